What follows belongs to an exercise in optimizing a design on an open flow for small area; a production flow would make more cautious choices.
RTL that was checked went through simulation tests only; none was proved equivalent to the original.
The runs stand in the order in which they began. Some may have run side by side, so a run need not build on the results above it, and the first need not be the original design.
The series may have gaps, and a smaller design here may also do less where the tests do not look.
The RTL of run 1 was laid out without a check of its function.
Power is estimated from default activity; no workload was simulated.

**flow/run.sh**
```bash
#!/bin/bash
# synth_recipe.tcl (not shown) runs the flow's synth.tcl, then flattens the netlist and writes it again
# the make line also repeats each setting of config.mk as NAME=value (left out here)
make -C /OpenROAD-flow-scripts/flow DESIGN_CONFIG=/design/flow/config.mk WORK_HOME=/design/flow/orfs CLKGATE_MAP_FILE= SYNTH_SCRIPT=/design/flow/synth_recipe.tcl finish
```
**flow/config.mk**
```make
export PLATFORM = sky130hd
export DESIGN_NAME = key_control
export DESIGN_NICKNAME = key_control
export VERILOG_FILES = /design/flow/design.v
export SDC_FILE = /design/flow/constraint.sdc
export NUM_CORES = 4
export LEC_CHECK = 0
export CAP_MARGIN = 20
export CORE_MARGIN = 2
export CORE_UTILIZATION = 40
export SLEW_MARGIN = 20
```
**flow/constraint.sdc**
```tcl
create_clock -name core_clock -period 10.0 [get_ports {clk}]
set_input_delay 2.0000 -clock core_clock [delete_from_list [all_inputs] [get_ports {clk}]]
set_output_delay 2.0000 -clock core_clock [all_outputs]
set_load 0.01 [all_outputs]
```
**flow/design.v**
```verilog
module key_fliter (
    input  wire sys_clk,
    input  wire sys_rst_n,
    input  wire key_in,
    output reg  key_flag
);
reg [7:0] cnt;
wire sat = cnt[7] & cnt[6] & cnt[3];                          
always @(posedge sys_clk or negedge sys_rst_n)
    if (!sys_rst_n)
        cnt <= 8'd0;
    else if (key_in)
        cnt <= 8'd0;
    else if (!sat)
        cnt <= cnt + 8'd1;
always @(posedge sys_clk or negedge sys_rst_n)
    if (!sys_rst_n)
        key_flag <= 1'b0;
    else
        key_flag <= cnt[7] & cnt[6] & cnt[2] & cnt[1] & cnt[0];   
endmodule
module key_control(
input wire clk,
input wire reset_n,
input wire key_in0, 
input wire key_in1, 
input wire key_in2, 
input wire key_in3, 
input wire key_in4, 
output wire  [5:0]   wave_sel,
output wire  [3:0]   mode_sel,
output wire  [8:0]   F,
output wire  [10:0]  T,
output wire  [6:0]   Z,
output wire         RCLK,
output wire         SRCLK,
output wire         DIO
);
wire kw, km, kf, kt, kz;
key_fliter kf0 (.sys_clk(clk), .sys_rst_n(reset_n), .key_in(key_in0), .key_flag(kw));
key_fliter kf1 (.sys_clk(clk), .sys_rst_n(reset_n), .key_in(key_in1), .key_flag(km));
key_fliter kf2 (.sys_clk(clk), .sys_rst_n(reset_n), .key_in(key_in2), .key_flag(kf));
key_fliter kf3 (.sys_clk(clk), .sys_rst_n(reset_n), .key_in(key_in3), .key_flag(kt));
key_fliter kf4 (.sys_clk(clk), .sys_rst_n(reset_n), .key_in(key_in4), .key_flag(kz));
reg [2:0] ws;
wire ws_zero = ws[2] & ws[1];
wire [2:0] ws_n = kw ? ws + 3'd1 : (ws_zero ? 3'd0 : ws);
reg [2:0] ms;
wire ms_zero = ms[2];
wire [2:0] ms_n = km ? ms + 3'd1 : (ms_zero ? 3'd0 : ms);
reg [4:0] fk;
wire [4:0] fk_n = kf ? fk + 5'd1 : ((fk[4] & fk[3] & fk[2] & fk[1]) ? 5'd1 : fk);    
reg [6:0] tk;
wire [6:0] tk_n = kt ? tk + 7'd1 : ((tk[6] & tk[4]) ? 7'd1 : tk);                   
reg [4:0] zv;
wire [4:0] zv_n = kz ? zv + 5'd1 : ((zv[4] & zv[2]) ? 5'd2 : zv);                  
reg [2:0] flag;
wire [2:0] flag_n = kw ? 3'd0 : km ? 3'd1 : kf ? 3'd2 : kt ? 3'd3 : kz ? 3'd4 : flag;
always @(posedge clk or negedge reset_n)
    if (!reset_n) begin
        ws <= 3'd0; ms <= 3'd0; fk <= 5'd1; tk <= 7'd1; zv <= 5'd2; flag <= 3'd0;
    end else begin
        ws <= ws_n; ms <= ms_n; fk <= fk_n; tk <= tk_n; zv <= zv_n; flag <= flag_n;
    end
assign wave_sel = {ws[2] & ws[0], ws[2] & ~ws[1] & ~ws[0], ws[1] & ws[0],
                   ~ws[2] & ws[1] & ~ws[0], ~ws[2] & ~ws[1] & ws[0], ~ws[2] & ~ws[1] & ~ws[0]};
assign mode_sel = {~ms[2] & ms[1] & ms[0], ~ms[2] & ms[1] & ~ms[0],
                   ~ms[2] & ~ms[1] & ms[0], ~ms[2] & ~ms[1] & ~ms[0]};
assign F = fk * 9'd10;
assign T = tk * 11'd10;
assign Z = {2'b00, zv};
reg [15:0] div;
reg [2:0]  cs;
reg [3:0]  c11;
wire div_end = div[15] & div[14] & div[9] & div[8] & div[6] & div[3] & div[2] & div[1] & div[0];  
wire [15:0] div_n = div_end ? 16'd0 : div + 16'd1;
wire [2:0]  cs_n  = cs + {2'b00, div_end};
always @(posedge clk or negedge reset_n)
    if (!reset_n) begin
        div <= 16'd0; cs <= 3'd0; c11 <= 4'd0;
    end else begin
        div <= div_n; cs <= cs_n; c11 <= (c11[3] & c11[1]) ? 4'd0 : c11 + 4'd1;
    end
wire [5:0] ph   = {div[5:4] + cs[1:0], div[3:0]};
wire [5:0] ph_n = ph + 6'd1;
wire ld_s = div[1] & div[0] & c11[3] & c11[1];               
wire ld_d = div[1] & ~div[0] & c11[3] & c11[0];              
reg [6:0] su, du;
reg       sx, dx;
reg [6:0] u_n;
reg       x_n;
always @(*) begin
    x_n = 1'b0;
    case (flag_n)
        3'd0: u_n = ws_zero ? 7'd1 : {4'd0, ws + 3'd1};
        3'd1: u_n = ms_zero ? 7'd0 : {4'd0, ms + 3'd1};
        3'd2: begin u_n = {2'd0, fk_n}; x_n = 1'b1; end
        3'd3: begin u_n = tk_n; x_n = 1'b1; end
        default: u_n = {2'd0, zv_n};
    endcase
end
always @(posedge clk or negedge reset_n)
    if (!reset_n) begin
        su <= 7'd0; sx <= 1'b0; du <= 7'd0; dx <= 1'b0;
    end else begin
        if (ld_s) begin su <= u_n; sx <= x_n; end
        if (ld_d) begin du <= su; dx <= sx; end
    end
wire [3:0] d_u = du % 7'd10;
wire [3:0] d_t = du / 7'd10;
reg  [3:0] nib;
always @(*)
    case (cs_n)
        3'd0: nib = dx ? 4'd0 : d_u;
        3'd1: nib = dx ? d_u : d_t;
        3'd2: nib = dx ? d_t : 4'd0;
        3'd7: nib = flag + 3'd1;
        default: nib = 4'd0;
    endcase
reg [7:0] seg;
always @(*)
    case (nib)
        4'h0: seg = 8'b1100_0000;
        4'h1: seg = 8'b1111_1001;
        4'h2: seg = 8'b1010_0100;
        4'h3: seg = 8'b1011_0000;
        4'h4: seg = 8'b1001_1001;
        4'h5: seg = 8'b1001_0010;
        4'h6: seg = 8'b1000_0010;
        4'h7: seg = 8'b1111_1000;
        4'h8: seg = 8'b1000_0000;
        default: seg = 8'b1001_0000;
    endcase
wire [2:0] j = ph_n[4:2];
wire bit_n = ph_n[5] ? (cs == ~j) : seg[~j];
reg pre, dio_r, srclk_r;
always @(posedge clk or negedge reset_n)
    if (!reset_n) begin
        dio_r <= 1'b0; srclk_r <= 1'b0;
    end else begin
        srclk_r <= ph[1];
        if (!ph[1]) dio_r <= pre;
    end
always @(posedge clk or negedge reset_n)
    if (!reset_n) pre <= 1'b1;
    else          pre <= bit_n;
assign DIO   = dio_r;
assign SRCLK = srclk_r;
assign RCLK  = ~ph[5] & ~ph[4] & ~ph[3] & ~ph[2] & (ph[1] ^ ph[0]);
endmodule
```
==> flow_summary.yaml, run 1 <==
synth:
  synthArstFlopShare_pct: 100
  syn_avg_cell_area_um2: 9.72
  ys_seq_elements: 113
  yosys.area.top_type: "dfrtp_1"
  synth_top_area_share_pct: 41.0
  yosysSeqAreaShare_pct: 42.6
  synth_edf_count: 0
  synth_cells: 684
  ys.flop_type: "dfrtp_1"
  yosys.cell_types.count: 70
  synthTopCellsByArea: "dfrtp_1, ha_1, nor2_1"
  yosysWarnings: 2
  syn-cell-area_mm2: 0.00665
detailed_routing:
  dr.pass1.iters: 4
  drt-wirelength-per-cell_um: 14.1
  antenna_left: 0
  vias: 4965
  drt-initial-drc-count: 290
  routed_wl_um: 13300
  vias_per_cell: 5.23
  drcViolationCount: 0
timing:
  tightest_slew_ns: 0.745
  slew_viol_final: 0
  holdWs_ns: 0.482
  max_freq_mhz: 201
  setup_viol: 0
  relSlewSlack_pct: 49.9
  hold_violations: 0
  fin_crit_ns: 4.97
  tns_ns: 0
  fin_skew_ns: 0.00766
  rsz0062_at_grt: "no"
  post-route-period-util_pct: 49.7
worst_setup_path:
  crit_required_ns: 8.00
  cp-start-kind: "flop"
  critPathKind: "flop to output port"
  critPathSlowestCell: "clkdlybuf4s50_1"
  crit_start: "tk[2]"
  cp.arrival_ns: 2.97
  reg2reg_depth: 14
  path_cells: "ha_1 -> ha_1 -> a21o_1 -> a21oi_1 -> inv_1 -> a21oi_1 -> nor2_1 -> nor2_1 -> xnor2_1 -> clkdlybuf4s50_1"
  cp_slowest_stage_delay_ns: 0.55
  end_kind: "output port"
  r2r_end: "pre"
  r2r_setup_slack_ns: 6.21
  cp_max_fo: 7
  r2r_start: "div[1]"
clocking:
  cts.repair.resized: 0
  cts_tree: "yes"
  post_cts.repair.setup_buffers: 0
  hold_buffers: 0
  cts_root_buf: "clkbuf_16"
  numCtsBuffers: 17
  cts_sinks: 113
  clock_path_buffers: 2
  clk_latency_ns: 0.41
  cts-htree-levels: 4
  cts.clk_slew.worst_paths_ns: 0.06
placed_design:
  dpl_cell_area_mm2: 0.00717
  io_buffer_count: 42
  dp_hpwl_um: 9590
  dp.cells: 917
  gp_congestion: 0.793
floorplanning:
  die_x_um: 133
  start_util_pct: 40.5
  rows: 47
  die_y_um: 133
  coreArea_mm2: 0.0164
  io_pins: 47
  dieArea_mm2: 0.0177
cells_and_area:
  area_growth_pct: 17.0
  drive_above_1_share_pct: 8.64
  final_common_cell: "dfrtp_1"
  antenna_cells: 0
  finalNonFillerCells: 949
  num-fill-cells: 1504
  finalInstanceArea_mm2: 0.00778
  post-route-util_pct: 47.4
  most-common-layout-cells: "dfrtp_1, nor2_1, nand2_1, ha_1, clkdlybuf4s50_1"
  nets: 767
power:
  ir_worst_vdd_mv: 0.107
  powerDensity_mw_per_mm2: 145
  leakage_nw: 3.67
outcome:
  status: "finished clean"
global_routing:
  overflow: 0
  grt_pass1_wl_um: 23600
  track_usage_pct: 16.3
  grt_pass1_vias: 5099
  antenna_found_initial: 0
  grt_max_degree: 58
worst_hold_path:
  hold_depth: 2
  hold_end: "su[0]"
  holdCritStartpoint: "su[0]"
  hold_path.class: "flop to flop"
job:
  drv_cap: 0
-- synth_stat cells (2+ instances only) --
cell type	instances
mux4_2	2
o22ai_1	2
fa_1	2
dfrtp_1	109
dfstp_2	4
a31oi_1	9
a21oi_1	27
inv_1	19
buf_4	9
a21boi_0	2
o21ai_0	30
nand4_1	11
o31ai_1	2
a2bb2oi_1	4
o211ai_1	5
nand2b_4	2
and3_1	25
a22oi_1	4
xnor2_1	26
a221o_1	2
buf_2	3
and2_1	4
nor2_1	80
ha_1	42
nor3_2	2
a22o_1	8
nor4_1	3
nand2b_1	10
nor3_1	10
nor3b_1	5
xor2_1	33
a21o_1	3
buf_6	5
nor2b_1	7
nand3_1	31
or3_1	4
nor4bb_1	2
buf_1	5
nand2_1	62
mux2i_1	19
mux2_2	9
clkbuf_1	12
and4_1	2
-- through the flow --
| step | power [mW] | setup WS [ns] |
|---|---|---|
| after floorplan | 0.499 | 6.07 |
| after global routing | 1.17 | 4.83 |
| after detailed placement | 0.518 | 5.46 |
| final | 1.13 | 5.03 |
| after global placement | 0.516 | 5.46 |
| after CTS | 1.14 | 5.01 |
-- critical path: cells and delay by family (launching register included) --
kind | cells | cell delay (ns)
AO/OA/AOI/OAI | 3 | 0.52
XOR/XNOR | 1 | 0.12
adder cells (fa/ha/maj) | 2 | 0.68
buffers and inverters | 2 | 0.62
flip-flops | 1 | 0.46
AND/OR/NAND/NOR | 2 | 0.17
-- flip-flops by register name, summed over array words and instances, names as in the netlist, 4 cells and up --
name     count
div         16
kf0.cnt      8
kf1.cnt      8
kf2.cnt      8
kf3.cnt      8
kf4.cnt      8
du           7
su           7
tk           7
fk           5
zv           5
c11          4
-- worst max-delay path by stage --
stage	to	slack [ns]
3_3_place_gp	T[9]	5.46
2_1_floorplan	T[8]	6.07
3_5_place_dp	T[9]	5.46
4_1_cts	T[9]	5.01
6_report	T[9]	5.03
5_1_grt	T[9]	4.83
-- power breakdown --
group / switching (mW) / internal [mW] / total [mW]
Sequential: 0.00710 / 0.465 / 0.472
Clock: 0.202 / 0.416 / 0.618
Combinational: 0.0234 / 0.0141 / 0.0375
-- per-layer routing --
layer | up-vias | wire, um | GRT usage (%)
met2 | 72 | 6660 | 27.8
met5 | - | 0 | 0
met4 | 0 | 202 | 5.56
met1 | 2418 | 6050 | 20.0
met3 | 16 | 430 | 4.21
li1 | 2459 | - | -
-- kinds of logic (layout without fill, tap and decap cells) --
| logic type | count (synthesis) | count (layout) | share of synthesized area (%) |
|---|---|---|---|
| other | 1 | 4 | 0.0564 |
| flip-flops | 113 | 113 | 42.6 |
| adder cells (fa/ha/maj) | 44 | 44 | 8.50 |
| AO/OA/AOI/OAI | 115 | 115 | 11.8 |
| buffers and inverters | 54 | 96 | 4.18 |
| XOR/XNOR | 60 | 60 | 8.01 |
| AND/OR/NAND/NOR | 267 | 267 | 19.8 |
| multiplexers | 30 | 30 | 5.06 |
-- area by class of cell --
class                      instances  area (um2)  share of cell area, %
clock buffer                      22         484                   6.22
clock inverter                    10         131                   1.69
inverter                          20        75.1                  0.964
multi-input combinational        520        3550                   45.6
sequential                       113        2830                   36.4
tap                              220         275                   3.54
timing repair buffer              44         433                   5.56
==> inputs of run 2 (changes only) <==
==> flow/design.v (replaced) <==
module key_fliter (
    input  wire sys_clk,
    input  wire sys_rst_n,
    input  wire key_in,
    output reg  key_flag
);
localparam [7:0] P  = 8'b0101_0101;
localparam [7:0] S0 = 8'b1101_0001 ^ P;         
reg  [7:0] s;
wire [7:0] q    = s ^ P;
wire       last = (q == 8'b0111_1111);          
wire       fb   = ~(q[7] ^ q[2]) | last;
always @(posedge sys_clk or negedge sys_rst_n)
    if (!sys_rst_n)
        s <= S0;
    else if (key_in)
        s <= S0;
    else
        s <= {q[6:0], fb} ^ P;
always @(posedge sys_clk or negedge sys_rst_n)
    if (!sys_rst_n)
        key_flag <= 1'b0;
    else
        key_flag <= last;
endmodule
module key_control(
input wire clk,
input wire reset_n,
input wire key_in0, 
input wire key_in1, 
input wire key_in2, 
input wire key_in3, 
input wire key_in4, 
output wire  [5:0]   wave_sel,
output wire  [3:0]   mode_sel,
output wire  [8:0]   F,
output wire  [10:0]  T,
output wire  [6:0]   Z,
output wire         RCLK,
output wire         SRCLK,
output wire         DIO
);
function [15:0] inc;
    input [15:0] a;
    integer i;
    reg c;
    begin
        c = 1'b1;
        for (i = 0; i < 16; i = i + 1) begin
            inc[i] = a[i] ^ c;
            c = a[i] & c;
        end
    end
endfunction
function [9:0] add;
    input [9:0] a, b;
    integer i;
    reg c;
    begin
        c = 1'b0;
        for (i = 0; i < 10; i = i + 1) begin
            add[i] = a[i] ^ b[i] ^ c;
            c = (a[i] & b[i]) | (c & (a[i] ^ b[i]));
        end
    end
endfunction
wire kw, km, kf, kt, kz;
key_fliter kf0 (.sys_clk(clk), .sys_rst_n(reset_n), .key_in(key_in0), .key_flag(kw));
key_fliter kf1 (.sys_clk(clk), .sys_rst_n(reset_n), .key_in(key_in1), .key_flag(km));
key_fliter kf2 (.sys_clk(clk), .sys_rst_n(reset_n), .key_in(key_in2), .key_flag(kf));
key_fliter kf3 (.sys_clk(clk), .sys_rst_n(reset_n), .key_in(key_in3), .key_flag(kt));
key_fliter kf4 (.sys_clk(clk), .sys_rst_n(reset_n), .key_in(key_in4), .key_flag(kz));
reg  [2:0] wi;
wire       wi_zero = &wi;
wire [2:0] wi_inc = inc({13'd0, wi});
wire [2:0] wi_n = kw ? wi_inc : (wi_zero ? 3'd1 : wi);
reg  [2:0] mi;
wire       mi_zero = mi[2] & mi[0];
wire [2:0] mi_inc = inc({13'd0, mi});
wire [2:0] mi_n = km ? mi_inc : (mi_zero ? 3'd1 : mi);
reg  [4:0] fk;
wire [4:0] fk_inc = inc({11'd0, fk});
wire [4:0] fk_n = kf ? fk_inc : ((fk[4] & fk[3] & fk[2] & fk[1]) ? 5'd1 : fk);   
reg  [6:0] tk;
wire [6:0] tk_inc = inc({9'd0, tk});
wire [6:0] tk_n = kt ? tk_inc : ((tk[6] & tk[4]) ? 7'd1 : tk);                  
reg  [4:0] zv;
wire [4:0] zv_inc = inc({11'd0, zv});
wire [4:0] zv_n = kz ? zv_inc : ((zv[4] & zv[2]) ? 5'd2 : zv);                 
reg  [2:0] flag;
wire [2:0] flag_n = kw ? 3'd0 : km ? 3'd1 : kf ? 3'd2 : kt ? 3'd3 : kz ? 3'd4 : flag;
always @(posedge clk or negedge reset_n)
    if (!reset_n) begin
        wi <= 3'd1; mi <= 3'd1; fk <= 5'd1; tk <= 7'd1; zv <= 5'd2; flag <= 3'd0;
    end else begin
        wi <= wi_n; mi <= mi_n; fk <= fk_n; tk <= tk_n; zv <= zv_n; flag <= flag_n;
    end
assign wave_sel = {wi == 3'd6, wi == 3'd5, wi == 3'd4, wi == 3'd3, wi == 3'd2, wi == 3'd1};
assign mode_sel = {mi == 3'd4, mi == 3'd3, mi == 3'd2, mi == 3'd1};
wire [9:0] f5 = add({5'd0, fk}, {3'd0, fk, 2'd0});
wire [9:0] t5 = add({3'd0, tk}, {1'd0, tk, 2'd0});
assign F = {f5[7:0], 1'b0};
assign T = {t5, 1'b0};
assign Z = {2'b00, zv};
reg  [15:0] div;
reg  [2:0]  cs;
reg  [3:0]  c11;
wire div_end = div[15] & div[14] & div[9] & div[8] & div[6] & div[3] & div[2] & div[1] & div[0];  
wire [15:0] div_n = div_end ? 16'd0 : inc(div);
wire [2:0]  cs_inc = inc({13'd0, cs});
wire [2:0]  cs_n  = div_end ? cs_inc : cs;
wire [3:0]  c11_inc = inc({12'd0, c11});
always @(posedge clk or negedge reset_n)
    if (!reset_n) begin
        div <= 16'd0; cs <= 3'd0; c11 <= 4'd0;
    end else begin
        div <= div_n; cs <= cs_n; c11 <= (c11[3] & c11[1]) ? 4'd0 : c11_inc;
    end
wire [5:0] ph   = {div[5] ^ cs[1] ^ (div[4] & cs[0]), div[4] ^ cs[0], div[3:0]};
wire [5:0] ph_n = {div_n[5] ^ cs_n[1] ^ (div_n[4] & cs_n[0]), div_n[4] ^ cs_n[0], div_n[3:0]};
wire ld_s = div[1] & div[0] & c11[3] & c11[1];               
wire ld_d = div[1] & ~div[0] & c11[3] & c11[0];              
reg [6:0] su, du;
reg       sx, dx;
reg [6:0] u_n;
reg       x_n;
always @(*) begin
    x_n = 1'b0;
    case (flag_n)
        3'd0: u_n = {4'd0, wi[2] & ~(wi[1] & wi[0]), wi[1] & ~(wi[2] & wi[0]), wi[0]};
        3'd1: u_n = mi_zero ? 7'd0 : {4'd0, mi};
        3'd2: begin u_n = {2'd0, fk_n}; x_n = 1'b1; end
        3'd3: begin u_n = tk_n; x_n = 1'b1; end
        default: u_n = {2'd0, zv_n};
    endcase
end
always @(posedge clk or negedge reset_n)
    if (!reset_n) begin
        sx <= 1'b1; dx <= 1'b1;
    end else begin
        if (ld_s) sx <= x_n;
        if (ld_d) dx <= sx;
    end
always @(posedge clk) begin
    if (ld_s) su <= u_n;
    if (ld_d) du <= su;
end
function [3:0] a3;
    input [3:0] x;
    case (x)
        4'd5: a3 = 4'd8;  4'd6: a3 = 4'd9;  4'd7: a3 = 4'd10;
        4'd8: a3 = 4'd11; 4'd9: a3 = 4'd12;
        default: a3 = x;
    endcase
endfunction
wire [3:0] s1 = a3({1'b0, du[6:4]});
wire [3:0] s2 = a3({s1[2:0], du[3]});
wire [3:0] s3 = a3({s2[2:0], du[2]});
wire [3:0] s4 = a3({s3[2:0], du[1]});
wire [3:0] d_t = {s1[3], s2[3], s3[3], s4[3]};
wire [3:0] d_u = {s4[2:0], du[0]};
reg  [3:0] nib;
always @(*)
    case (cs_n)
        3'd0: nib = dx ? 4'd0 : d_u;
        3'd1: nib = dx ? d_u : d_t;
        3'd2: nib = dx ? d_t : 4'd0;
        3'd7: nib = {flag == 3'd3 || flag == 3'd4, flag == 3'd1 || flag == 3'd2, flag == 3'd0 || flag == 3'd2 || flag == 3'd4};
        default: nib = 4'd0;
    endcase
reg [7:0] seg;
always @(*)
    case (nib)
        4'h0: seg = 8'b1100_0000;
        4'h1: seg = 8'b1111_1001;
        4'h2: seg = 8'b1010_0100;
        4'h3: seg = 8'b1011_0000;
        4'h4: seg = 8'b1001_1001;
        4'h5: seg = 8'b1001_0010;
        4'h6: seg = 8'b1000_0010;
        4'h7: seg = 8'b1111_1000;
        4'h8: seg = 8'b1000_0000;
        default: seg = 8'b1001_0000;
    endcase
wire [2:0] j = ph_n[4:2];
wire bit_n = ph_n[5] ? (cs == ~j) : seg[~j];
reg pre, dio_r, srclk_r;
always @(posedge clk or negedge reset_n)
    if (!reset_n) begin
        dio_r <= 1'b0; srclk_r <= 1'b0; pre <= 1'b1;
    end else begin
        srclk_r <= ph[1];
        if (!ph[1]) dio_r <= pre;
        pre <= bit_n;
    end
assign DIO   = dio_r;
assign SRCLK = srclk_r;
assign RCLK  = ~ph[5] & ~ph[4] & ~ph[3] & ~ph[2] & (ph[1] ^ ph[0]);
endmodule
--- a/flow/config.mk
+++ b/flow/config.mk
@@ -6,6 +6,10 @@
 export NUM_CORES = 4
 export LEC_CHECK = 0
+export ABC_AREA = 1
 export CAP_MARGIN = 20
 export CORE_MARGIN = 2
-export CORE_UTILIZATION = 40
+export CORE_UTILIZATION = 60
+export CTS_BUF_LIST = sky130_fd_sc_hd__clkbuf_4
+export CTS_CLUSTER_DIAMETER = 100
+export CTS_CLUSTER_SIZE = 40
 export SLEW_MARGIN = 20
==> flow_summary.yaml, run 2 <==
clocking:
  numCtsBuffers: 17
  cts.repair.resized: 0
  clk_latency_ns: 0.52
  cts-htree-levels: 4
  cts_root_buf: "clkbuf_4"
  cts_sinks: 113
  post_cts.repair.setup_buffers: 0
  cts.clk_slew.worst_paths_ns: 0.11
  hold_buffers: 0
  cts_tree: "yes"
  clock_path_buffers: 2
global_routing:
  grt_pass1_wl_um: 20400
  track_usage_pct: 23.4
  grt_pass1_vias: 4502
  overflow: 0
  antenna_found_initial: 0
  grt_max_degree: 55
synth:
  syn-cell-area_mm2: 0.00600
  synthArstFlopShare_pct: 87.6
  synth_common_cells: "nand2_1, inv_1, dfrtp_1"
  synth_top_area_share_pct: 33.8
  synth_edf_count: 14
  yosys.area.top_type: "dfrtp_1"
  synthTopCellsByArea: "dfrtp_1, ha_1, nand2_1"
  syn_avg_cell_area_um2: 9.20
  yosys.cell_types.count: 49
  ys_seq_elements: 113
  ys.flop_type: "dfrtp_1"
  synth_cells: 652
  yosysSeqAreaShare_pct: 48.7
  yosysWarnings: 2
  yosysMostFrequentCell: "nand2_1"
cells_and_area:
  largest_reg_flops: 16
  drive_above_1_share_pct: 11.3
  most-common-layout-cells: "nand2_1, inv_1, dfrtp_1, nor2_1, ha_1"
  nets: 775
  area_growth_pct: 13.7
  top_register: "div"
  final_common_cell: "nand2_1"
  antenna_cells: 0
floorplanning:
  coreArea_mm2: 0.00973
  start_util_pct: 61.7
  die_y_um: 104
  rows: 36
  dieArea_mm2: 0.0108
  die_x_um: 104
  io_pins: 47
power:
  p_comb_share_pct: 2.6
  switchingPower_mw: 0.190
  seqPwrFrac_pct: 56.5
  clkPwrFrac_pct: 40.9
  p_sw_share_pct: 22.3
  powerDensity_mw_per_mm2: 125
  ir_worst_vdd_mv: 0.0726
  leakage_nw: 3.53
  intPower_mw: 0.662
placed_design:
  dp_hpwl_um: 8520
  gp_congestion: 0.805
  io_buffer_count: 42
detailed_routing:
  routed_wl_um: 11400
  drcViolationCount: 0
  vias_per_cell: 5.09
  antenna_left: 0
  vias: 4334
  drt-wirelength-per-cell_um: 13.4
  dr.pass1.iters: 4
  drt-initial-drc-count: 237
timing:
  max_freq_mhz: 178
  rsz0062_at_grt: "no"
  setup_viol: 0
  holdWs_ns: 0.400
  post-route-period-util_pct: 56.0
  tns_ns: 0
  fin_skew_ns: 0.0212
  hold_violations: 0
  fin_crit_ns: 5.60
  relSlewSlack_pct: 42.6
  slew_viol_final: 0
  tightest_slew_ns: 0.854
worst_setup_path:
  reg2reg_depth: 17
  cp_max_fo: 4
  r2r_start: "div[1]"
  critPathKind: "flop to output port"
  r2r_end: "div[15]"
  end_kind: "output port"
  crit_required_ns: 8.00
  crit_start: "tk[2]"
  r2r_setup_slack_ns: 6.57
  cp-start-kind: "flop"
  cp.arrival_ns: 3.60
worst_hold_path:
  hold_path.class: "flop to flop"
  hold_end: "kf4.s[2]"
  holdCritStartpoint: "kf4.s[1]"
  hold_depth: 1
job:
  drv_cap: 0
outcome:
  status: "finished clean"
## run 2: metrics by stage
step	cells	area, um2	power (mW)	setup WS, ns	util [%]
finish	852	6820	0.852	4.40	70.1
global route	852	6820	0.887	4.25	70.1
CTS	852	6820	0.862	4.34	70.1
detailed placement	820	6530	0.514	4.94	67.1
global placement	820	6530	0.513	5.00	67.1
floorplan	655	6010	0.499	5.57	-
## run 2: final cells by class
cell class,instances,area [um2]
Sequential cell,113,2920
Fill cell,814,2910
Clock inverter,12,143
Clock buffer,20,150
Multi-Input combinational cell,417,2580
Timing Repair Buffer,43,425
Tap cell,133,166
Inverter,114,432
## run 2: critical path: stages (launching register included)
cell and delay [ns]:
dfrtp_1 0.45, ha_1 0.21, inv_1 0.07, fa_1 0.17, inv_1 0.05, fa_1 0.39, fa_1 0.41, fa_1 0.37
ha_1 0.19, ha_1 0.27, clkdlybuf4s50_1 0.52
## run 2: how the worst max path moves through the flow
stage / end / slack, ns / cells past startpoint
finish: T[9] / 4.40 / 10
CTS: T[9] / 4.34 / 10
floorplan: T[9] / 5.57 / 9
detailed placement: T[9] / 4.94 / 10
global placement: T[9] / 5.00 / 10
global route: T[9] / 4.25 / 10
## run 2: cell families after synthesis
kind of cell / after synthesis / synth area share [%]
AND/OR/NAND/NOR: 279 / 21.0
buffers and inverters: 125 / 8.43
flip-flops: 113 / 48.7
adder cells (fa/ha/maj): 62 / 13.7
AO/OA/AOI/OAI: 60 / 5.99
XOR/XNOR: 11 / 1.92
other: 1 / 0.0625
multiplexers: 1 / 0.188
## run 2: per-layer routing
metal	up-vias	GRT usage [%]	routed length (um)
met5	-	0	0
met2	74	39.4	5640
li1	2171	-	-
met4	0	8.78	224
met3	19	5.64	365
met1	2070	29.5	5160
## run 2: power groups by stage
stage	Clock, mW	Sequential, mW	Combinational [mW]
after floorplan	0	0.489	0.0103
after global placement	0	0.490	0.0223
after detailed placement	0	0.491	0.0231
after CTS	0.357	0.482	0.0232
after global routing	0.377	0.483	0.0266
final	0.348	0.482	0.0223
==> inputs of run 3 (changes only) <==
--- a/flow/config.mk
+++ b/flow/config.mk
@@ -9,7 +9,4 @@
 export CAP_MARGIN = 20
 export CORE_MARGIN = 2
-export CORE_UTILIZATION = 60
-export CTS_BUF_LIST = sky130_fd_sc_hd__clkbuf_4
-export CTS_CLUSTER_DIAMETER = 100
-export CTS_CLUSTER_SIZE = 40
+export CORE_UTILIZATION = 40
 export SLEW_MARGIN = 20
==> flow_summary.yaml, run 3 <==
clocking:
  numCtsBuffers: 17
  post_cts.repair.setup_buffers: 0
  cts_tree: "yes"
  cts-htree-levels: 4
  cts_root_buf: "clkbuf_16"
  clock_path_buffers: 2
  cts_sinks: 113
  hold_buffers: 0
  cts.repair.resized: 0
  cts.clk_slew.worst_paths_ns: 0.05
  clk_latency_ns: 0.41
floorplanning:
  io_pins: 47
  die_y_um: 126
  dieArea_mm2: 0.0160
  coreArea_mm2: 0.0146
  start_util_pct: 41.1
  die_x_um: 126
  rows: 44
worst_setup_path:
  path_cells: "ha_1 -> inv_1 -> fa_1 -> inv_1 -> fa_1 -> fa_1 -> fa_1 -> ha_1 -> ha_1 -> clkdlybuf4s50_1"
  critPathSlowestCell: "clkdlybuf4s50_1"
  cp.arrival_ns: 3.46
  r2r_end: "div[15]"
  critPathKind: "flop to output port"
  cp_max_fo: 4
  reg2reg_depth: 17
  crit_top_cell: "fa_1"
  cp_slowest_stage_delay_ns: 0.53
  r2r_start: "div[1]"
  end_kind: "output port"
  crit_required_ns: 8.00
  cp-start-kind: "flop"
  r2r_setup_slack_ns: 6.57
cells_and_area:
  most-common-layout-cells: "nand2_1, inv_1, dfrtp_1, nor2_1, ha_1"
  top_register: "div"
  finalInstanceArea_mm2: 0.00724
  ff_latch_area_mm2: 0.00292
  post-route-util_pct: 49.6
  num-fill-cells: 1318
  final_common_cell: "nand2_1"
  nets: 775
  largest_reg_flops: 16
  area_growth_pct: 20.8
  drive_above_1_share_pct: 11.5
  antenna_cells: 0
  multi_input_area_mm2: 0.00258
worst_hold_path:
  holdCritStartpoint: "kf1.s[6]"
  hold_depth: 1
  hold_end: "kf1.s[7]"
  hold_path.class: "flop to flop"
detailed_routing:
  dr.pass1.iters: 4
  drcViolationCount: 0
  routed_wl_um: 11500
  antenna_left: 0
  vias_per_cell: 4.78
  drt-wirelength-per-cell_um: 12.7
  vias: 4315
  drt-initial-drc-count: 217
timing:
  hold_violations: 0
  setup_viol: 0
  relSlewSlack_pct: 45.8
  fin_skew_ns: 0.00839
  rsz0062_at_grt: "no"
  max_freq_mhz: 183
  tightest_slew_ns: 0.807
  slew_viol_final: 0
  tns_ns: 0
  holdWs_ns: 0.393
  fin_crit_ns: 5.46
  post-route-period-util_pct: 54.6
power:
  intPower_mw: 0.920
  switchingPower_mw: 0.234
  powerDensity_mw_per_mm2: 159
  p_comb_share_pct: 2.0
  clkPwrFrac_pct: 56.2
  seqPwrFrac_pct: 41.9
  ir_worst_vdd_mv: 0.119
  p_sw_share_pct: 20.3
  leakage_nw: 3.68
synth:
  synth_common_cells: "nand2_1, inv_1, dfrtp_1"
  synth_top_area_share_pct: 33.8
  yosysWarnings: 2
  ys.flop_type: "dfrtp_1"
  syn_avg_cell_area_um2: 9.20
  synth_cells: 652
  yosys.area.top_type: "dfrtp_1"
  synthTopCellsByArea: "dfrtp_1, ha_1, nand2_1"
  syn-cell-area_mm2: 0.00600
  ys_seq_elements: 113
  yosysSeqAreaShare_pct: 48.7
  yosysMostFrequentCell: "nand2_1"
  yosys.cell_types.count: 49
  synth_edf_count: 14
  synthArstFlopShare_pct: 87.6
placed_design:
  dpl_cell_area_mm2: 0.00659
  io_buffer_count: 42
  dp_hpwl_um: 8570
  gp_congestion: 0.784
global_routing:
  antenna_found_initial: 0
  grt_max_degree: 62
  grtUsageMet1_pct: 17.9
  grt_pass1_vias: 4485
  top_usage_layer: "met2"
  grt_pass1_wl_um: 19900
  use_met3_pct: 4.77
  grt_util_met2_pct: 27.6
  overflow: 0
  track_usage_pct: 15.6
outcome:
  status: "finished clean"
job:
  drv_cap: 0
run 3: cell counts after synthesis:
Identical to the previous run, type by type.
run 3: cells by family after synthesis:
| logic type | after synthesis | synth area share, % |
|---|---|---|
| flip-flops | 113 | 48.7 |
| AND/OR/NAND/NOR | 279 | 21.0 |
| multiplexers | 1 | 0.188 |
| other | 1 | 0.0625 |
| AO/OA/AOI/OAI | 60 | 5.99 |
| XOR/XNOR | 11 | 1.92 |
| buffers and inverters | 125 | 8.43 |
| adder cells (fa/ha/maj) | 62 | 13.7 |
run 3: per-layer routing:
layer / wire [um] / up-vias
li1: - / 2171
met1: 5060 / 2072
met2: 5870 / 60
met3: 427 / 12
met4: 134 / 0
met5: 0 / -
run 3: cell type report:
cell class                      instances  share of cell area, %
Timing Repair Buffer                   43                   5.87
Clock buffer                           22                   7.00
Tap cell                              184                   3.18
Sequential cell                       113                   40.3
Inverter                              114                   5.96
Clock inverter                         10                   2.00
Multi-Input combinational cell        417                   35.7
run 3: how the worst max path moves through the flow:
stage	slack [ns]	to	cells past startpoint	startpoint
after floorplan	5.57	T[9]	9	tk[2]
after global placement	5.02	T[9]	10	tk[2]
after detailed placement	4.98	T[9]	10	tk[2]
after CTS	4.52	T[9]	10	tk[2]
after global routing	4.42	T[9]	10	tk[2]
final	4.54	T[9]	10	tk[2]
run 3: power groups by stage:
stage / clock network, mW / logic, mW / registers, mW
after floorplan: 0 / 0.0103 / 0.489
after global placement: 0 / 0.0226 / 0.490
after detailed placement: 0 / 0.0235 / 0.491
after CTS: 0.662 / 0.0236 / 0.483
after global routing: 0.686 / 0.0268 / 0.484
final: 0.648 / 0.0225 / 0.483
run 3: worst max-delay path: cells and delay by family, from the launching register on:
family / cells / cell delay (ns)
adders and majority gates: 7 / 1.99
DFF: 1 / 0.43
buffers and inverters: 3 / 0.64
run 3: stage by stage:
| stage | setup WS [ns] | instances | power (mW) |
|---|---|---|---|
| 6_report | 4.54 | 903 | 1.15 |
| 5_1_grt | 4.42 | 903 | 1.20 |
| 4_1_cts | 4.52 | 903 | 1.17 |
| 3_5_place_dp | 4.98 | 871 | 0.514 |
| 3_3_place_gp | 5.02 | 871 | 0.513 |
| 2_1_floorplan | 5.57 | 655 | 0.499 |
==> inputs of run 4 (changes only) <==
--- a/flow/design.v
+++ b/flow/design.v
@@ -41,14 +41,16 @@
 output wire         DIO
 );
-function [15:0] inc;
+function [16:0] inc;
     input [15:0] a;
+    input ci;
     integer i;
     reg c;
     begin
-        c = 1'b1;
+        c = ci;
         for (i = 0; i < 16; i = i + 1) begin
             inc[i] = a[i] ^ c;
             c = a[i] & c;
         end
+        inc[16] = c;
     end
 endfunction
@@ -73,19 +75,19 @@
 reg  [2:0] wi;
 wire       wi_zero = &wi;
-wire [2:0] wi_inc = inc({13'd0, wi});
-wire [2:0] wi_n = kw ? wi_inc : (wi_zero ? 3'd1 : wi);
+wire [2:0] wi_inc = inc({13'd0, wi}, kw);
+wire [2:0] wi_n = wi_zero ? 3'd1 : wi_inc;
 reg  [2:0] mi;
 wire       mi_zero = mi[2] & mi[0];
-wire [2:0] mi_inc = inc({13'd0, mi});
-wire [2:0] mi_n = km ? mi_inc : (mi_zero ? 3'd1 : mi);
+wire [2:0] mi_inc = inc({13'd0, mi}, km);
+wire [2:0] mi_n = mi_zero ? 3'd1 : mi_inc;
 reg  [4:0] fk;
-wire [4:0] fk_inc = inc({11'd0, fk});
-wire [4:0] fk_n = kf ? fk_inc : ((fk[4] & fk[3] & fk[2] & fk[1]) ? 5'd1 : fk);   
+wire [4:0] fk_inc = inc({11'd0, fk}, kf);
+wire [4:0] fk_n = (fk[4] & fk[3] & fk[2] & fk[1]) ? 5'd1 : fk_inc;    
 reg  [6:0] tk;
-wire [6:0] tk_inc = inc({9'd0, tk});
-wire [6:0] tk_n = kt ? tk_inc : ((tk[6] & tk[4]) ? 7'd1 : tk);                  
+wire [6:0] tk_inc = inc({9'd0, tk}, kt);
+wire [6:0] tk_n = (tk[6] & tk[4]) ? 7'd1 : tk_inc;                   
 reg  [4:0] zv;
-wire [4:0] zv_inc = inc({11'd0, zv});
-wire [4:0] zv_n = kz ? zv_inc : ((zv[4] & zv[2]) ? 5'd2 : zv);                 
+wire [4:0] zv_inc = inc({11'd0, zv}, kz);
+wire [4:0] zv_n = (zv[4] & zv[2]) ? 5'd2 : zv_inc;                  
 reg  [2:0] flag;
 wire [2:0] flag_n = kw ? 3'd0 : km ? 3'd1 : kf ? 3'd2 : kt ? 3'd3 : kz ? 3'd4 : flag;
@@ -103,22 +105,23 @@
 assign T = {t5, 1'b0};
 assign Z = {2'b00, zv};
-reg  [15:0] div;
+localparam [15:0] DV0 = 16'd15536;
+reg  [15:0] dv;
 reg  [2:0]  cs;
 reg  [3:0]  c11;
-wire div_end = div[15] & div[14] & div[9] & div[8] & div[6] & div[3] & div[2] & div[1] & div[0];  
-wire [15:0] div_n = div_end ? 16'd0 : inc(div);
-wire [2:0]  cs_inc = inc({13'd0, cs});
-wire [2:0]  cs_n  = div_end ? cs_inc : cs;
-wire [3:0]  c11_inc = inc({12'd0, c11});
-always @(posedge clk or negedge reset_n)
-    if (!reset_n) begin
-        div <= 16'd0; cs <= 3'd0; c11 <= 4'd0;
-    end else begin
-        div <= div_n; cs <= cs_n; c11 <= (c11[3] & c11[1]) ? 4'd0 : c11_inc;
-    end
-wire [5:0] ph   = {div[5] ^ cs[1] ^ (div[4] & cs[0]), div[4] ^ cs[0], div[3:0]};
-wire [5:0] ph_n = {div_n[5] ^ cs_n[1] ^ (div_n[4] & cs_n[0]), div_n[4] ^ cs_n[0], div_n[3:0]};
-wire ld_s = div[1] & div[0] & c11[3] & c11[1];               
-wire ld_d = div[1] & ~div[0] & c11[3] & c11[0];              
+wire [16:0] dv_inc = inc(dv, 1'b1);
+wire        dv_end = dv_inc[16];
+wire [15:0] dv_n = dv_inc[15:0] | (dv_end ? DV0 : 16'd0);
+wire [2:0]  cs_n = inc({13'd0, cs}, dv_end);
+wire [3:0]  c11_inc = inc({12'd0, c11}, 1'b1);
+always @(posedge clk or negedge reset_n)
+    if (!reset_n) begin
+        dv <= DV0; cs <= 3'd0; c11 <= 4'd0;
+    end else begin
+        dv <= dv_n; cs <= cs_n; c11 <= (c11[3] & c11[1]) ? 4'd0 : c11_inc;
+    end
+wire [5:0] ph   = {dv[5] ^ cs[1] ^ (dv[4] | cs[0]), ~(dv[4] ^ cs[0]), dv[3:0]};
+wire [5:0] ph_n = {dv_n[5] ^ cs_n[1] ^ (dv_n[4] | cs_n[0]), ~(dv_n[4] ^ cs_n[0]), dv_n[3:0]};
+wire ld_s = dv[1] & dv[0] & c11[3] & c11[1];               
+wire ld_d = dv[1] & ~dv[0] & c11[3] & c11[0];              
 reg [6:0] su, du;
 reg       sx, dx;
==> flow/flow/run.sh (new file) <==
#!/bin/bash
set -euo pipefail
export BUFFER_PORTS_ARGS="-buffer_cell sky130_fd_sc_hd__buf_1"
export CTS_ARGS="-sink_clustering_enable -repair_clock_nets -dont_use_dummy_load"
bash standard.sh > standard.log 2>&1
==> flow/standard.sh (new file) <==
#!/bin/bash
# synth_recipe.tcl (not shown) runs the flow's synth.tcl, then flattens the netlist and writes it again
# the make line also repeats each setting of config.mk as NAME=value (left out here)
make -C /OpenROAD-flow-scripts/flow DESIGN_CONFIG=/design/flow/config.mk WORK_HOME=/design/flow/orfs CLKGATE_MAP_FILE= SYNTH_SCRIPT=/design/flow/synth_recipe.tcl "${@:-finish}"
removed: flow/run.sh
==> flow_summary.yaml, run 4 <==
cells_and_area:
  top_register: "dv"
  drive_above_1_share_pct: 12.1
  multi_input_area_mm2: 0.00219
  ff_latch_area_mm2: 0.00293
  nets: 676
  area_growth_pct: 13.7
  antenna_cells: 0
  final_common_cell: "inv_1"
  largest_reg_flops: 16
  num-fill-cells: 1266
  most-common-layout-cells: "inv_1, nand2_1, nor2_1, dfrtp_1, ha_1"
synth:
  yosys.area.top_type: "dfrtp_1"
  yosysSeqAreaShare_pct: 53.1
  synth_top_area_share_pct: 33.6
  synthTopCellsByArea: "dfrtp_1, dfstp_2, ha_1"
  synth_cells: 558
  syn-cell-area_mm2: 0.00552
  yosysWarnings: 2
  syn_avg_cell_area_um2: 9.89
  ys.flop_type: "dfrtp_1"
  synth_common_cells: "inv_1, nand2_1, dfrtp_1, nor2_1, ha_1"
  ys_seq_elements: 113
  yosys.cell_types.count: 42
  yosysMostFrequentCell: "inv_1"
  synthArstFlopShare_pct: 87.6
  synth_edf_count: 14
floorplanning:
  die_x_um: 121
  die_y_um: 121
  start_util_pct: 41.3
  io_pins: 47
  coreArea_mm2: 0.0133
  rows: 42
  dieArea_mm2: 0.0147
detailed_routing:
  drt-initial-drc-count: 207
  dr.pass1.iters: 4
  vias: 3796
  routed_wl_um: 9800
  vias_per_cell: 4.82
  antenna_left: 0
  drcViolationCount: 0
  drt-wirelength-per-cell_um: 12.5
clocking:
  cts-htree-levels: 4
  clock_path_buffers: 2
  cts.clk_slew.worst_paths_ns: 0.05
  cts_root_buf: "clkbuf_16"
  cts_tree: "yes"
  post_cts.repair.setup_buffers: 0
  cts_sinks: 113
  hold_buffers: 0
  numCtsBuffers: 17
  clk_latency_ns: 0.40
  cts.repair.resized: 0
timing:
  max_freq_mhz: 176
  slew_viol_final: 0
  rsz0062_at_grt: "no"
  setup_viol: 0
  fin_skew_ns: 0.0169
  tns_ns: 0
  fin_crit_ns: 5.68
  holdWs_ns: 0.397
  tightest_slew_ns: 0.720
  hold_violations: 0
  post-route-period-util_pct: 56.8
  relSlewSlack_pct: 52.0
worst_setup_path:
  cp.arrival_ns: 6.01
  crit_required_ns: 10.32
  critPathSlowestCell: "dfrtp_1"
  cp_slowest_stage_delay_ns: 0.41
  cp-start-kind: "flop"
  cp_max_fo: 8
  end_kind: "flop"
  crit_top_cell: "ha_1"
  critPathKind: "flop to flop"
outcome:
  status: "finished clean"
job:
  drv_cap: 0
placed_design:
  dp_hpwl_um: 7560
  io_buffer_count: 42
  gp_congestion: 0.828
power:
  leakage_nw: 3.22
  ir_worst_vdd_mv: 0.114
  powerDensity_mw_per_mm2: 153
global_routing:
  grt_max_degree: 83
  overflow: 0
  grt_pass1_vias: 3886
  antenna_found_initial: 0
  grt_pass1_wl_um: 17500
  track_usage_pct: 15.1
worst_hold_path:
  hold_path.class: "flop to flop"
-- run 4: kinds of logic after synthesis --
| group | Yosys count | synth area share (%) |
|---|---|---|
| AO/OA/AOI/OAI | 47 | 5.17 |
| buffers and inverters | 99 | 7.39 |
| adder cells (fa/ha/maj) | 56 | 13.5 |
| AND/OR/NAND/NOR | 229 | 18.5 |
| multiplexers | 1 | 0.204 |
| XOR/XNOR | 12 | 2.04 |
| flip-flops | 113 | 53.1 |
| other | 1 | 0.0680 |
-- run 4: report_power, final --
group	leakage, nW	total (mW)	internal [mW]	switching, mW
clock	0.209	0.455	0.291	0.163
sequential	1.35	0.484	0.478	0.00611
combinational	1.66	0.0204	0.00547	0.0149
-- run 4: worst max-delay path, delay by kind of cell, from the launching register on --
family / cells / cell delay (ns)
adder cells (fa/ha/maj): 18 / 3.50
AO/OA/AOI/OAI: 6 / 0.92
flip-flops: 1 / 0.41
AND/OR/NAND/NOR: 4 / 0.39
XOR/XNOR: 2 / 0.35
buffers and inverters: 1 / 0.03
-- run 4: cell type report --
type,instances,area share (%)
Sequential cell,113,46.7
Multi-Input combinational cell,349,34.9
Clock buffer,17,6.78
Inverter,89,5.36
Tap cell,176,3.51
Timing Repair Buffer,43,2.75
-- run 4: path summary, 6_finish.rpt --
| check | slack, ns | to | cells after the start | start |
|---|---|---|---|---|
| worst min-delay path | 0.40 | kf4.s[2] | 1 | kf4.s[1] |
| worst max-delay path | 4.32 | pre | 31 | dv[1] |
| min in group asynchronous | 1.51 | tk[1] | 1 | reset_n |
| max in group asynchronous | 7.49 | cs[1] | 2 | reset_n |
| worst min register to register | 0.40 | kf4.s[2] | 1 | kf4.s[1] |
| worst max register to register | 4.32 | pre | 31 | dv[1] |
-- run 4: per-stage QoR --
stage | std cells | util, % | setup slack, ns | total power, mW | instance area (um2)
global placement | 770 | 43.8 | 4.49 | 0.511 | 5850
finish | 787 | 47.0 | 4.32 | 0.959 | 6270
floorplan | 561 | - | 4.77 | 0.499 | 5530
CTS | 787 | 47.0 | 4.30 | 0.972 | 6270
global route | 787 | 47.0 | 3.92 | 1.00 | 6270
detailed placement | 770 | 43.8 | 4.30 | 0.512 | 5850
-- run 4: routing by layer --
metal,share of wire [%],GRT usage [%]
met5,0,0
met1,43,17.4
met4,1.7,5.75
met2,51,26.5
met3,4.1,4.56
==> inputs of run 5 (changes only) <==
==> flow/flow/run.sh (replaced) <==
#!/bin/bash
set -euo pipefail
export BUFFER_PORTS_ARGS="-buffer_cell sky130_fd_sc_hd__buf_1"
export CTS_ARGS="-sink_clustering_enable -repair_clock_nets -dont_use_dummy_load -buf_list {sky130_fd_sc_hd__clkbuf_4 sky130_fd_sc_hd__clkbuf_8} -sink_clustering_size 30 -sink_clustering_max_diameter 100"
bash standard.sh > standard.log 2>&1
==> flow_summary.yaml, run 5 <==
global_routing:
  grt_util_met2_pct: 25.9
  top_usage_layer: "met2"
  use_met3_pct: 4.42
  grt_pass1_wl_um: 17300
  antenna_found_initial: 0
  grt_max_degree: 83
  track_usage_pct: 15.0
  overflow: 0
  grt_pass1_vias: 3860
  grtUsageMet1_pct: 17.6
clocking:
  cts_sinks: 113
  cts-htree-levels: 4
  cts.clk_slew.worst_paths_ns: 0.06
  post_cts.repair.setup_buffers: 0
  clock_path_buffers: 2
  clk_latency_ns: 0.42
  hold_buffers: 0
  numCtsBuffers: 17
  cts_root_buf: "clkbuf_8"
  cts.repair.resized: 0
  cts_tree: "yes"
timing:
  relSlewSlack_pct: 52.3
  fin_crit_ns: 5.66
  hold_violations: 0
  setup_viol: 0
  fin_skew_ns: 0.0267
  slew_viol_final: 0
  layout_setup_ws_ns: 4.34
  max_freq_mhz: 177
  tns_ns: 0
  rsz0062_at_grt: "no"
  tightest_slew_ns: 0.716
  post-route-period-util_pct: 56.6
synth:
  yosys.cell_types.count: 42
  yosysWarnings: 2
  synth_top_area_share_pct: 33.6
  synth_edf_count: 14
  synthArstFlopShare_pct: 87.6
  syn-cell-area_mm2: 0.00552
  synth_cells: 558
  ys_seq_elements: 113
  syn_avg_cell_area_um2: 9.89
  yosys.area.top_type: "dfrtp_1"
  synthTopCellsByArea: "dfrtp_1, dfstp_2, ha_1"
  yosysMostFrequentCell: "inv_1"
  yosysSeqAreaShare_pct: 53.1
  ys.flop_type: "dfrtp_1"
  synth_common_cells: "inv_1, nand2_1, dfrtp_1, nor2_1, ha_1"
detailed_routing:
  drt-initial-drc-count: 208
  dr.pass1.iters: 4
  vias_per_cell: 4.82
  drt-wirelength-per-cell_um: 12.4
  vias: 3796
  routed_wl_um: 9760
  antenna_left: 0
  drcViolationCount: 0
worst_setup_path:
  cp_slowest_stage_delay_ns: 0.41
  r2r_end: "pre"
  worstPathBufferInverterCount: 1
  crit_required_ns: 10.34
  cp_max_fo: 8
  cpLargestDelayFamily: "adder cells"
  critPathSlowestCell: "dfrtp_1"
  end_kind: "flop"
  critPathKind: "flop to flop"
  crit_start: "dv[1]"
  cp-start-kind: "flop"
  endpoint: "pre"
  cp.arrival_ns: 6.00
  reg2reg_depth: 31
  r2r_setup_slack_ns: 4.34
  worst-path-stages: 31
  r2r_start: "dv[1]"
  crit_top_cell: "ha_1"
floorplanning:
  start_util_pct: 41.3
  coreArea_mm2: 0.0133
  die_y_um: 121
  die_x_um: 121
  rows: 42
  io_pins: 47
  dieArea_mm2: 0.0147
worst_hold_path:
  hold_path.class: "flop to flop"
cells_and_area:
  antenna_cells: 0
  drive_above_1_share_pct: 12.1
  ff_latch_area_mm2: 0.00293
  top_register: "dv"
  most-common-layout-cells: "inv_1, nand2_1, nor2_1, dfrtp_1, ha_1"
  area_growth_pct: 10.3
  final_common_cell: "inv_1"
  num-fill-cells: 1281
  largest_reg_flops: 16
  nets: 676
  multi_input_area_mm2: 0.00219
power:
  leakage_nw: 3.13
  ir_worst_vdd_mv: 0.0972
  powerDensity_mw_per_mm2: 131
placed_design:
  gp_congestion: 0.828
  io_buffer_count: 42
  dp_hpwl_um: 7560
  preCtsSetupSlack_ns: 4.30
outcome:
  status: "finished clean"
job:
  drv_cap: 0
run 5: cell count changes in the layout (fill, tap and decap cells not counted):
cell,before,now
clkbuf_16,17,0
clkbuf_8,0,17
run 5: area by class of cell:
| cell class | instances | area share [%] |
|---|---|---|
| Inverter | 89 | 5.53 |
| Tap cell | 176 | 3.62 |
| Clock buffer | 17 | 3.85 |
| Multi-Input combinational cell | 349 | 36.0 |
| Sequential cell | 113 | 48.1 |
| Timing Repair Buffer | 43 | 2.84 |
run 5: per-stage QoR:
step | area [um2] | instances | power (mW) | hold slack (ns) | utilization, %
after floorplan | 5530 | 561 | 0.499 | 0.375 | -
after global placement | 5850 | 770 | 0.511 | 0.386 | 43.8
after detailed placement | 5850 | 770 | 0.512 | 0.393 | 43.8
after CTS | 6080 | 787 | 0.809 | 0.402 | 45.5
after global routing | 6080 | 787 | 0.836 | 0.410 | 45.6
final | 6080 | 787 | 0.795 | 0.398 | 45.6
run 5: metal layers:
metal | vias up | wire, um
met3 | 22 | 422
li1 | 1884 | -
met1 | 1824 | 4190
met2 | 66 | 4940
met5 | - | 0
met4 | 0 | 206
run 5: power breakdown:
part           leakage [nW]  internal (mW)  total [mW]  switching, mW
Sequential             1.35          0.477       0.483        0.00608
Combinational          1.66        0.00547      0.0203         0.0148
Clock                 0.122          0.148       0.292          0.144
Total                  3.13          0.631       0.795          0.165
run 5: how the worst min path moves through the flow:
stage,endpoint,depth (start not counted),startpoint,slack (ns)
floorplan,kf2.s[7],1,kf2.s[6],0.38
global placement,kf1.s[7],1,kf1.s[6],0.39
detailed placement,kf4.s[2],1,kf4.s[1],0.39
CTS,kf4.s[2],1,kf4.s[1],0.40
global route,kf4.s[2],1,kf4.s[1],0.41
finish,kf4.s[2],1,kf4.s[1],0.40
run 5: logic make-up after synthesis:
group / count (synthesis) / synth area share [%]
fa+ha+maj: 56 / 13.5
simple gates: 229 / 18.5
compound gates: 47 / 5.17
buf+inv: 99 / 7.39
mux: 1 / 0.204
flops: 113 / 53.1
other cells: 1 / 0.0680
xor+xnor: 12 / 2.04
==> inputs of run 6 (changes only) <==
==> flow/flow/run.sh (replaced) <==
#!/bin/bash
# Layout flow: the standard flow (standard.sh) with three changes.
#  1. Synthesis is the standard one, but ABC maps the logic with an
#     area-oriented script (flow/abc_area.script, used as ABC_AREA=1 is set).
#  2. Ports are buffered with buf_1 cells.
#  3. Clock tree synthesis uses clkbuf_4 buffers and inserts no dummy loads.
# Each step's output goes to its own log file in this folder.
set -euo pipefail
rm -rf abc_scripts
cp -r "$FLOW_HOME/scripts" abc_scripts
cp flow/abc_area.script abc_scripts/abc_area.script
SCRIPTS_DIR="$PWD/abc_scripts" bash standard.sh synth > synth.log 2>&1
export BUFFER_PORTS_ARGS="-buffer_cell sky130_fd_sc_hd__buf_1"
export CTS_ARGS="-sink_clustering_enable -repair_clock_nets -dont_use_dummy_load -buf_list {sky130_fd_sc_hd__clkbuf_4}"
bash standard.sh > standard.log 2>&1
==> flow/flow/abc_area.script (new file) <==
strash
&get -n
&fraig -x
&put
scorr
dc2
strash
&get -n
&dch -f
&nf -R 1000
&put
strash
dc2
&get -n
&dch -f
&nf -R 1000
&put
topo
stime -c
==> flow_summary.yaml, run 6 <==
outcome:
  status: "finished clean"
synth:
  synth_common_cells: "dfrtp_1, nor2_1, ha_1"
  yosysSeqAreaShare_pct: 55.5
  synth_cells: 456
  yosys.cell_types.count: 52
  yosys.area.top_type: "dfrtp_1"
  ys.flop_type: "dfrtp_1"
  syn-cell-area_mm2: 0.00527
  synth_edf_count: 14
  yosysMostFrequentCell: "dfrtp_1"
  synth_top_area_share_pct: 35.1
  synthTopCellsByArea: "dfrtp_1, dfstp_2, ha_1"
  synthArstFlopShare_pct: 87.6
  ys_seq_elements: 113
  yosysWarnings: 2
  syn_avg_cell_area_um2: 11.6
global_routing:
  grt_pass1_vias: 3565
  grt_pass1_wl_um: 16400
  antenna_found_initial: 0
  overflow: 0
  track_usage_pct: 14.6
  grt_max_degree: 89
worst_setup_path:
  cpLargestDelayFamily: "adder cells"
  cp_slowest_stage_delay_ns: 0.42
  r2r_setup_slack_ns: 3.70
  crit_start: "dv[1]"
  cp-start-kind: "flop"
  worstPathBufferInverterCount: 1
  crit_required_ns: 10.36
  r2r_start: "dv[1]"
  worst-path-stages: 31
  critPathKind: "flop to flop"
  end_kind: "flop"
  cp.arrival_ns: 6.67
  cp_max_fo: 8
  endpoint: "pre"
  r2r_end: "pre"
  critPathSlowestCell: "dfrtp_1"
  crit_top_cell: "ha_1"
  reg2reg_depth: 31
detailed_routing:
  drt-initial-drc-count: 124
  antenna_left: 0
  routed_wl_um: 9200
  drt-wirelength-per-cell_um: 13.5
  drcViolationCount: 0
  dr.pass1.iters: 6
  vias: 3383
  vias_per_cell: 4.95
worst_hold_path:
  hold_path.class: "flop to flop"
cells_and_area:
  most-common-layout-cells: "dfrtp_1, nor2_1, ha_1, buf_1, nand2_1"
  nets: 576
  top_register: "dv"
  antenna_cells: 0
  area_growth_pct: 8.85
  multi_input_area_mm2: 0.00220
  ff_latch_area_mm2: 0.00293
  drive_above_1_share_pct: 8.61
  num-fill-cells: 1242
  post-route-util_pct: 45.1
  largest_reg_flops: 16
  final_common_cell: "dfrtp_1"
clocking:
  cts_sinks: 113
  cts-htree-levels: 4
  numCtsBuffers: 17
  cts.repair.resized: 0
  hold_buffers: 0
  cts_root_buf: "clkbuf_4"
  cts_tree: "yes"
  cts.clk_slew.worst_paths_ns: 0.10
  clock_path_buffers: 2
  clk_latency_ns: 0.49
  post_cts.repair.setup_buffers: 0
timing:
  max_freq_mhz: 159
  slew_viol_final: 0
  relSlewSlack_pct: 46.3
  fin_skew_ns: 0.0425
  fin_crit_ns: 6.30
  holdWs_ns: 0.391
  rsz0062_at_grt: "no"
  tns_ns: 0
  hold_violations: 0
  post-route-period-util_pct: 63.0
  layout_setup_ws_ns: 3.70
  tightest_slew_ns: 0.799
  setup_viol: 0
floorplanning:
  die_x_um: 119
  coreArea_mm2: 0.0127
  io_pins: 47
  start_util_pct: 41.5
  rows: 41
  die_y_um: 119
  dieArea_mm2: 0.0141
power:
  powerDensity_mw_per_mm2: 124
  ir_worst_vdd_mv: 0.104
  leakage_nw: 2.65
  p_total_mw: 0.713
placed_design:
  io_buffer_count: 42
  gp_congestion: 0.825
  dp_hpwl_um: 7020
  preCtsSetupSlack_ns: 3.70
job:
  drv_cap: 0
run 6: cell count changes in the layout (fill, tap and decap cells not counted), sizes merged, moves of 17 or more:
cell / previous run / this run
inv: 89 / 0
nand2: 89 / 27
nor2: 75 / 58
nand3: 24 / 7
clkinv: 0 / 25
nand2b: 0 / 19
run 6: worst min path at each step:
| stage | from | to | slack [ns] | cells after the start |
|---|---|---|---|---|
| after detailed placement | kf0.s[6] | kf0.s[7] | 0.39 | 1 |
| after floorplan | kf3.s[1] | kf3.s[2] | 0.37 | 1 |
| after global routing | kf2.s[6] | kf2.s[7] | 0.41 | 1 |
| after global placement | kf0.s[6] | kf0.s[7] | 0.38 | 1 |
| final | kf2.s[6] | kf2.s[7] | 0.39 | 1 |
| after CTS | kf2.s[6] | kf2.s[7] | 0.39 | 1 |
run 6: report_power, final:
part / switching, mW / leakage (nW) / internal, mW
registers: 0.00626 / 1.35 / 0.476
clock network: 0.133 / 0.0782 / 0.0775
logic: 0.0136 / 1.23 / 0.00585
total: 0.153 / 2.65 / 0.559
run 6: routing by layer:
| layer | global-route usage [%] | wire [um] | up-vias |
|---|---|---|---|
| li1 | - | - | 1677 |
| met1 | 18.4 | 4240 | 1644 |
| met2 | 23.6 | 4570 | 58 |
| met3 | 4.41 | 314 | 4 |
| met4 | 5.51 | 82 | 0 |
| met5 | 0 | 0 | - |
run 6: cell type report:
cell class                 count  share of cell area, %
clock buffer                  17                   2.22
sequential                   113                   51.0
multi-input combinational    313                   38.4
inverter                      25                   1.63
tap                          172                   3.75
timing repair buffer          43                   3.01
run 6: metrics by stage:
step / instances / instance area [um2]
3_3_place_gp: 666 / 5610
4_1_cts: 683 / 5740
6_report: 683 / 5740
5_1_grt: 683 / 5740
2_1_floorplan: 459 / 5290
3_5_place_dp: 666 / 5610
run 6: kinds of logic after synthesis:
logic type | after synthesis | synth area share [%]
other | 1 | 0.0711
adders and majority gates | 56 | 14.1
xor gates and xnor gates | 15 | 2.49
and+or+nand+nor | 175 | 16.8
buffers and inverters | 33 | 2.92
DFF | 113 | 55.5
AOI/OAI and AO/OA | 60 | 7.43
muxes | 3 | 0.617
==> inputs of run 7 (changes only) <==
--- a/flow/design.v
+++ b/flow/design.v
@@ -113,40 +113,37 @@
 wire [15:0] dv_n = dv_inc[15:0] | (dv_end ? DV0 : 16'd0);
 wire [2:0]  cs_n = inc({13'd0, cs}, dv_end);
-wire [3:0]  c11_inc = inc({12'd0, c11}, 1'b1);
 always @(posedge clk or negedge reset_n)
     if (!reset_n) begin
         dv <= DV0; cs <= 3'd0; c11 <= 4'd0;
     end else begin
-        dv <= dv_n; cs <= cs_n; c11 <= (c11[3] & c11[1]) ? 4'd0 : c11_inc;
+        dv <= dv_n; cs <= cs_n; c11 <= {c11[2:0], ~(((c11[0] & c11[1]) | c11[2]) ^ c11[3])};
     end
 wire [5:0] ph   = {dv[5] ^ cs[1] ^ (dv[4] | cs[0]), ~(dv[4] ^ cs[0]), dv[3:0]};
 wire [5:0] ph_n = {dv_n[5] ^ cs_n[1] ^ (dv_n[4] | cs_n[0]), ~(dv_n[4] ^ cs_n[0]), dv_n[3:0]};
-wire ld_s = dv[1] & dv[0] & c11[3] & c11[1];               
-wire ld_d = dv[1] & ~dv[0] & c11[3] & c11[0];              
+wire ld_s = dv[1] & dv[0] & (c11 == 4'b1000);              
+wire ld_d = dv[1] & ~dv[0] & (c11 == 4'b0100);             
 reg [6:0] su, du;
-reg       sx, dx;
 reg [6:0] u_n;
-reg       x_n;
-always @(*) begin
-    x_n = 1'b0;
+always @(*)
     case (flag_n)
-        3'd0: u_n = {4'd0, wi[2] & ~(wi[1] & wi[0]), wi[1] & ~(wi[2] & wi[0]), wi[0]};
-        3'd1: u_n = mi_zero ? 7'd0 : {4'd0, mi};
-        3'd2: begin u_n = {2'd0, fk_n}; x_n = 1'b1; end
-        3'd3: begin u_n = tk_n; x_n = 1'b1; end
-        default: u_n = {2'd0, zv_n};
+        3'd0: u_n = {4'b1100, wi[2] & ~(wi[1] & wi[0]), wi[1] & ~(wi[2] & wi[0]), wi[0]};
+        3'd1: u_n = mi_zero ? 7'b1100000 : {4'b1100, mi};
+        3'd2: u_n = {2'b00, fk_n};
+        3'd3: u_n = tk_n;
+        default: u_n = {2'b11, zv_n};
     endcase
-end
 always @(posedge clk or negedge reset_n)
     if (!reset_n) begin
-        sx <= 1'b1; dx <= 1'b1;
+        su[6] <= 1'b0; du[6] <= 1'b0;
     end else begin
-        if (ld_s) sx <= x_n;
-        if (ld_d) dx <= sx;
+        if (ld_s) su[6] <= u_n[6];
+        if (ld_d) du[6] <= su[6];
     end
 always @(posedge clk) begin
-    if (ld_s) su <= u_n;
-    if (ld_d) du <= su;
+    if (ld_s) su[5:0] <= u_n[5:0];
+    if (ld_d) du[5:0] <= su[5:0];
 end
+wire       dx = ~(du[6] & du[5]);
+wire [6:0] dn = {du[6:5] & {2{dx}}, du[4:0]};
 function [3:0] a3;
     input [3:0] x;
@@ -157,10 +154,10 @@
     endcase
 endfunction
-wire [3:0] s1 = a3({1'b0, du[6:4]});
-wire [3:0] s2 = a3({s1[2:0], du[3]});
-wire [3:0] s3 = a3({s2[2:0], du[2]});
-wire [3:0] s4 = a3({s3[2:0], du[1]});
+wire [3:0] s1 = a3({1'b0, dn[6:4]});
+wire [3:0] s2 = a3({s1[2:0], dn[3]});
+wire [3:0] s3 = a3({s2[2:0], dn[2]});
+wire [3:0] s4 = a3({s3[2:0], dn[1]});
 wire [3:0] d_t = {s1[3], s2[3], s3[3], s4[3]};
-wire [3:0] d_u = {s4[2:0], du[0]};
+wire [3:0] d_u = {s4[2:0], dn[0]};
 reg  [3:0] nib;
 always @(*)
==> flow/flow/run.sh (replaced) <==
#!/bin/bash
# Layout flow: the standard flow (standard.sh) with three changes.
#  1. Synthesis is the standard one, but ABC maps the logic with an
#     area-oriented script (flow/abc_area.script, used as ABC_AREA=1 is set).
#  2. Ports are buffered with buf_1 cells.
#  3. Clock tree synthesis uses clkbuf_8 buffers and inserts no dummy loads.
# Each step's output goes to its own log file in this folder.
set -euo pipefail
rm -rf abc_scripts
cp -r "$FLOW_HOME/scripts" abc_scripts
cp flow/abc_area.script abc_scripts/abc_area.script
SCRIPTS_DIR="$PWD/abc_scripts" bash standard.sh synth > synth.log 2>&1
export BUFFER_PORTS_ARGS="-buffer_cell sky130_fd_sc_hd__buf_1"
export CTS_ARGS="-sink_clustering_enable -repair_clock_nets -dont_use_dummy_load -buf_list {sky130_fd_sc_hd__clkbuf_8}"
bash standard.sh > standard.log 2>&1
==> flow_summary.yaml, run 7 <==
cells_and_area:
  antenna_cells: 0
  nets: 552
  finalNonFillerCells: 661
  most-common-layout-cells: "dfrtp_1, ha_1, nor2_1, buf_1, nand2_1"
  area_growth_pct: 9.18
  largest_reg_flops: 16
  num-fill-cells: 1215
  drive_above_1_share_pct: 7.36
  final_common_cell: "dfrtp_1"
  top_register: "dv"
power:
  powerDensity_mw_per_mm2: 125
  ir_worst_vdd_mv: 0.0775
  seqPwrFrac_pct: 67.1
  p_comb_share_pct: 2.7
  clkPwrFrac_pct: 30.1
  intPower_mw: 0.554
  leakage_nw: 2.60
  p_sw_share_pct: 21.5
  switchingPower_mw: 0.151
detailed_routing:
  vias: 3316
  antenna_left: 0
  drt-wirelength-per-cell_um: 13.7
  drt-initial-drc-count: 167
  dr.pass1.iters: 4
  drcViolationCount: 0
  routed_wl_um: 9060
  vias_per_cell: 5.02
synth:
  syn_avg_cell_area_um2: 11.7
  yosys.cell_types.count: 52
  ys_seq_elements: 111
  synth_common_cells: "dfrtp_1, ha_1, nor2_1"
  synthSimpleGateAreaFrac_pct: 17.7
  synth_edf_count: 12
  synthArstFlopShare_pct: 89.2
  synth_compound_area_share_pct: 6.60
  synthTopCellsByArea: "dfrtp_1, dfstp_2, ha_1"
  synth_top_area_share_pct: 36.9
  synth_fa_ha_area_share_pct: 14.0
  synth_cells: 441
  yosysWarnings: 2
  synth_top_family_by_area: "simple AND/OR/NAND/NOR gates"
  yosysSeqAreaShare_pct: 55.6
  ys.flop_type: "dfrtp_1"
  synth_mux_area_share_pct: 0.631
  syn-cell-area_mm2: 0.00515
  yosys.area_share.xor_xnor_pct: 2.72
  yosys.area.top_type: "dfrtp_1"
  yosysMostFrequentCell: "dfrtp_1"
placed_design:
  preCtsSetupSlack_ns: 3.97
  io_buffer_count: 42
  gp_congestion: 0.782
  dp_hpwl_um: 6740
  dp.cells: 652
worst_setup_path:
  r2r_start: "dv[1]"
  crit_start: "dv[1]"
  critPathKind: "flop to flop"
  crit_required_ns: 10.28
  end_kind: "flop"
  r2r_end: "pre"
  cp_max_fo: 8
  cp_slowest_stage_delay_ns: 0.47
  cp.arrival_ns: 6.31
  r2r_setup_slack_ns: 3.97
  crit_top_cell: "ha_1"
  critPathSlowestCell: "nor3_1"
  endpoint: "pre"
  reg2reg_depth: 32
  cp-start-kind: "flop"
timing:
  fin_skew_ns: 0.0349
  post-route-period-util_pct: 60.3
  tns_ns: 0
  relSlewSlack_pct: 38.0
  fin_crit_ns: 6.03
  hold_violations: 0
  rsz0062_at_grt: "no"
  tightest_slew_ns: 0.923
  layout_setup_ws_ns: 3.97
  max_freq_mhz: 166
  setup_viol: 0
  slew_viol_final: 0
job:
  drv_cap: 0
clocking:
  clk_latency_ns: 0.38
  post_cts.repair.setup_buffers: 0
  cts.clk_slew.worst_paths_ns: 0.11
  clock_path_buffers: 2
  cts-htree-levels: 3
  cts_root_buf: "clkbuf_8"
  cts_tree: "yes"
  numCtsBuffers: 9
  cts_sinks: 111
  hold_buffers: 0
  cts.repair.resized: 0
floorplanning:
  dieArea_mm2: 0.0138
  io_pins: 47
  die_x_um: 118
  coreArea_mm2: 0.0126
  die_y_um: 118
  start_util_pct: 40.8
  rows: 41
global_routing:
  grt_pass1_vias: 3331
  antenna_found_initial: 0
  overflow: 0
  track_usage_pct: 14.2
  grt_pass1_wl_um: 15900
  grt_max_degree: 66
outcome:
  status: "finished clean"
worst_hold_path:
  hold_path.class: "flop to flop"
run 7: changes by cell type in the layout (fill, tap and decap cells not counted), moves of 4 or more:
cell	change
clkbuf_4	-17
o22ai_1	-5
clkbuf_8	+9
a21oi_1	-6
nor2_1	-11
clkinv_1	-4
run 7: critical path: cells and delay by family (launching register included):
family / cells / cell delay, ns
DFF: 1 / 0.42
adders and majority gates: 18 / 3.47
buffers and inverters: 1 / 0.19
and+or+nand+nor: 6 / 0.86
AOI/OAI and AO/OA: 6 / 0.71
xor gates and xnor gates: 1 / 0.31
run 7: worst min path at each step:
stage | endpoint | cells after the start | startpoint
2_1_floorplan | kf0.s[2] | 1 | kf0.s[1]
3_3_place_gp | kf0.s[2] | 1 | kf0.s[1]
3_5_place_dp | kf2.s[7] | 1 | kf2.s[6]
4_1_cts | kf4.s[7] | 1 | kf4.s[6]
5_1_grt | kf4.s[7] | 1 | kf4.s[6]
6_report | kf4.s[7] | 1 | kf4.s[6]
run 7: kinds of logic after synthesis:
kind of cell             count (synthesis)
AO/OA/AOI/OAI                           51
multiplexers                             3
adder cells (fa/ha/maj)                 54
flip-flops                             111
XOR/XNOR                                16
buffers and inverters                   29
other                                    1
AND/OR/NAND/NOR                        176
run 7: routing by layer:
layer  global-route usage, %  vias up  wire, um
li1                        -     1602         -
met5                       0        -         0
met3                    4.26       13       393
met1                    17.8     1630      4030
met2                    23.6       71      4450
met4                    4.82        0       190
run 7: area by class of cell:
cell class              instances  area (um2)  area share [%]
flip-flops and latches        111        2870            50.9
multi-input cells             304        2170            38.5
well taps                     172         215            3.82
repair buffers                 44         176            3.14
clock buffers                   9         124            2.20
inverters                      21        78.8            1.40
run 7: per-stage QoR:
stage,area (um2),power (mW),hold slack (ns),utilization (%)
after floorplan,5160,0.489,0.371,-
after CTS,5630,0.717,0.389,44.6
after global placement,5500,0.501,0.386,43.6
after detailed placement,5500,0.502,0.392,43.6
after global routing,5630,0.733,0.414,44.6
final,5630,0.705,0.380,44.6
run 7: power groups by stage:
stage	Combinational (mW)	Clock (mW)	Sequential [mW]
global placement	0.0196	0	0.482
global route	0.0233	0.235	0.474
CTS	0.0203	0.223	0.473
floorplan	0.00915	0	0.480
detailed placement	0.0204	0	0.482
finish	0.0194	0.212	0.473
==> inputs of run 8 (changes only) <==
--- a/flow/config.mk
+++ b/flow/config.mk
@@ -9,4 +9,4 @@
 export CAP_MARGIN = 20
 export CORE_MARGIN = 2
-export CORE_UTILIZATION = 40
+export CORE_UTILIZATION = 70
 export SLEW_MARGIN = 20
==> flow_summary.yaml, run 8 <==
detailed_routing:
  antenna_left: 0
  drt-wirelength-per-cell_um: 14.7
  drcViolationCount: 0
  vias_per_cell: 5.60
  dr.pass1.iters: 4
  vias: 3296
  routed_wl_um: 8680
  drt-initial-drc-count: 151
power:
  p_comb_share_pct: 2.7
  switchingPower_mw: 0.145
  seqPwrFrac_pct: 67.8
  p_sw_share_pct: 20.7
  clkPwrFrac_pct: 29.5
  ir_worst_vdd_mv: 0.100
  intPower_mw: 0.554
  leakage_nw: 2.60
  powerDensity_mw_per_mm2: 126
synth:
  ys.flop_type: "dfrtp_1"
  syn_avg_cell_area_um2: 11.7
  yosys.cell_types.count: 52
  synth_edf_count: 12
  synthTopCellsByArea: "dfrtp_1, dfstp_2, ha_1"
  synth_top_area_share_pct: 36.9
  yosys.area.top_type: "dfrtp_1"
  syn-cell-area_mm2: 0.00515
  synthArstFlopShare_pct: 89.2
  synth_cells: 441
  ys_seq_elements: 111
  yosysSeqAreaShare_pct: 55.6
  yosysWarnings: 2
  synth_common_cells: "dfrtp_1, ha_1, nor2_1"
  yosysMostFrequentCell: "dfrtp_1"
global_routing:
  antenna_found_initial: 0
  track_usage_pct: 23.8
  overflow: 0
  grt_pass1_wl_um: 15300
  grt_max_degree: 91
  grt_pass1_vias: 3351
worst_setup_path:
  crit_required_ns: 10.28
  critPathSlowestCell: "nor3_1"
  end_kind: "flop"
  r2r_end: "pre"
  cp_slowest_stage_delay_ns: 0.47
  reg2reg_depth: 32
  r2r_start: "dv[1]"
  cp.arrival_ns: 6.38
  r2r_setup_slack_ns: 3.91
  cp_max_fo: 8
  crit_start: "dv[1]"
  critPathKind: "flop to flop"
  crit_top_cell: "ha_1"
  cp-start-kind: "flop"
timing:
  fin_skew_ns: 0.0323
  post-route-period-util_pct: 60.9
  hold_violations: 0
  fin_crit_ns: 6.09
  relSlewSlack_pct: 44.5
  rsz0062_at_grt: "no"
  tns_ns: 0
  tightest_slew_ns: 0.827
  slew_viol_final: 0
  setup_viol: 0
  max_freq_mhz: 164
floorplanning:
  die_y_um: 89.8
  rows: 31
  coreArea_mm2: 0.00718
  start_util_pct: 71.8
  dieArea_mm2: 0.00806
  die_x_um: 89.8
  io_pins: 47
cells_and_area:
  antenna_cells: 0
  num-fill-cells: 497
  most-common-layout-cells: "dfrtp_1, ha_1, nor2_1, buf_1, nand2_1"
  drive_above_1_share_pct: 7.35
  top_register: "dv"
  post-route-util_pct: 77.2
  area_growth_pct: 7.50
  largest_reg_flops: 16
  final_common_cell: "dfrtp_1"
  nets: 553
outcome:
  status: "finished clean"
worst_hold_path:
  hold_depth: 1
  hold_end: "kf1.s[2]"
  holdCritStartpoint: "kf1.s[1]"
  hold_path.class: "flop to flop"
clocking:
  cts-htree-levels: 3
  clk_latency_ns: 0.37
  cts_root_buf: "clkbuf_8"
  numCtsBuffers: 9
  cts_sinks: 111
  cts.repair.resized: 0
  hold_buffers: 0
  clock_path_buffers: 2
  post_cts.repair.setup_buffers: 0
  cts.clk_slew.worst_paths_ns: 0.09
  cts_tree: "yes"
placed_design:
  io_buffer_count: 42
  dp_hpwl_um: 6550
  gp_congestion: 0.843
job:
  drv_cap: 0
-- run 8: cell counts after synthesis --
Identical to the previous run, type by type.
-- run 8: cell type report --
cell class / count / area [um2] / area share (%)
flip-flops and latches: 111 / 2870 / 51.7
multi-input cells: 304 / 2160 / 39.0
repair buffers: 45 / 188 / 3.39
clock buffers: 9 / 124 / 2.24
well taps: 99 / 124 / 2.24
inverters: 21 / 78.8 / 1.42
-- run 8: how the worst max path moves through the flow --
| stage | cells after the start | to | slack [ns] |
|---|---|---|---|
| after floorplan | 29 | pre | 4.49 |
| after global placement | 32 | pre | 4.18 |
| after detailed placement | 32 | pre | 3.95 |
| after CTS | 32 | pre | 3.91 |
| after global routing | 32 | pre | 3.27 |
| final | 32 | pre | 3.91 |
-- run 8: cell families (layout without fill, tap and decap cells) --
| kind of cell | count (synthesis) | after routing | synth area share, % |
|---|---|---|---|
| AO/OA/AOI/OAI | 51 | 51 | 6.60 |
| XOR/XNOR | 16 | 16 | 2.72 |
| adder cells (fa/ha/maj) | 54 | 54 | 14.0 |
| buffers and inverters | 29 | 75 | 2.69 |
| flip-flops | 111 | 111 | 55.6 |
| multiplexers | 3 | 3 | 0.631 |
| other | 1 | 4 | 0.0728 |
| AND/OR/NAND/NOR | 176 | 176 | 17.7 |
-- run 8: power groups by stage --
stage                     logic [mW]  clock network (mW)  registers, mW
after detailed placement      0.0198                   0          0.482
after global placement        0.0190                   0          0.481
after floorplan              0.00915                   0          0.480
after global routing          0.0229               0.229          0.475
final                         0.0192               0.206          0.473
after CTS                     0.0198               0.210          0.473
-- run 8: metal layers --
| metal | GRT usage (%) | routed length [um] | vias to the layer above |
|---|---|---|---|
| li1 | - | - | 1614 |
| met1 | 32.8 | 3980 | 1608 |
| met2 | 39.0 | 4260 | 61 |
| met3 | 3.77 | 312 | 13 |
| met4 | 8.97 | 130 | 0 |
| met5 | 0 | 0 | - |
-- run 8: critical path, delay by kind of cell (launching register included) --
kind                       cells  cell delay, ns
AOI/OAI and AO/OA              6            0.70
xor gates and xnor gates       1            0.35
adders and majority gates     18            3.48
buffers and inverters          1            0.19
DFF                            1            0.43
and+or+nand+nor                6            0.85
-- run 8: through the flow --
step	worst slack, ns	power (mW)	area (um2)	hold slack [ns]	std cells
2_1_floorplan	4.49	0.489	5160	0.371	444
3_3_place_gp	4.18	0.500	5410	0.384	580
3_5_place_dp	3.95	0.502	5410	0.392	580
4_1_cts	3.91	0.703	5540	0.404	589
5_1_grt	3.27	0.727	5540	0.425	589
6_report	3.91	0.698	5540	0.401	589
==> inputs of run 9 (changes only) <==
--- a/flow/design.v
+++ b/flow/design.v
@@ -151,4 +151,6 @@
         4'd5: a3 = 4'd8;  4'd6: a3 = 4'd9;  4'd7: a3 = 4'd10;
         4'd8: a3 = 4'd11; 4'd9: a3 = 4'd12;
+        4'd10: a3 = 4'd11; 4'd11: a3 = 4'd14; 4'd12: a3 = 4'd7;
+        4'd13: a3 = 4'd12; 4'd14: a3 = 4'd11; 4'd15: a3 = 4'd14;
         default: a3 = x;
     endcase
@@ -181,5 +183,11 @@
         4'h7: seg = 8'b1111_1000;
         4'h8: seg = 8'b1000_0000;
-        default: seg = 8'b1001_0000;
+        4'h9: seg = 8'b1001_0000;
+        4'ha: seg = 8'b1010_0100;
+        4'hb: seg = 8'b1011_0000;
+        4'hc: seg = 8'b1001_1001;
+        4'hd: seg = 8'b1001_0010;
+        4'he: seg = 8'b1000_0010;
+        default: seg = 8'b1111_1000;
     endcase
 wire [2:0] j = ph_n[4:2];
--- a/flow/config.mk
+++ b/flow/config.mk
@@ -9,4 +9,4 @@
 export CAP_MARGIN = 20
 export CORE_MARGIN = 2
-export CORE_UTILIZATION = 70
+export CORE_UTILIZATION = 40
 export SLEW_MARGIN = 20
==> flow_summary.yaml, run 9 <==
power:
  clkPwrFrac_pct: 29.9
  p_total_mw: 0.703
  powerDensity_mw_per_mm2: 125
  p_comb_share_pct: 2.8
  switchingPower_mw: 0.149
  intPower_mw: 0.554
  ir_worst_vdd_mv: 0.0952
  seqPwrFrac_pct: 67.3
  p_sw_share_pct: 21.2
  leakage_nw: 2.62
timing:
  hold_violations: 0
  tightest_slew_ns: 0.815
  relSlewSlack_pct: 45.7
  holdWs_ns: 0.395
  post-route-period-util_pct: 60.3
  fin_crit_ns: 6.03
  max_freq_mhz: 166
  rsz0062_at_grt: "no"
  tns_ns: 0
  fin_skew_ns: 0.0264
  setup_viol: 0
  slew_viol_final: 0
synth:
  synthTopCellsByArea: "dfrtp_1, dfstp_2, ha_1"
  syn-cell-area_mm2: 0.00513
  synth_fa_ha_area_share_pct: 14.0
  yosys.cell_types.count: 44
  ys_seq_elements: 111
  yosysSeqAreaShare_pct: 55.9
  synth_common_cells: "dfrtp_1, nor2_1, ha_1"
  yosys.area_share.xor_xnor_pct: 2.73
  ys.flop_type: "dfrtp_1"
  synth_cells: 445
  synth_top_family_by_area: "simple AND/OR/NAND/NOR gates"
  synthArstFlopShare_pct: 89.2
  yosysMostFrequentCell: "dfrtp_1"
  synth_compound_area_share_pct: 6.29
  synth_mux_area_share_pct: 0.609
  yosysWarnings: 2
  synth_top_area_share_pct: 37.1
  syn_avg_cell_area_um2: 11.5
  synthSimpleGateAreaFrac_pct: 17.3
  yosys.area.top_type: "dfrtp_1"
  synth_edf_count: 12
global_routing:
  grt_pass1_vias: 3348
  top_usage_layer: "met2"
  grtUsageMet1_pct: 18.5
  grt_util_met2_pct: 23.5
  grt_pass1_wl_um: 15500
  grt_max_degree: 67
  track_usage_pct: 14.3
  overflow: 0
  use_met3_pct: 3.81
  antenna_found_initial: 0
clocking:
  numCtsBuffers: 9
  clk_latency_ns: 0.38
  clock_path_buffers: 2
  cts.clk_slew.worst_paths_ns: 0.10
  hold_buffers: 0
  post_cts.repair.setup_buffers: 0
  cts_root_buf: "clkbuf_8"
  cts_tree: "yes"
  cts.repair.resized: 0
  cts-htree-levels: 3
  cts_sinks: 111
outcome:
  status: "finished clean"
placed_design:
  io_buffer_count: 42
  gp_congestion: 0.783
  dp_hpwl_um: 6790
floorplanning:
  die_y_um: 117
  io_pins: 47
  dieArea_mm2: 0.0138
  start_util_pct: 40.8
  die_x_um: 117
  rows: 41
  coreArea_mm2: 0.0126
worst_setup_path:
  reg2reg_depth: 28
  r2r_setup_slack_ns: 3.97
  cp.arrival_ns: 6.32
  cp_slowest_stage_delay_ns: 0.42
  cp-start-kind: "flop"
  crit_required_ns: 10.29
  critPathKind: "flop to flop"
  r2r_start: "dv[1]"
  crit_top_cell: "ha_1"
  r2r_end: "pre"
  critPathSlowestCell: "dfrtp_1"
  cp_max_fo: 8
  end_kind: "flop"
cells_and_area:
  most-common-layout-cells: "dfrtp_1, nor2_1, ha_1, buf_1"
  final_common_cell: "dfrtp_1"
  drive_above_1_share_pct: 7.29
  largest_reg_flops: 16
  area_growth_pct: 9.24
  antenna_cells: 0
  nets: 557
  top_register: "dv"
worst_hold_path:
  hold_path.class: "flop to flop"
  hold_depth: 1
  holdCritStartpoint: "kf3.s[1]"
  hold_end: "kf3.s[2]"
detailed_routing:
  dr.pass1.iters: 4
  drt-wirelength-per-cell_um: 13.5
  drt-initial-drc-count: 124
  routed_wl_um: 8960
  vias: 3274
  vias_per_cell: 4.92
  drcViolationCount: 0
  antenna_left: 0
job:
  drv_cap: 0
-- run 9: cell types whose count changed after synthesis, moves of 3 or more --
| cell | previous run | this run |
|---|---|---|
| clkinv_1 | 21 | 27 |
| nand2_1 | 30 | 27 |
| nor2_1 | 47 | 58 |
| nor2b_1 | 11 | 7 |
| nor3_1 | 16 | 11 |
| nor4b_1 | 4 | 0 |
| o22ai_1 | 0 | 3 |
-- run 9: metal layers --
metal / routed length, um / share of wire (%)
met2: 4340 / 48
met3: 384 / 4.3
met1: 4100 / 46
met5: 0 / 0
met4: 136 / 1.5
-- run 9: power by group through the flow --
stage / combinational (mW) / sequential [mW] / clock, mW
floorplan: 0.00937 / 0.480 / 0
global placement: 0.0194 / 0.481 / 0
detailed placement: 0.0205 / 0.482 / 0
CTS: 0.0204 / 0.473 / 0.223
global route: 0.0230 / 0.474 / 0.239
finish: 0.0194 / 0.473 / 0.210
-- run 9: cells by family (layout without fill, tap and decap cells) --
group / count (synthesis) / after routing
AO/OA/AOI/OAI: 51 / 51
XOR/XNOR: 16 / 16
adder cells (fa/ha/maj): 54 / 54
buffers and inverters: 35 / 81
flip-flops: 111 / 111
multiplexers: 3 / 3
other: 1 / 4
AND/OR/NAND/NOR: 174 / 174
-- run 9: worst max path at each step --
stage           to  start
6_report       pre  dv[1]
5_1_grt        pre  dv[1]
4_1_cts        pre  dv[1]
3_5_place_dp   pre  dv[1]
3_3_place_gp   pre  dv[1]
2_1_floorplan  pre  dv[1]
-- run 9: metrics by stage --
stage,setup WS [ns],cells,cell area [um2],utilization [%]
2_1_floorplan,4.67,448,5140,-
3_3_place_gp,4.37,657,5480,43.6
3_5_place_dp,4.00,657,5480,43.6
4_1_cts,3.98,666,5610,44.6
5_1_grt,3.62,666,5610,44.6
6_report,3.97,666,5610,44.6
-- run 9: final cells by class --
| cell class | instances | area [um2] |
|---|---|---|
| Sequential cell | 111 | 2870 |
| Fill cell | 1199 | 6960 |
| Tap cell | 172 | 215 |
| Multi-Input combinational cell | 302 | 2120 |
| Timing Repair Buffer | 45 | 184 |
| Clock buffer | 9 | 124 |
| Inverter | 27 | 101 |
-- run 9: critical path, delay by kind of cell, from the launching register on --
kind,cells,cell delay (ns)
AO/OA/AOI/OAI,5,0.96
XOR/XNOR,1,0.17
adder cells (fa/ha/maj),17,3.48
buffers and inverters,2,0.31
flip-flops,1,0.42
AND/OR/NAND/NOR,3,0.60

[what the ideal ports hide]
The flow's constraints put no driver on any port. The routed layouts listed below were extracted and timed again, unchanged, in two steps.
Step 1, drivers: a clkbuf_16 drives clk and a buf_2 each remaining input, both assumed.
Step 2 adds t to the input delays and takes it off the output delays; t is the mean of the earliest and latest rising clock arrival at the registers after step 1. Input paths then give back, and output paths get back, about the clock's delay inside the block.
a / b / c = ideal / step 1 / step 2; a / b = the first two.
| run | t (ns) | setup slack, ns | worst setup path at the end | slew at the worst register clock pin (ns) |
|---|---|---|---|---|
| run 1 | 0.439 | 5.034 / 4.997 / 5.436 | register to output | 0.06 / 0.06 |
| run 2 | 0.538 | 4.396 / 4.363 / 4.900 | register to output | 0.11 / 0.11 |
| run 3 | 0.447 | 4.538 / 4.497 / 4.943 | register to output | 0.06 / 0.06 |
| run 4 | 0.426 | 4.316 / 4.316 / 4.316 | register to register | 0.05 / 0.05 |
| run 5 | 0.436 | 4.339 / 4.339 / 4.339 | register to register | 0.06 / 0.06 |
| run 6 | 0.495 | 3.699 / 3.699 / 3.699 | register to register | 0.11 / 0.11 |
| run 7 | 0.401 | 3.973 / 3.973 / 3.973 | register to register | 0.11 / 0.11 |
| run 8 | 0.386 | 3.907 / 3.907 / 3.907 | register to register | 0.11 / 0.11 |
| run 9 | 0.389 | 3.972 / 3.972 / 3.972 | register to register | 0.10 / 0.10 |
After both steps setup and hold are still met in every run listed.
